From an optimization exercise on the open Yosys and OpenROAD flow, aimed at a short achievable clock period and few clock cycles; shortcuts taken in it are not production practice. In this exercise RTL edits were held to simulation tests only and were not proved equivalent to the original. Order is by start time. A run may have started before the one above it ended, and the first run may already hold edits. Not every run is shown, and edits may drop behaviour that the tests do not exercise. The clock cells of runs 3 to 5 come from the design's own scripts or RTL, not from TritonCTS. The clock input has no modelled driver; a real chip could not lean on it and would need a root buffer or a full tree.

`config.mk`:
```
export PLATFORM = sky130hd
export DESIGN_NAME = cpu_sc_part
export DESIGN_NICKNAME = cpu_sc_part
export VERILOG_FILES = /design/flow/design.v
export SDC_FILE = /design/flow/constraint.sdc
export NUM_CORES = 8
export LEC_CHECK = 0
export CAP_MARGIN = 20
export CORE_MARGIN = 2
export CORE_UTILIZATION = 40
export SETUP_SLACK_MARGIN = 0.2
export SLEW_MARGIN = 20
```
`constraint.sdc`:
```
create_clock -name core_clock -period 9.0 [get_ports {clk}]
set_input_delay 1.8000 -clock core_clock [delete_from_list [all_inputs] [get_ports {clk}]]
set_output_delay 1.8000 -clock core_clock [all_outputs]
set_load 0.01 [all_outputs]
```
`design.v`:
```
`timescale 1ns/1ps
module reg32 (
    input clk,
    input reset,
    input we,
    input [31:0] d,
    output [31:0] q
);
    reg [31:0] data;
    always @(posedge clk) begin
        if (reset)
            data <= 32'b0;
        else if (we)
            data <= d;
    end
    assign q = data;
endmodule
`timescale 1ns/1ps
module decoder5to32 (
    input [4:0] rd,
    input reg_write_en,
    output [31:0] dec_out
);
    assign dec_out = (reg_write_en) ? (32'b1 << rd) : 32'b0;
endmodule
`timescale 1ns/1ps
module reg_file (
    input clk,
    input reset,
    input reg_write_en,
    input [4:0] rs1,
    input [4:0] rs2,
    input [4:0] rd,
    input [31:0] wd,
    output [31:0] rdata1,
    output [31:0] rdata2
);
    wire [31:0] reg_outputs [0:31];
    wire [31:0] dec_out;
    decoder5to32 decoder_inst (
        .rd(rd),
        .reg_write_en(reg_write_en),
        .dec_out(dec_out)
    );
    genvar i;
    generate
        for (i = 0; i < 32; i = i + 1) begin : reg_gen
            if (i == 0) begin
                assign reg_outputs[0] = 32'b0;
            end else begin
                reg32 reg_inst (
                    .clk(clk),
                    .reset(reset),
                    .we(dec_out[i]),
                    .d(wd),
                    .q(reg_outputs[i])
                );
            end
        end
    endgenerate
    assign rdata1 = reg_outputs[rs1];
    assign rdata2 = reg_outputs[rs2];
endmodule
`timescale 1ns/1ps
module aluaddsub (
  input  signed [31:0] A,
  input  signed [31:0] B,
  input  [0:0]         ctrl,       
  output signed [31:0] Y,
  output               pos_overflow,
  output               neg_overflow
);
  wire signed [31:0] B_inverted;
  wire signed [31:0] adder_input_B;
  wire signed [31:0] result;
  assign B_inverted = ~B;
  assign adder_input_B = ctrl ? B : (B_inverted);
  assign result = A + adder_input_B + (ctrl ? 32'b0 : 32'b1);
  assign Y = result;
  wire pos_ovf_add = ~A[31] & ~B[31] & result[31];
  wire neg_ovf_add = A[31] & B[31] & ~result[31];
  wire pos_ovf_sub = ~A[31] & B[31] & result[31];
  wire neg_ovf_sub = A[31] & ~B[31] & ~result[31];
  assign pos_overflow = ctrl ? pos_ovf_add : pos_ovf_sub;
  assign neg_overflow = ctrl ? neg_ovf_add : neg_ovf_sub;
endmodule
`timescale 1ns/1ps
module alulogic (
  input  [31:0] A,
  input  [31:0] B,
  input  [0:0]  ctrl,  
  output [31:0] Y
);
  assign Y = (ctrl ? (A | B) : (A & B));
endmodule
`timescale 1ns/1ps
module alushift (
  input  [31:0] A,
  input  [31:0] B,
  input  ctrl,  
  output [31:0] Y
);
  wire [4:0] shamt = B[4:0];
  assign Y = ctrl ? ($unsigned(A) >> shamt) : (A << shamt);
endmodule
`timescale 1ns/1ps
module alucomp (
  input  signed [31:0] A,
  input  signed [31:0] B,
  output [31:0] Y
);
  wire signed [31:0] sub;
  wire pos_ovf, neg_ovf;
  aluaddsub u_addsub (
    .A(A),
    .B(B),
    .ctrl(1'b0),
    .Y(sub),
    .pos_overflow(pos_ovf),
    .neg_overflow(neg_ovf)
  );
  wire overflow = pos_ovf | neg_ovf;
  assign Y = (sub[31] ^ overflow) ? 32'b1 : 32'b0;
endmodule
`timescale 1ns/1ps
module rv32ialu (
  input  signed [31:0] A,
  input  signed [31:0] B,
  input  [2:0]         alu_ctrl,
  output signed [31:0] Y,
  output               zero
);
  wire signed [31:0] add_sub_result;
  wire               add_sub_zero;
  wire signed [31:0] logic_result;
  wire signed [31:0] shift_result;
  wire signed [31:0] comp_result;
  aluaddsub adder_inst (
    .A(A),
    .B(B),
    .ctrl(alu_ctrl[0]),   
    .Y(add_sub_result),
    .pos_overflow(),
    .neg_overflow()
  );
  alulogic logic_inst (
    .A(A),
    .B(B),
    .ctrl(alu_ctrl[0]),   
    .Y(logic_result)
  );
  alushift shift_inst (
    .A(A),
    .B(B),
    .ctrl(alu_ctrl[0]),   
    .Y(shift_result)
  );
  alucomp comp_inst (
    .A(A),
    .B(B),
    .Y(comp_result)
  );
  wire signed [31:0] result;
  assign result = (alu_ctrl == 3'b001) ? add_sub_result :   
                  (alu_ctrl == 3'b000) ? add_sub_result :   
                  (alu_ctrl == 3'b010) ? logic_result :     
                  (alu_ctrl == 3'b011) ? logic_result :     
                  (alu_ctrl == 3'b100) ? shift_result :     
                  (alu_ctrl == 3'b101) ? shift_result :     
                  (alu_ctrl == 3'b110) ? comp_result :      
                  32'b0;                                     
  assign Y = result;
  assign zero = (result == 32'b0);
endmodule
`timescale 1ns/1ps
module immGen (
    input  [1:0]  immSel,
    input  [31:0] instruction,
    output [31:0] immOut
);
    wire signed [31:0] imm_I = {{20{instruction[31]}}, instruction[31:20]};
    wire signed [31:0] imm_S = {{20{instruction[31]}}, instruction[31:25], instruction[11:7]};
    wire signed [31:0] imm_B = {{19{instruction[31]}}, instruction[31], instruction[7], instruction[30:25], instruction[11:8], 1'b0};
    assign immOut = (immSel == 2'b00) ? imm_I :
                    (immSel == 2'b01) ? imm_S :
                    (immSel == 2'b10) ? imm_B :
                    32'b0;
endmodule
`timescale 1ns/1ps
module PCInc (
    input  clk,
    input  [31:0] oldPC,
    output [31:0] newPC
);
    aluaddsub adder_inst (
        .A(oldPC),
        .B(32'd4),
        .ctrl(1'b1),               
        .Y(newPC),
        .pos_overflow(),
        .neg_overflow()
    );
endmodule
`timescale 1ns/1ps
module ControlUnit (
    input  [31:0] instruction,
    output        RegWrite,
    output        ALUSrc,
    output        MemWrite,
    output        MemRead,
    output [2:0]  ALUOp,
    output [1:0]  ImmSel
);
    wire [6:0] opcode = instruction[6:0];
    wire [2:0] funct3 = instruction[14:12];
    wire [6:0] funct7 = instruction[31:25];
    localparam OP_R_TYPE    = 7'b0110011;   
    localparam OP_I_TYPE    = 7'b0010011;   
    localparam OP_LW        = 7'b0000011;   
    localparam OP_SW        = 7'b0100011;   
    assign RegWrite = (opcode == OP_R_TYPE) ? 1'b1 :
                      (opcode == OP_I_TYPE) ? 1'b1 :
                      (opcode == OP_LW)    ? 1'b1 :
                      1'b0;
    assign ALUSrc = (opcode == OP_I_TYPE) ? 1'b1 :
                    (opcode == OP_LW)    ? 1'b1 :
                    (opcode == OP_SW)    ? 1'b1 :
                    1'b0;
    assign MemWrite = (opcode == OP_SW) ? 1'b1 : 1'b0;
    assign MemRead = (opcode == OP_LW) ? 1'b1 : 1'b0;
    assign ALUOp = (opcode == OP_R_TYPE) ?
                   (funct7[5] == 1'b0 ?
                       (funct3 == 3'b000 ? 3'b001 :   
                        funct3 == 3'b111 ? 3'b010 :   
                        funct3 == 3'b110 ? 3'b011 :   
                        3'b001) :                      
                       (funct3 == 3'b000 ? 3'b000 :   
                        3'b001)) :                     
                   (opcode == OP_I_TYPE) ?
                       (funct3 == 3'b000 ? 3'b001 :   
                        funct3 == 3'b111 ? 3'b010 :   
                        3'b001) :                      
                   3'b001;                            
    assign ImmSel = (opcode == OP_SW)  ? 2'b01 :   
                    (opcode == OP_LW)  ? 2'b00 :   
                    (opcode == OP_I_TYPE) ? 2'b00 :   
                    2'b00;   
endmodule
`timescale 1ns/1ps
module cpu_sc_part (
    input         clk,
    input         reset,
    output [9:0]  imem_addr,
    input  [31:0] imem_rdata,
    output [9:0]  dmem_addr,
    output [31:0] dmem_wdata,
    output        dmem_we,
    input  [31:0] dmem_rdata
);
    wire [31:0] pc;
    wire [31:0] pc_plus4;
    wire [31:0] instruction;
    wire RegWrite;
    wire ALUSrc;
    wire MemWrite;
    wire MemRead;
    wire [2:0] ALUOp;
    wire [1:0] ImmSel;
    wire [31:0] rdata1;
    wire [31:0] rdata2;
    wire [31:0] immOut;
    wire [31:0] alu_b;
    wire [31:0] alu_result;
    wire alu_zero;
    wire [31:0] mem_read_data;
    wire [31:0] wb_data;
    reg32 PC_reg (
        .clk(clk),
        .reset(reset),
        .we(1'b1),
        .d(pc_plus4),
        .q(pc)
    );
    PCInc pcinc_inst (
        .clk(clk),
        .oldPC(pc),
        .newPC(pc_plus4)
    );
    assign imem_addr   = pc[11:2];
    assign instruction = imem_rdata;
    ControlUnit CU (
        .instruction(instruction),
        .RegWrite(RegWrite),
        .ALUSrc(ALUSrc),
        .MemWrite(MemWrite),
        .MemRead(MemRead),
        .ALUOp(ALUOp),
        .ImmSel(ImmSel)
    );
    immGen IMM (
        .immSel(ImmSel),
        .instruction(instruction),
        .immOut(immOut)
    );
    reg_file RF (
        .clk(clk),
        .reset(reset),
        .reg_write_en(RegWrite),
        .rs1(instruction[19:15]),
        .rs2(instruction[24:20]),
        .rd(instruction[11:7]),
        .wd(wb_data),
        .rdata1(rdata1),
        .rdata2(rdata2)
    );
    assign alu_b = ALUSrc ? immOut : rdata2;
    rv32ialu ALU (
        .A(rdata1),
        .B(alu_b),
        .alu_ctrl(ALUOp),
        .Y(alu_result),
        .zero(alu_zero)
    );
    assign dmem_addr     = alu_result[11:2];
    assign dmem_wdata    = rdata2;
    assign dmem_we       = MemWrite;
    assign mem_read_data = dmem_rdata;
    assign wb_data = MemRead ? mem_read_data : alu_result;
endmodule
```
`run.sh`:
```
#!/bin/bash
# synth_recipe.tcl (not shown) runs the flow's synth.tcl, then flattens the netlist and writes it again
# the make line also repeats each setting of config.mk as NAME=value (left out here)
make -C /OpenROAD-flow-scripts/flow DESIGN_CONFIG=/design/flow/config.mk WORK_HOME=/design/flow/orfs CLKGATE_MAP_FILE= SYNTH_SCRIPT=/design/flow/synth_recipe.tcl finish
```
==> results of run 1 <==
## layer usage
| layer | vias to the layer above | global-route usage [%] | part of all wire (%) |
|---|---|---|---|
| li1 | 23900 | - | - |
| met1 | 28100 | 61.1 | 35 |
| met2 | 5687 | 71.2 | 39 |
| met3 | 2032 | 21.5 | 15 |
| met4 | 24 | 44.1 | 11 |
| met5 | - | 1.74 | 0.12 |
## cells in the final DEF, fill, tap and decap left out, drive strengths merged, types with 16 or more instances in the layout
cell type	netlist	routed
o41ai	94	94
nand4	108	108
and3	117	117
or4	28	28
o21ai	306	306
a222oi	39	39
a22o	53	53
nand3	451	451
a221oi	41	41
and2	44	44
inv	16	20
clkbuf	385	150
nor3	84	84
o21a	48	48
xnor2	41	41
clkinv	0	23
a21oi	518	518
nor4	20	20
a21o	30	30
diode	0	29
o31ai	38	38
buf	289	495
clkdlybuf4s50	0	111
nor2	448	448
nand2	893	893
maj3	19	19
a31oi	49	49
ha	31	31
a211oi	195	195
mux2i	18	18
a22oi	707	707
or3	16	16
dfxtp	1002	1002
a2111oi	35	35
nand3b	21	21
## repair_timing
| action | CTS | global route |
|---|---|---|
| hold endpoints to repair | 0 | 0 |
| endpoints found under the setup margin | 5 | 5 |
| resized for setup | 21 | 29 |
| pin swaps | 1 | 3 |
## tightest hold or removal path: cells and delay by family, from the launching register on
kind	cells	cell delay, ps
compound gates	1	50
flops	1	320
simple gates	1	50
## metrics by stage
| stage | cells | hold slack, ps |
|---|---|---|
| 2_1_floorplan | 6369 | 440 |
| 3_3_place_gp | 7963 | 445 |
| 6_report | 8191 | 471 |
| 3_5_place_dp | 7965 | 461 |
| 5_1_grt | 8164 | 490 |
| 4_1_cts | 8160 | 469 |
## registers in the layout, summed over array words and instances (netlist names)
name and cells:
PC_reg.data 10, RF.reg_gen.genblk1.reg_inst.data 992
## area by class of cell
type                            instances  area [um^2]  share of cell area [%]
Multi-Input combinational cell       4675        28800                    47.8
Sequential cell                      1002        20100                    33.2
Timing Repair Buffer                  612         5350                    8.86
Clock buffer                          147         3120                    5.17
Tap cell                             1662         2080                    3.44
Clock inverter                         48          772                    1.28
Antenna cell                           29         72.6                   0.120
Inverter                               16         67.6                   0.112
## worst min path at each step
stage	end	slack, ps	cells after the start
floorplan	RF.reg_gen[14].genblk1.reg_inst.data[26]	440	2
global placement	PC_reg.data[2]	440	1
detailed placement	RF.reg_gen[20].genblk1.reg_inst.data[13]	460	2
CTS	RF.reg_gen[20].genblk1.reg_inst.data[13]	470	2
global route	RF.reg_gen[12].genblk1.reg_inst.data[20]	490	2
finish	RF.reg_gen[7].genblk1.reg_inst.data[1]	470	2
## cells by family after synthesis
family / Yosys count
fa+ha+maj: 51
buf+inv: 692
flops: 1002
xor+xnor: 53
simple gates: 2315
compound gates: 2227
mux: 29
==> summary.txt, run 1 <==
Global routing
  – First-pass GRT wire length: 466000 um
  – GRT Util Overall: 51.5%
  – Antenna violations before repair: 34
  – Pin count of the biggest net entering global routing: 189
  – Vias in the first global route: 54300
  – Gr ovfl total: 0

Die
  – Die H: roughly 360 um
  – Row cnt: 131
  – Die area: about 130000 um^2
  – Core area: around 130000 um^2
  – Io pins: between 100 and 150
  – Initial Util: between 40% and 50%
  – Chip Width: 361 um

Worst setup path
  – WS Path Type: primary input to primary output
  – Reg2Reg Capture Point: RF.reg_gen[24].genblk1.reg_inst.data[24]
  – Startpoint types: primary input
  – Reg2Reg Depth: 20
  – Crit path top cell by count: buf_4
  – Worst path arrival time: between 6000 and 7000 ps
  – Critical-path cell list: clkdlybuf4s50_1, buf_4, nand2_1, buf_12, nor2_4, buf_4, a22oi_1, nand2_1, nor4_1, and2_1, inv_1, ha_1, and2_1, a221o_1, buf_4, nor2b_1, xnor2_1, mux2i_1, dlygate4sd2_1
  – End of the critical path: dmem_addr[7]
  – Worst stage delay on the critical path: about 900 ps
  – CP max-delay cell: nor2_4
  – CP delay by family, top: buffers and inverters
  – Crit path required time: 7200 ps
  – Worst Setup End Kind: primary output
  – CP Max Fanout: 12
  – R2R setup slack: ~3000 ps
  – Critical path startpoint: imem_rdata[19]
  – Worst path buffer plus inverter count: 7
  – Critical path depth: 19
  – Reg-to-Reg Start: RF.reg_gen[25].genblk1.reg_inst.data[13]

Drt
  – Post-route ant nets: 0
  – Initial DRC count: 12100
  – DRT Pass-1 Iters: 8
  – Drt total wl: 348000 um
  – DRC: 0
  – Post-DR wirelength/cell: between 40 and 50 um
  – Vias: 59800
  – Via density: approximately 7.3

Synthesis
  – EDFF count, synth: 0
  – Synth Area in Compound Gates: between 30% and 40%
  – Synth warn: 2
  – Post-Synth XOR/XNOR Area: 0.909%
  – Syn avg cell area: 8.01 um^2
  – Async set-reset flop share out of synthesis: 0%
  – Cell area after synthesis: 51000 um^2
  – Post-synthesis sequential area ratio: between 30% and 40%
  – Top cells by area, synth: dfxtp_1 (39%), a22oi_1 (10%), nand2_1 (6.4%), a21oi_1 (4.9%), nand3_1 (4.4%)
  – Post-synth top area share: 39.3%
  – Cells after Synth: 6369
  – Largest family of logic cells by synthesized area: compound AO/OA/AOI/OAI gates
  – Area leader, netlist: dfxtp_1
  – Mux contribution to synthesized area: 0.672%
  – Most frequent cell after synthesis: dfxtp_1
  – Post-synthesis adder-cell area fraction: 1.18%
  – Commonest cells in the synthesized netlist: dfxtp_1 (1002), nand2_1 (873), a22oi_1 (707)
  – Post-Syn Nets: 6467
  – Register bit count reported by yosys: about 1000
  – Synth Flop Type: dfxtp_1
  – Post-Synth Simple-Gate Area: 21.4%
  – Synth unique cells: 112

CTS
  – Total CTS buffers: 109
  – Clock transition at path regs: 60 ps
  – CTS Hold Buffers Added: 0
  – H-tree lvl count: 3
  – CTS tree: built
  – Clock sink total: 1002
  – Latest clock arrival within the worst-skew pair: 840 ps
  – Clock Tree Buf Depth: 3
  – Setup repair bufs after CTS: 0
  – CTS Root Cell: clkbuf_16

Final layout
  – Post-layout util: 47.5%
  – Fin area: 60400 um^2
  – Layout overhead on the synthesized area: 18.3%
  – Share of cells above drive strength 1: 15.2%
  – Final net count: roughly 6500
  – Fillers: 12300

STA
  – Slew at the pin closest to its max-slew limit: about 1200 ps
  – Setup-failing EPs final: 0
  – Fin worst setup slack: ~230 ps
  – Slew headroom: 17.7%
  – Fmax achieved: 114 MHz
  – Final cycle utilization of the critical path: between 90% and 100%
  – RSZ-0062 raised after global routing: false
  – Sum Neg Setup Slack: 0 ps
  – Slew Limit Fails: 0
  – Max Clock Skew: 76.3 ps
  – Fin. Hold Viols: 0
  – Tmin final: roughly 8800 ps

Place
  – Area of placed instances: 56200 um^2
  – Dpl ws: -207 ps
  – Final HPWL DP: approximately 230000 um
  – Placer's final routability congestion estimate: roughly 1.1
  – Number of port buffers: 118

Min path
  – Hold path startpoint: RF.reg_gen[7].genblk1.reg_inst.data[1]
  – Min-delay worst type: flop to flop

Run
  – Max-cap violation count: 0

Run status
  – Status: no timing/DRC/antenna violations
Testbench counts, summed over its fixed seeds: cycles 30,849.
Power of run 1 is not shown: the default activity estimate is doubtful for this run.
==> inputs of run 2 (changes only) <==
--- a/design.v
+++ b/design.v
@@ -259,71 +259,123 @@
 );
-    wire [31:0] pc;
-    wire [31:0] pc_plus4;
-    wire [31:0] instruction;
-    wire RegWrite;
-    wire ALUSrc;
-    wire MemWrite;
-    wire MemRead;
-    wire [2:0] ALUOp;
-    wire [1:0] ImmSel;
-    wire [31:0] rdata1;
-    wire [31:0] rdata2;
-    wire [31:0] immOut;
-    wire [31:0] alu_b;
-    wire [31:0] alu_result;
-    wire alu_zero;
-    wire [31:0] mem_read_data;
-    wire [31:0] wb_data;
-    reg32 PC_reg (
-        .clk(clk),
-        .reset(reset),
-        .we(1'b1),
-        .d(pc_plus4),
-        .q(pc)
-    );
-    PCInc pcinc_inst (
-        .clk(clk),
-        .oldPC(pc),
-        .newPC(pc_plus4)
-    );
-    assign imem_addr   = pc[11:2];
-    assign instruction = imem_rdata;
-    ControlUnit CU (
-        .instruction(instruction),
-        .RegWrite(RegWrite),
-        .ALUSrc(ALUSrc),
-        .MemWrite(MemWrite),
-        .MemRead(MemRead),
-        .ALUOp(ALUOp),
-        .ImmSel(ImmSel)
-    );
-    immGen IMM (
-        .immSel(ImmSel),
-        .instruction(instruction),
-        .immOut(immOut)
-    );
-    reg_file RF (
-        .clk(clk),
-        .reset(reset),
-        .reg_write_en(RegWrite),
-        .rs1(instruction[19:15]),
-        .rs2(instruction[24:20]),
-        .rd(instruction[11:7]),
-        .wd(wb_data),
-        .rdata1(rdata1),
-        .rdata2(rdata2)
-    );
-    assign alu_b = ALUSrc ? immOut : rdata2;
-    rv32ialu ALU (
-        .A(rdata1),
-        .B(alu_b),
-        .alu_ctrl(ALUOp),
-        .Y(alu_result),
-        .zero(alu_zero)
-    );
-    assign dmem_addr     = alu_result[11:2];
-    assign dmem_wdata    = rdata2;
-    assign dmem_we       = MemWrite;
-    assign mem_read_data = dmem_rdata;
-    assign wb_data = MemRead ? mem_read_data : alu_result;
+    reg  [9:0]  pc;
+    reg  [31:0] ir;
+    reg         e_wr;        
+    reg  [4:0]  e_rd;
+    reg         e_ld;
+    reg         e_st;
+    reg         e_and;
+    reg         e_or;
+    reg         e_sub;
+    reg         e_fa;        
+    reg         e_fb;        
+    reg  [31:0] e_a;
+    reg  [31:0] e_b;
+    reg  [9:0]  e_addr;
+    reg         w_wr;
+    reg  [4:0]  w_rd;
+    reg  [31:0] w_res;
+    reg  [9:0]  p_addr;
+    reg         p_we;
+    reg  [31:0] p_wdata;
+    reg         b_v;
+    reg  [9:0]  b_addr;
+    reg  [31:0] b_data;
+    reg  [31:0] rf [1:31];
+    wire [6:0] d_op  = ir[6:0];
+    wire [4:0] d_rd  = ir[11:7];
+    wire [2:0] d_f3  = ir[14:12];
+    wire [4:0] d_rs1 = ir[19:15];
+    wire [4:0] d_rs2 = ir[24:20];
+    wire d_isr = (d_op == 7'b0110011);
+    wire d_isi = (d_op == 7'b0010011);
+    wire d_isl = (d_op == 7'b0000011);
+    wire d_iss = (d_op == 7'b0100011);
+    wire d_wr  = (d_isr | d_isi | d_isl) & (d_rd != 5'd0);
+    wire d_and = (d_isr & ~ir[30] & (d_f3 == 3'b111)) | (d_isi & (d_f3 == 3'b111));
+    wire d_or  =  d_isr & ~ir[30] & (d_f3 == 3'b110);
+    wire d_sub =  d_isr &  ir[30] & (d_f3 == 3'b000);
+    wire [31:0] d_immi = {{20{ir[31]}}, ir[31:20]};
+    wire [11:0] d_imma = d_iss ? {ir[31:25], ir[11:7]} : ir[31:20];
+    wire [31:0] rf1 = (d_rs1 == 5'd0) ? 32'd0 : rf[d_rs1];
+    wire [31:0] rf2 = (d_rs2 == 5'd0) ? 32'd0 : rf[d_rs2];
+    wire [31:0] d_v1 = (w_wr && w_rd == d_rs1) ? w_res : rf1;
+    wire [31:0] d_v2 = (w_wr && w_rd == d_rs2) ? w_res : rf2;
+    wire [11:0] d_asum = d_v1[11:0] + d_imma;
+    wire stall = (d_isl | d_iss) & e_wr & (e_rd == d_rs1);
+    wire d_go  = ~stall;    
+    wire [31:0] x_a = e_fa ? w_res : e_a;
+    wire [31:0] x_b = e_fb ? w_res : e_b;
+    wire [31:0] x_alu = e_and ? (x_a & x_b) :
+                        e_or  ? (x_a | x_b) :
+                        e_sub ? (x_a - x_b) :
+                                (x_a + x_b);
+    wire        x_hit = b_v & (b_addr == p_addr);
+    wire [31:0] x_ld  = x_hit ? b_data : dmem_rdata;
+    wire [31:0] x_res = e_ld ? x_ld : x_alu;
+    wire        pend_v    = b_v | e_st;
+    wire [9:0]  pend_addr = b_v ? b_addr : e_addr;
+    wire [31:0] pend_data = b_v ? b_data : x_b;
+    wire        next_ld   = d_isl & d_go;
+    always @(posedge clk) begin
+        if (reset) begin
+            pc    <= 10'd0;
+            ir    <= 32'd0;
+            e_wr  <= 1'b0;
+            e_ld  <= 1'b0;
+            e_st  <= 1'b0;
+            w_wr  <= 1'b0;
+            p_we  <= 1'b0;
+            b_v   <= 1'b0;
+        end else begin
+            if (d_go) begin
+                pc <= pc + 10'd1;
+                ir <= imem_rdata;
+            end
+            e_wr <= d_go & d_wr;
+            e_ld <= d_go & d_isl;
+            e_st <= d_go & d_iss;
+            w_wr <= e_wr;
+            if (next_ld) begin
+                p_we <= 1'b0;
+                b_v  <= pend_v;
+            end else begin
+                p_we <= pend_v;
+                b_v  <= 1'b0;
+            end
+        end
+    end
+    always @(posedge clk) begin
+        e_rd   <= d_rd;
+        e_and  <= d_and;
+        e_or   <= d_or;
+        e_sub  <= d_sub;
+        e_fa   <= e_wr & (e_rd == d_rs1);
+        e_fb   <= ~d_isi & e_wr & (e_rd == d_rs2);
+        e_a    <= d_v1;
+        e_b    <= d_isi ? d_immi : d_v2;
+        e_addr <= d_asum[11:2];
+        w_rd   <= e_rd;
+        w_res  <= x_res;
+        if (next_ld) begin
+            p_addr <= d_asum[11:2];
+            b_addr <= pend_addr;
+            b_data <= pend_data;
+        end else begin
+            p_addr  <= pend_addr;
+            p_wdata <= pend_data;
+        end
+    end
+    integer i;
+    always @(posedge clk) begin
+        for (i = 1; i < 32; i = i + 1) begin
+            if (reset)
+                rf[i] <= 32'd0;
+            else if (w_wr && w_rd == i)
+                rf[i] <= w_res;
+        end
+    end
+    assign imem_addr  = pc;
+    assign dmem_addr  = p_addr;
+    assign dmem_wdata = p_wdata;
+    assign dmem_we    = p_we;
 endmodule
==> summary.txt, run 2 <==
Global routing
  – First-pass GRT wire length: 470000 um (+0.86%)
  – Gr ovfl total: 0 (unchanged)
  – Vias in the first global route: 59200 (+9.0%)
  – Antenna violations before repair: 26 (-24%)
  – Pin count of the biggest net entering global routing: 217 (+15%)
  – GRT Util Overall: 44.0% (-7.5 points)

STA
  – Setup-failing EPs final: 0 (unchanged)
  – Final cycle utilization of the critical path: 64.7% (-33 points)
  – Max Clock Skew: 41.1 ps (-35.2 ps)
  – Slew at the pin closest to its max-slew limit: 1330 ps (+91.1 ps)
  – RSZ-0062 raised after global routing: false
  – Slew Limit Fails: 0 (unchanged)
  – Fin worst setup slack: 3180 ps (+2950 ps)
  – Fin. Hold Viols: 0 (unchanged)
  – Slew headroom: 11.6% (-6.1 points)
  – Fmax achieved: 172 MHz (+51%)
  – Sum Neg Setup Slack: 0 ps (unchanged)
  – Tmin final: 5820 ps (-2950 ps)

Worst setup path
  – WS Path Type: flop to flop
  – Startpoint types: flop
  – Worst Setup End Kind: flop
  – Critical-path cell list: buf_4, nand2b_1, nor2_4, buf_4, a22oi_1, nand2_1, nor3_1, a211oi_1, a21o_1, ha_1, and3_1, a211o_1, o31a_1, xor2_1, mux2_2
  – CP max-delay cell: nor2_4
  – Worst stage delay on the critical path: 930 ps (+30 ps)
  – Crit path required time: 9670 ps (+2470 ps)
  – Worst path arrival time: 6490 ps (-480 ps)
  – CP Max Fanout: 21 (+9)
  – Crit path top cell by count: buf_4

CTS
  – Clock sink total: 1245 (+24%)
  – CTS tree: built
  – Latest clock arrival within the worst-skew pair: 820 ps (-20 ps)
  – Clock transition at path regs: 60 ps (about the same)
  – CTS Hold Buffers Added: 0 (unchanged)
  – H-tree lvl count: 4 (+1)
  – Clock Tree Buf Depth: 3 (unchanged)
  – Setup repair bufs after CTS: 0 (unchanged)
  – Resized cells post-CTS: 0 (-100%)
  – Total CTS buffers: 139 (+28%)
  – CTS Root Cell: clkbuf_16

Synthesis
  – Cell area after synthesis: 58900 um^2 (+15%)
  – Top cells by area, synth: dfxtp_1 (40%), nand2_1 (15%), a21oi_1 (9.8%), a22oi_1 (5.1%), clkbuf_1 (4.4%)
  – Async set-reset flop share out of synthesis: 0% (unchanged)
  – Area leader, netlist: dfxtp_1
  – Post-Syn Nets: 7689 (+19%)
  – Syn avg cell area: 7.77 um^2 (-3.0%)
  – Synth warn: 34 (+32)
  – Register bit count reported by yosys: 1245 (+24%)
  – Post-synth top area share: 39.8% (+0.50 points)
  – Synth unique cells: 80 (-29%)
  – Most frequent cell after synthesis: nand2_1
  – Commonest cells in the synthesized netlist: nand2_1 (2320), dfxtp_1 (1171), a21oi_1 (1150)
  – Cells after Synth: 7577 (+19%)
  – Synth Flop Type: dfxtp_1
  – EDFF count, synth: 74 (+74)
  – Post-synthesis sequential area ratio: 43.6% (+4.3 points)

Min path
  – Min-delay worst type: flop to flop

Die
  – Die H: 388 um (+7.3%)
  – Die area: 150000 um^2 (+15%)
  – Initial Util: 40.4% (+0.19 points)
  – Io pins: 119 (unchanged)
  – Chip Width: 388 um (+7.3%)
  – Core area: 146000 um^2 (+15%)
  – Row cnt: 140 (+6.9%)

Drt
  – Vias: 66300 (+11%)
  – DRT Pass-1 Iters: 12 (+4)
  – DRC: 0 (unchanged)
  – Post-DR wirelength/cell: 37.2 um (-12%)
  – Post-route ant nets: 0 (unchanged)
  – Drt total wl: 347000 um (-0.32%)
  – Via density: 7.11 (-2.5%)
  – Initial DRC count: 16400 (+36%)

Final layout
  – Commonest non-fill, non-tap cell in the layout: nand2_1
  – Layout overhead on the synthesized area: 13.3%
  – Commonest non-fill, non-tap cells in the layout: nand2_1 (2287), dfxtp_1 (1155), a21oi_1 (1150), a22oi_1 (403), a221oi_1 (228)
  – Biggest register: rf
  – Share of cells above drive strength 1: 8.22% (-6.9 points)
  – Final net count: 7385 (+13%)
  – Fillers: 14200 (+15%)
  – Multi-input combinational cell area: 31100 um^2 (+7.6%)
  – Number of flip-flops in the largest register: 992 (unchanged)
  – Register area: 25700 um^2 (+28%)

Place
  – Dpl ws: 3510 ps (+3720 ps)
  – Final HPWL DP: 188000 um (-18%)
  – Placer's final routability congestion estimate: 1.01 (-6.2%)
  – Number of port buffers: 118 (unchanged)

Run
  – Max-cap violation count: 0 (unchanged)

Run status
  – Status: no timing/DRC/antenna violations
[run 2: kinds of logic (layout without fill, tap and decap cells)]
kind of cell               count (synthesis)  count (layout)  synth area share (%)
muxes                                    164             164                  2.88
other                                      0              28                     0
AOI/OAI and AO/OA                       2324            2324                  25.7
DFF                                     1245            1245                  43.6
and+or+nand+nor                         2883            2883                  20.0
buffers and inverters                    812             619                  5.33
xor gates and xnor gates                 103             103                  1.53
adders and majority gates                 46              46                 0.990
[run 2: critical path, delay by kind of cell, from the launching register on]
family                   cells  cell delay (ps)
adder cells (fa/ha/maj)      1              290
multiplexers                 1              270
AO/OA/AOI/OAI                5             1850
XOR/XNOR                     1              170
AND/OR/NAND/NOR              5             1900
flip-flops                   1              310
buffers and inverters        2              840
[run 2: worst paths after layout]
path,start,end,slack (ps),cells past startpoint
hold reg to reg,ir[10],e_rd[3],390,0
setup / recovery,ir[15],p_addr[9],3180,15
hold / removal,ir[10],e_rd[3],390,0
setup reg to reg,ir[15],p_addr[9],3180,15
[run 2: layout make-up]
class                           count  area share (%)
Multi-Input combinational cell   5520            46.5
Sequential cell                  1245            38.5
Clock buffer                      207            6.18
Timing Repair Buffer              287            3.83
Tap cell                         1917            3.59
Clock inverter                     45           0.814
Inverter                           80           0.450
Antenna cell                       28           0.105
[run 2: metrics by stage]
step	hold slack [ps]	utilization, %	cells	instance area [um^2]
2_1_floorplan	356	-	7577	58900
6_report	385	45.7	9329	66700
4_1_cts	391	45.6	9299	66600
3_3_place_gp	378	42.4	9047	61900
3_5_place_dp	383	42.4	9047	61900
5_1_grt	396	45.7	9305	66700
[run 2: routing by layer]
metal / global-route usage (%) / part of all wire [%]
met5: 1.72 / 0.13
met4: 32.4 / 9.6
met3: 21.4 / 17
met2: 59.6 / 38
met1: 53.3 / 35
Testbench counts for the RTL of run 2, summed over its fixed seeds: cycles 31,934.
Power of run 2 is not shown: the default activity estimate is doubtful for this run.
==> inputs of run 3 (changes only) <==
--- a/design.v
+++ b/design.v
@@ -259,16 +259,64 @@
 );
+    function [11:0] add12;
+        input [11:0] a;
+        input [11:0] b;
+        reg   [11:0] g, p, gn, pn;
+        integer l, n;
+        begin
+            g = a & b;
+            p = a ^ b;
+            for (l = 1; l < 12; l = l * 2) begin
+                gn = g;
+                pn = p;
+                for (n = l; n < 12; n = n + 1) begin
+                    gn[n] = g[n] | (p[n] & g[n-l]);
+                    pn[n] = p[n] & p[n-l];
+                end
+                g = gn;
+                p = pn;
+            end
+            add12 = (a ^ b) ^ {g[10:0], 1'b0};
+        end
+    endfunction
     reg  [9:0]  pc;
-    reg  [31:0] ir;
-    reg         e_wr;        
+    reg         r_wr;        
+    reg  [4:0]  r_rd;
+    reg         r_isl;       
+    reg         r_iss;       
+    reg         r_add;       
+    reg         r_lg;        
+    reg         r_and;
+    reg         r_sub;
+    reg  [31:0] r_immi;
+    reg  [11:0] r_imma;      
+    reg  [31:1] r_s1;        
+    reg  [31:1] r_s2;
+    reg         r_b1, r_b2;  
+    reg         r_1s, r_1l, r_1m, r_1w, r_1r;
+    reg         r_2s, r_2l, r_2m, r_2w, r_2r, r_2i;    
+    reg         r_3s, r_3l, r_3m, r_3w, r_3r;          
+    reg         d_wr;
+    reg  [4:0]  d_rd;
+    reg         d_isl;
+    reg         d_iss;
+    reg         d_add;
+    reg         d_lg;
+    reg         d_and;
+    reg         d_sub;
+    reg  [31:0] d_immi;
+    reg  [11:0] d_imma;
+    reg  [31:0] d_r1;        
+    reg  [31:0] d_r2;
+    reg         d_1s, d_1l, d_1m, d_1w, d_1r;
+    reg         d_2s, d_2l, d_2m, d_2w, d_2r, d_2i;
+    reg         d_3s, d_3l, d_3m, d_3w, d_3r;
+    reg         e_wr;
     reg  [4:0]  e_rd;
     reg         e_ld;
-    reg         e_st;
+    reg         e_add;
+    reg         e_lg;
     reg         e_and;
-    reg         e_or;
-    reg         e_sub;
-    reg         e_fa;        
-    reg         e_fb;        
-    reg  [31:0] e_a;
-    reg  [31:0] e_b;
-    reg  [9:0]  e_addr;
+    reg  [31:0] e_p;         
+    reg  [31:0] e_g;         
+    reg         e_cin;       
     reg         w_wr;
@@ -279,41 +327,76 @@
     reg  [31:0] p_wdata;
-    reg         b_v;
-    reg  [9:0]  b_addr;
-    reg  [31:0] b_data;
     reg  [31:0] rf [1:31];
-    wire [6:0] d_op  = ir[6:0];
-    wire [4:0] d_rd  = ir[11:7];
-    wire [2:0] d_f3  = ir[14:12];
-    wire [4:0] d_rs1 = ir[19:15];
-    wire [4:0] d_rs2 = ir[24:20];
-    wire d_isr = (d_op == 7'b0110011);
-    wire d_isi = (d_op == 7'b0010011);
-    wire d_isl = (d_op == 7'b0000011);
-    wire d_iss = (d_op == 7'b0100011);
-    wire d_wr  = (d_isr | d_isi | d_isl) & (d_rd != 5'd0);
-    wire d_and = (d_isr & ~ir[30] & (d_f3 == 3'b111)) | (d_isi & (d_f3 == 3'b111));
-    wire d_or  =  d_isr & ~ir[30] & (d_f3 == 3'b110);
-    wire d_sub =  d_isr &  ir[30] & (d_f3 == 3'b000);
-    wire [31:0] d_immi = {{20{ir[31]}}, ir[31:20]};
-    wire [11:0] d_imma = d_iss ? {ir[31:25], ir[11:7]} : ir[31:20];
-    wire [31:0] rf1 = (d_rs1 == 5'd0) ? 32'd0 : rf[d_rs1];
-    wire [31:0] rf2 = (d_rs2 == 5'd0) ? 32'd0 : rf[d_rs2];
-    wire [31:0] d_v1 = (w_wr && w_rd == d_rs1) ? w_res : rf1;
-    wire [31:0] d_v2 = (w_wr && w_rd == d_rs2) ? w_res : rf2;
-    wire [11:0] d_asum = d_v1[11:0] + d_imma;
-    wire stall = (d_isl | d_iss) & e_wr & (e_rd == d_rs1);
-    wire d_go  = ~stall;    
-    wire [31:0] x_a = e_fa ? w_res : e_a;
-    wire [31:0] x_b = e_fb ? w_res : e_b;
-    wire [31:0] x_alu = e_and ? (x_a & x_b) :
-                        e_or  ? (x_a | x_b) :
-                        e_sub ? (x_a - x_b) :
-                                (x_a + x_b);
-    wire        x_hit = b_v & (b_addr == p_addr);
-    wire [31:0] x_ld  = x_hit ? b_data : dmem_rdata;
-    wire [31:0] x_res = e_ld ? x_ld : x_alu;
-    wire        pend_v    = b_v | e_st;
-    wire [9:0]  pend_addr = b_v ? b_addr : e_addr;
-    wire [31:0] pend_data = b_v ? b_data : x_b;
-    wire        next_ld   = d_isl & d_go;
+    wire [31:0] f_ins = imem_rdata;
+    wire [6:0]  f_op  = f_ins[6:0];
+    wire [4:0]  f_rd  = f_ins[11:7];
+    wire [2:0]  f_f3  = f_ins[14:12];
+    wire [4:0]  f_rs1 = f_ins[19:15];
+    wire [4:0]  f_rs2 = f_ins[24:20];
+    wire f_isr = (f_op == 7'b0110011);
+    wire f_isi = (f_op == 7'b0010011);
+    wire f_isl = (f_op == 7'b0000011);
+    wire f_iss = (f_op == 7'b0100011);
+    wire f_and = (f_isr & ~f_ins[30] & (f_f3 == 3'b111)) | (f_isi & (f_f3 == 3'b111));
+    wire f_or  =  f_isr & ~f_ins[30] & (f_f3 == 3'b110);
+    wire f_r1 = r_wr & (r_rd == f_rs1);
+    wire f_d1 = d_wr & (d_rd == f_rs1);
+    wire f_e1 = e_wr & (e_rd == f_rs1);
+    wire f_r2 = r_wr & (r_rd == f_rs2);
+    wire f_d2 = d_wr & (d_rd == f_rs2);
+    wire f_e2 = e_wr & (e_rd == f_rs2);
+    wire f_stall = (f_isl | f_iss) & f_r1 & r_isl;
+    wire [31:0] k_g [0:5];
+    wire [31:0] k_p [0:5];
+    assign k_g[0] = e_g;
+    assign k_p[0] = e_p;
+    genvar gi, gl;
+    generate
+        for (gl = 0; gl < 5; gl = gl + 1) begin : ks_lvl
+            for (gi = 0; gi < 32; gi = gi + 1) begin : ks_bit
+                if (gi >= (1 << gl)) begin : ks_op
+                    assign k_g[gl+1][gi] = k_g[gl][gi] | (k_p[gl][gi] & k_g[gl][gi-(1<<gl)]);
+                    assign k_p[gl+1][gi] = k_p[gl][gi] & k_p[gl][gi-(1<<gl)];
+                end else begin : ks_pass
+                    assign k_g[gl+1][gi] = k_g[gl][gi];
+                    assign k_p[gl+1][gi] = k_p[gl][gi];
+                end
+            end
+        end
+    endgenerate
+    wire [31:0] x_c   = k_g[5] | (k_p[5] & {32{e_cin}});
+    wire [31:0] x_sum = e_p ^ {x_c[30:0], e_cin};
+    wire [31:0] x_lg  = e_and ? e_g : (e_p | e_g);
+    wire [31:0] x_ld  = dmem_rdata;
+    wire [31:0] x_res = ({32{e_add}} & x_sum) |
+                        ({32{e_lg}}  & x_lg)  |
+                        ({32{e_ld}}  & x_ld);
+    reg  [31:0] r_rf1, r_rf2;
+    integer j;
+    always @(*) begin
+        r_rf1 = 32'd0;
+        r_rf2 = 32'd0;
+        for (j = 1; j < 32; j = j + 1) begin
+            r_rf1 = r_rf1 | ({32{r_s1[j]}} & rf[j]);
+            r_rf2 = r_rf2 | ({32{r_s2[j]}} & rf[j]);
+        end
+    end
+    wire [31:0] d_e1 = ({32{d_1l}} & x_lg) | ({32{d_1m}} & x_ld) |
+                       ({32{d_1w}} & w_res) | ({32{d_1r}} & d_r1);
+    wire [31:0] d_v1 = d_1s ? x_sum : d_e1;
+    wire [31:0] d_e2 = ({32{d_2l}} & x_lg) | ({32{d_2m}} & x_ld) |
+                       ({32{d_2w}} & w_res) | ({32{d_2r}} & d_r2) | ({32{d_2i}} & d_immi);
+    wire [31:0] d_bx = d_2s ? (x_sum ^ {32{d_sub}}) : (d_e2 ^ {32{d_sub}});
+    wire [31:0] d_v3 = ({32{d_3s}} & x_sum) | ({32{d_3l}} & x_lg) | ({32{d_3m}} & x_ld) |
+                       ({32{d_3w}} & w_res) | ({32{d_3r}} & d_r2);
+    wire [11:0] a_rf = add12(d_r1[11:0], d_imma);
+    wire [11:0] a_w  = add12(w_res[11:0], d_imma);
+    wire [11:0] a_lg = add12(x_lg[11:0], d_imma);
+    wire [11:0] s_cs = e_p[11:0] ^ {e_g[10:0], e_cin} ^ d_imma;
+    wire [11:0] c_cs = (e_p[11:0] & {e_g[10:0], e_cin}) |
+                       (e_p[11:0] & d_imma) |
+                       ({e_g[10:0], e_cin} & d_imma);
+    wire [11:0] a_ad = add12(s_cs, {c_cs[10:0], 1'b0});
+    wire [9:0]  d_addr = ({10{d_1s}} & a_ad[11:2]) | ({10{d_1l}} & a_lg[11:2]) |
+                         ({10{d_1w}} & a_w[11:2])  |
+                         ({10{d_1r}} & a_rf[11:2]);
     always @(posedge clk) begin
@@ -321,47 +404,78 @@
             pc    <= 10'd0;
-            ir    <= 32'd0;
+            r_wr  <= 1'b0;
+            r_iss <= 1'b0;
+            d_wr  <= 1'b0;
+            d_iss <= 1'b0;
             e_wr  <= 1'b0;
-            e_ld  <= 1'b0;
-            e_st  <= 1'b0;
             w_wr  <= 1'b0;
             p_we  <= 1'b0;
-            b_v   <= 1'b0;
         end else begin
-            if (d_go) begin
+            if (!f_stall)
                 pc <= pc + 10'd1;
-                ir <= imem_rdata;
-            end
-            e_wr <= d_go & d_wr;
-            e_ld <= d_go & d_isl;
-            e_st <= d_go & d_iss;
-            w_wr <= e_wr;
-            if (next_ld) begin
-                p_we <= 1'b0;
-                b_v  <= pend_v;
-            end else begin
-                p_we <= pend_v;
-                b_v  <= 1'b0;
-            end
+            r_wr  <= (f_isr | f_isi | f_isl) & (f_rd != 5'd0) & ~f_stall;
+            r_iss <= f_iss & ~f_stall;
+            d_wr  <= r_wr;
+            d_iss <= r_iss;
+            e_wr  <= d_wr;
+            w_wr  <= e_wr;
+            p_we  <= d_iss;
         end
     end
+    integer k;
     always @(posedge clk) begin
+        r_rd   <= f_rd;
+        r_isl  <= f_isl;
+        r_add  <= ~f_isl & ~f_and & ~f_or;
+        r_lg   <= f_and | f_or;
+        r_and  <= f_and;
+        r_sub  <= f_isr & f_ins[30] & (f_f3 == 3'b000);
+        r_immi <= {{20{f_ins[31]}}, f_ins[31:20]};
+        r_imma <= f_iss ? {f_ins[31:25], f_ins[11:7]} : f_ins[31:20];
+        for (k = 1; k < 32; k = k + 1) begin
+            r_s1[k] <= (f_rs1 == k);
+            r_s2[k] <= (f_rs2 == k);
+        end
+        r_b1   <= f_e1;
+        r_b2   <= f_e2;
+        r_1s   <= f_r1 & r_add;
+        r_1l   <= f_r1 & r_lg;
+        r_1m   <= f_r1 & r_isl;
+        r_1w   <= ~f_r1 & f_d1;
+        r_1r   <= ~f_r1 & ~f_d1;
+        r_2s   <= ~f_isi & f_r2 & r_add;
+        r_2l   <= ~f_isi & f_r2 & r_lg;
+        r_2m   <= ~f_isi & f_r2 & r_isl;
+        r_2w   <= ~f_isi & ~f_r2 & f_d2;
+        r_2r   <= ~f_isi & ~f_r2 & ~f_d2;
+        r_2i   <= f_isi;
+        r_3s   <= f_r2 & r_add;
+        r_3l   <= f_r2 & r_lg;
+        r_3m   <= f_r2 & r_isl;
+        r_3w   <= ~f_r2 & f_d2;
+        r_3r   <= ~f_r2 & ~f_d2;
+        d_rd   <= r_rd;
+        d_isl  <= r_isl;
+        d_add  <= r_add;
+        d_lg   <= r_lg;
+        d_and  <= r_and;
+        d_sub  <= r_sub;
+        d_immi <= r_immi;
+        d_imma <= r_imma;
+        d_r1   <= r_b1 ? w_res : r_rf1;
+        d_r2   <= r_b2 ? w_res : r_rf2;
+        {d_1s, d_1l, d_1m, d_1w, d_1r} <= {r_1s, r_1l, r_1m, r_1w, r_1r};
+        {d_2s, d_2l, d_2m, d_2w, d_2r, d_2i} <= {r_2s, r_2l, r_2m, r_2w, r_2r, r_2i};
+        {d_3s, d_3l, d_3m, d_3w, d_3r} <= {r_3s, r_3l, r_3m, r_3w, r_3r};
         e_rd   <= d_rd;
+        e_ld   <= d_isl;
+        e_add  <= d_add;
+        e_lg   <= d_lg;
         e_and  <= d_and;
-        e_or   <= d_or;
-        e_sub  <= d_sub;
-        e_fa   <= e_wr & (e_rd == d_rs1);
-        e_fb   <= ~d_isi & e_wr & (e_rd == d_rs2);
-        e_a    <= d_v1;
-        e_b    <= d_isi ? d_immi : d_v2;
-        e_addr <= d_asum[11:2];
+        e_p    <= d_v1 ^ d_bx;
+        e_g    <= d_v1 & d_bx;
+        e_cin  <= d_sub;
+        p_addr  <= d_addr;
+        p_wdata <= d_v3;
         w_rd   <= e_rd;
         w_res  <= x_res;
-        if (next_ld) begin
-            p_addr <= d_asum[11:2];
-            b_addr <= pend_addr;
-            b_data <= pend_data;
-        end else begin
-            p_addr  <= pend_addr;
-            p_wdata <= pend_data;
-        end
     end
==> flow/run.sh (new file) <==
#!/bin/bash
# The standard layout with two changes:
#  - the clock tree is built by flow/mycts.tcl (clock port -> 4 buffers ->
#    leaf buffers -> flip-flops) instead of TritonCTS, through ORFS's
#    PRE_CTS_TCL hook (flow/cts_hook.tcl);
#  - timing repair aims at a setup slack of SETUP_MARGIN ns at the design's
#    clock period.
# ORFS writes each step's log under orfs/logs/; the make output goes to
# standard_flow.log.
set -euo pipefail
here=$(pwd)
export MYCTS_LEAF=22 MYCTS_MID=4 MYCTS_ROOT=0
SETUP_MARGIN=6.3
bash standard.sh SETUP_SLACK_MARGIN=$SETUP_MARGIN PRE_CTS_TCL=$here/flow/cts_hook.tcl finish > standard_flow.log 2>&1
==> flow/cts_hook.tcl (new file) <==
# Sourced by ORFS's cts.tcl before clock tree synthesis (PRE_CTS_TCL): builds
# the clock tree with mycts.tcl and turns the clock_tree_synthesis call that
# follows into a no-op.  The rest of cts.tcl (legalisation, timing repair)
# runs as usual.
source [file join [file dirname [info script]] mycts.tcl]
mycts_build
global_connect
set_propagated_clock [all_clocks]
rename clock_tree_synthesis {}
proc clock_tree_synthesis { args } {
  puts "clock tree built by mycts.tcl; clock_tree_synthesis $args skipped"
}
==> flow/mycts.tcl (new file) <==
# Clock tree built by hand: clock port -> (optional root buffer) -> mid buffers
# -> leaf buffers -> flip-flops.  Sinks are split into leaf clusters by
# recursive bisection along the longer side; leaf buffers are grouped the same
# way under the mid buffers.  Buffers sit at the centroid of what they drive
# and are legalised by the detailed placement that follows.
#
# Settings (environment): MYCTS_LEAF  most sinks per leaf buffer
#                         MYCTS_MID   number of mid buffers
#                         MYCTS_ROOT  1: one root buffer drives the mid buffers
#                         MYCTS_BUF   buffer cell

proc mycts_env { name default } {
  if { [info exists ::env($name)] && $::env($name) != "" } { return $::env($name) }
  return $default
}

# items: list of {x y payload}; split into groups of at most max items
proc mycts_bisect { items max } {
  if { [llength $items] <= $max } { return [list $items] }
  set xs [lmap it $items { lindex $it 0 }]
  set ys [lmap it $items { lindex $it 1 }]
  set dx [expr { [tcl::mathfunc::max {*}$xs] - [tcl::mathfunc::min {*}$xs] }]
  set dy [expr { [tcl::mathfunc::max {*}$ys] - [tcl::mathfunc::min {*}$ys] }]
  set k [expr { $dx >= $dy ? 0 : 1 }]
  set sorted [lsort -integer -index $k $items]
  # split so that both halves are a whole number of groups as far as possible
  set n [llength $sorted]
  set groups [expr { ($n + $max - 1) / $max }]
  set left [expr { $groups / 2 }]
  set cut [expr { int(round(double($n) * $left / $groups)) }]
  return [concat [mycts_bisect [lrange $sorted 0 [expr { $cut - 1 }]] $max] \
            [mycts_bisect [lrange $sorted $cut end] $max]]
}

# split items into exactly n groups of nearly equal size
proc mycts_split { items n } {
  if { $n <= 1 } { return [list $items] }
  set xs [lmap it $items { lindex $it 0 }]
  set ys [lmap it $items { lindex $it 1 }]
  set dx [expr { [tcl::mathfunc::max {*}$xs] - [tcl::mathfunc::min {*}$xs] }]
  set dy [expr { [tcl::mathfunc::max {*}$ys] - [tcl::mathfunc::min {*}$ys] }]
  set k [expr { $dx >= $dy ? 0 : 1 }]
  set sorted [lsort -integer -index $k $items]
  set nl [expr { $n / 2 }]
  set cut [expr { int(round(double([llength $sorted]) * $nl / $n)) }]
  return [concat [mycts_split [lrange $sorted 0 [expr { $cut - 1 }]] $nl] \
            [mycts_split [lrange $sorted $cut end] [expr { $n - $nl }]]]
}

proc mycts_centroid { items } {
  set sx 0.0
  set sy 0.0
  foreach it $items {
    set sx [expr { $sx + [lindex $it 0] }]
    set sy [expr { $sy + [lindex $it 1] }]
  }
  set n [llength $items]
  return [list [expr { int($sx / $n) }] [expr { int($sy / $n) }]]
}

proc mycts_build { } {
  set leafmax [mycts_env MYCTS_LEAF 20]
  set nmid [mycts_env MYCTS_MID 4]
  set useroot [mycts_env MYCTS_ROOT 1]
  set bufname [mycts_env MYCTS_BUF sky130_fd_sc_hd__clkbuf_16]

  set db [ord::get_db]
  set block [ord::get_db_block]
  set master [$db findMaster $bufname]
  set clknet [$block findNet clk]
  $clknet setSigType CLOCK

  set sinks {}
  foreach it [$clknet getITerms] {
    set xy [$it getAvgXY]
    lappend sinks [list [lindex $xy 1] [lindex $xy 2] $it]
  }
  puts "mycts: [llength $sinks] sinks"

  set leaves [mycts_bisect $sinks $leafmax]
  set leafbufs {}
  set i 0
  foreach grp $leaves {
    set c [mycts_centroid $grp]
    set inst [odb::dbInst_create $block $master "mycts_leaf_$i"]
    set net [odb::dbNet_create $block "mycts_leafnet_$i"]
    $net setSigType CLOCK
    foreach it $grp {
      set iterm [lindex $it 2]
      $iterm disconnect
      $iterm connect $net
    }
    [$inst findITerm X] connect $net
    $inst setLocation [lindex $c 0] [lindex $c 1]
    $inst setPlacementStatus PLACED
    lappend leafbufs [list [lindex $c 0] [lindex $c 1] $inst]
    incr i
  }
  puts "mycts: [llength $leafbufs] leaf buffers"

  set mids [mycts_split $leafbufs $nmid]
  set midbufs {}
  set j 0
  foreach grp $mids {
    set c [mycts_centroid $grp]
    set inst [odb::dbInst_create $block $master "mycts_mid_$j"]
    set net [odb::dbNet_create $block "mycts_midnet_$j"]
    $net setSigType CLOCK
    foreach it $grp {
      [[lindex $it 2] findITerm A] connect $net
    }
    [$inst findITerm X] connect $net
    $inst setLocation [lindex $c 0] [lindex $c 1]
    $inst setPlacementStatus PLACED
    lappend midbufs [list [lindex $c 0] [lindex $c 1] $inst]
    incr j
  }
  puts "mycts: [llength $midbufs] mid buffers"

  if { $useroot } {
    set c [mycts_centroid $midbufs]
    set inst [odb::dbInst_create $block $master "mycts_root"]
    set net [odb::dbNet_create $block "mycts_rootnet"]
    $net setSigType CLOCK
    foreach it $midbufs {
      [[lindex $it 2] findITerm A] connect $net
    }
    [$inst findITerm X] connect $net
    [$inst findITerm A] connect $clknet
    $inst setLocation [lindex $c 0] [lindex $c 1]
    $inst setPlacementStatus PLACED
  } else {
    foreach it $midbufs {
      [[lindex $it 2] findITerm A] connect $clknet
    }
  }
}
==> standard.sh (new file) <==
#!/bin/bash
# synth_recipe.tcl (not shown) runs the flow's synth.tcl, then flattens the netlist and writes it again
# the make line also repeats each setting of config.mk as NAME=value (left out here)
make -C /OpenROAD-flow-scripts/flow DESIGN_CONFIG=/design/flow/config.mk WORK_HOME=/design/flow/orfs CLKGATE_MAP_FILE= SYNTH_SCRIPT=/design/flow/synth_recipe.tcl "${@:-finish}"
--- a/config.mk
+++ b/config.mk
@@ -8,5 +8,6 @@
 export CAP_MARGIN = 20
+export CELL_PAD_IN_SITES_DETAIL_PLACEMENT = 1
+export CELL_PAD_IN_SITES_GLOBAL_PLACEMENT = 1
 export CORE_MARGIN = 2
 export CORE_UTILIZATION = 40
-export SETUP_SLACK_MARGIN = 0.2
 export SLEW_MARGIN = 20
removed: run.sh
==> summary.txt, run 3 <==
Run status
  – Status: no timing/DRC/antenna violations

Worst setup path
  – Reg-to-Reg Start: e_p[3]
  – CP max-delay cell: dfxtp_4
  – Reg2Reg Capture Point: e_p[18]
  – Worst path buffer plus inverter count: 3 (+1)
  – Crit path required time: 9440 ps (-230 ps)
  – Worst Setup End Kind: flop
  – R2R setup slack: 6040 ps (+2860 ps)
  – Critical-path cell list: ha_4, nor4_4, a221oi_4, a21oi_4, o22ai_4, buf_12, buf_8, a41oi_4, buf_6, xnor2_4, o21a_1, xor2_1, ha_2
  – Worst path arrival time: 3390 ps (-3100 ps)
  – CP delay by family, top: compound AO/OA/AOI/OAI gates
  – CP Max Fanout: 4 (-81%)
  – Startpoint types: flop
  – Reg2Reg Depth: 13 (-2)
  – WS Path Type: flop to flop
  – Worst stage delay on the critical path: 370 ps (-560 ps)

Place
  – Placer's final routability congestion estimate: 0.938 (-7.3%)
  – Final HPWL DP: 236000 um (+26%)
  – Area of placed instances: 64900 um^2 (+4.8%)
  – Number of port buffers: 118 (unchanged)

Drt
  – Vias: 70400 (+6.1%)
  – Post-DR wirelength/cell: 43.0 um (+16%)
  – Post-route ant nets: 0 (unchanged)
  – DRC: 0 (unchanged)
  – Via density: 7.32 (+3.0%)
  – Initial DRC count: 12600 (-23%)
  – DRT Pass-1 Iters: 9 (-3)
  – Drt total wl: 414000 um (+19%)

Synthesis
  – Commonest cells in the synthesized netlist: nand2_1 (2195), dfxtp_1 (1376), a21oi_1 (1168)
  – EDFF count, synth: 0 (-100%)
  – Synth Flop Type: dfxtp_1
  – Post-synth top area share: 44.6% (+4.8 points)
  – Synth warn: 2 (-94%)
  – Async set-reset flop share out of synthesis: 0% (unchanged)
  – Post-Syn Nets: 7921 (+3.0%)
  – Register bit count reported by yosys: 1376 (+11%)
  – Most frequent cell after synthesis: nand2_1
  – Synth unique cells: 75 (-6.3%)
  – Post-synthesis sequential area ratio: 44.6% (+1.0 points)
  – Area leader, netlist: dfxtp_1
  – Cells after Synth: 7760 (+2.4%)
  – Cell area after synthesis: 61700 um^2 (+4.8%)
  – Syn avg cell area: 7.96 um^2 (+2.4%)
  – Top cells by area, synth: dfxtp_1 (45%), nand2_1 (13%), a21oi_1 (9.5%), a221oi_1 (4.6%), a22o_1 (4.6%)

STA
  – Slew Limit Fails: 0 (unchanged)
  – Hold_ws: 321 ps (-63.9 ps)
  – Max Clock Skew: 48.4 ps (+7.25 ps)
  – RSZ-0062 raised after global routing: true
  – Sum Neg Setup Slack: 0 ps (unchanged)
  – Setup-failing EPs final: 0 (unchanged)
  – Slew at the pin closest to its max-slew limit: 1180 ps (-147 ps)
  – Final cycle utilization of the critical path: 32.9% (-32 points)
  – Fin. Hold Viols: 0 (unchanged)
  – Slew headroom: 21.4% (+9.8 points)
  – Tmin final: 2960 ps (-2860 ps)
  – Fmax achieved: 338 MHz (+97%)

Min path
  – Hold path startpoint: r_3s
  – Hold Crit Depth: 0 (unchanged)
  – Hold endpoint: d_3s
  – Min-delay worst type: flop to flop

Final layout
  – Number of flip-flops in the largest register: 992 (unchanged)
  – Final net count: 7703 (+4.3%)
  – Commonest non-fill, non-tap cell in the layout: nand2_1
  – Biggest register: rf
  – Fin area: 69300 um^2 (+3.8%)
  – Register area: 27800 um^2 (+8.4%)
  – Share of cells above drive strength 1: 12.1% (+3.9 points)
  – Commonest non-fill, non-tap cells in the layout: nand2_1 (2147), dfxtp_1 (1224), a21oi_1 (1148), a22oi_1 (342), a22o_1 (324)
  – Fillers: 18100 (+28%)
  – Multi-input combinational cell area: 32700 um^2 (+5.3%)
  – Layout overhead on the synthesized area: 12.2%

Global routing
  – GRT Util Overall: 50.2% (+6.1 points)
  – Vias in the first global route: 65400 (+11%)
  – Pin count of the biggest net entering global routing: 118 (-46%)
  – Gr ovfl total: 0 (unchanged)
  – First-pass GRT wire length: 554000 um (+18%)
  – Antenna violations before repair: 40 (+54%)

Die
  – Core area: 154000 um^2 (+5.3%)
  – Chip Width: 397 um (+2.4%)
  – Initial Util: 40.2% (-0.19 points)
  – Io pins: 119 (unchanged)
  – Die H: 397 um (+2.4%)
  – Row cnt: 144 (+2.9%)
  – Die area: 158000 um^2 (+4.8%)

CTS
  – Clock transition at path regs: 100 ps (+40 ps)
  – CTS Hold Buffers Added: 0 (unchanged)
  – Latest clock arrival within the worst-skew pair: 570 ps (-250 ps)

Run
  – Max-cap violation count: 0 (unchanged)
[run 3: changes by cell type in the layout (fill, tap and decap cells not counted), sizes merged, moves of 39 or more]
| cell | change |
|---|---|
| nand3 | +68 |
| nand2 | -126 |
| dfxtp | +205 |
| a22oi | -57 |
| a221oi | +98 |
| mux2i | -121 |
| edfxtp | -74 |
| ha | +39 |
| nor3 | +45 |
| clkbuf | -134 |
| clkdlybuf4s50 | -102 |
| a222oi | +56 |
| a22o | +132 |
| buf | +227 |
[run 3: how the worst max path moves through the flow]
stage                         startpoint  endpoint  slack, ps  cells past startpoint
after floorplan           imem_rdata[18]     pc[7]       5670                     10
after global placement    imem_rdata[19]     pc[4]       4470                     10
after detailed placement  imem_rdata[19]     pc[8]       4520                     10
after CTS                 dmem_rdata[28]   e_p[28]       6100                      6
after global routing              e_p[3]   e_p[28]       5960                     11
final                             e_p[3]   e_p[18]       6040                     13
[run 3: kinds of logic after synthesis]
logic type / count (synthesis) / synth area share [%]
compound gates: 2469 / 27.1
fa+ha+maj: 95 / 2.06
mux: 10 / 0.176
xor+xnor: 147 / 2.09
simple gates: 2839 / 18.8
flops: 1376 / 44.6
buf+inv: 824 / 5.17
[run 3: timing repair]
item / 4_1_cts / 5_1_grt
buffers inserted: 68 / 31
setup endpoints to repair: 1200 / 505
pin swaps: 119 / 83
gates resized for setup: 652 / 173
cloned: 7 / 0
[run 3: worst reg2reg max path: stages, from the launching register on]
cell and delay, ps:
dfxtp_4 370, ha_4 170, nor4_4 320, a221oi_4 140, a21oi_4 270, o22ai_4 150, buf_12 160, buf_8 120
a41oi_4 270, buf_6 160, xnor2_4 130, o21a_1 150, xor2_1 150, ha_2 290
[run 3: through the flow]
step	worst slack (ps)	std cells	util [%]
2_1_floorplan	5670	7760	-
3_3_place_gp	4470	9411	42.2
3_5_place_dp	4520	9411	42.2
4_1_cts	6100	9553	44.4
5_1_grt	5960	9585	45.0
6_report	6040	9615	45.1
[run 3: cell type report]
type / instances / area share [%]
Antenna cell: 31 / 0.112
Buffer: 67 / 2.42
Inverter: 84 / 0.463
Multi-Input combinational cell: 5561 / 47.2
Sequential cell: 1376 / 40.2
Tap cell: 2044 / 3.69
Timing Repair Buffer: 452 / 5.90
[run 3: layer usage]
layer  global-route usage (%)  vias to the layer above  part of all wire [%]
met5                        0                        -                 0.077
met3                     17.9                     1988                    14
met2                     68.9                     6493                    39
met4                     37.7                       36                   9.4
li1                         -                    27100                     -
met1                     63.8                    34700                    37
Testbench counts for the RTL of run 3, summed over its fixed seeds: cycles 31,255.
Power of run 3 is not shown: the default activity estimate is doubtful for this run.
==> inputs of run 4 (changes only) <==
--- a/design.v
+++ b/design.v
@@ -312,2 +312,5 @@
     reg         d_3s, d_3l, d_3m, d_3w, d_3r;
+    reg         d_l1s, d_l1e, d_l2s, d_l2e;
+    reg         d_qn, d_qa, d_qb, d_qc;
+    reg         d_qs;
     reg         e_wr;
@@ -318,5 +321,5 @@
     reg         e_and;
-    reg  [31:0] e_p;         
-    reg  [31:0] e_g;         
-    reg         e_cin;       
+    reg  [31:0] e_p;
+    reg  [31:0] e_g;
+    reg         e_cin;
     reg         w_wr;
@@ -340,2 +343,3 @@
     wire f_or  =  f_isr & ~f_ins[30] & (f_f3 == 3'b110);
+    wire f_lg  =  f_and | f_or;
     wire f_r1 = r_wr & (r_rd == f_rs1);
@@ -367,3 +371,3 @@
     wire [31:0] x_sum = e_p ^ {x_c[30:0], e_cin};
-    wire [31:0] x_lg  = e_and ? e_g : (e_p | e_g);
+    wire [31:0] x_lg  = e_and ? (e_p & e_g) : (e_p | e_g);
     wire [31:0] x_ld  = dmem_rdata;
@@ -382,8 +386,28 @@
     end
-    wire [31:0] d_e1 = ({32{d_1l}} & x_lg) | ({32{d_1m}} & x_ld) |
+    wire [31:0] d_ea = ({32{d_1l}} & x_lg) | ({32{d_1m}} & x_ld) |
                        ({32{d_1w}} & w_res) | ({32{d_1r}} & d_r1);
-    wire [31:0] d_v1 = d_1s ? x_sum : d_e1;
-    wire [31:0] d_e2 = ({32{d_2l}} & x_lg) | ({32{d_2m}} & x_ld) |
+    wire [31:0] d_eb = ({32{d_2l}} & x_lg) | ({32{d_2m}} & x_ld) |
                        ({32{d_2w}} & w_res) | ({32{d_2r}} & d_r2) | ({32{d_2i}} & d_immi);
-    wire [31:0] d_bx = d_2s ? (x_sum ^ {32{d_sub}}) : (d_e2 ^ {32{d_sub}});
+    wire [31:0] d_sb = {32{d_sub}};
+    wire [31:0] d_bx = d_eb ^ d_sb;              
+    wire [31:0] d_aw = ({32{d_1w}} & w_res) | ({32{d_1r}} & d_r1);
+    wire [31:0] d_bw = (({32{d_2w}} & w_res) | ({32{d_2r}} & d_r2) |
+                        ({32{d_2i}} & d_immi)) ^ d_sb;
+    wire [31:0] e_gc = {e_g[30:0], e_cin};
+    wire [31:0] q_as = e_p ^ e_gc ^ d_bw;
+    wire [31:0] q_ac = (e_p & e_gc) | (e_p & d_bw) | (e_gc & d_bw);
+    wire [31:0] q_bp = e_p ^ d_sb;
+    wire [31:0] q_bg = e_gc ^ d_sb;
+    wire [31:0] q_bs = d_aw ^ q_bp ^ q_bg;
+    wire [31:0] q_bc = (d_aw & q_bp) | (d_aw & q_bg) | (q_bp & q_bg);
+    wire [31:0] d_x  = ({32{d_qa}} & q_as) | ({32{d_qb}} & q_bs) |
+                       ({32{d_qc & ~d_sub}} & {e_p[30:0], 1'b0});
+    wire [31:0] d_y  = ({32{d_qa}} & {q_ac[30:0], 1'b0}) |
+                       ({32{d_qb}} & {q_bc[30:0], d_sub}) |
+                       ({32{d_qc & ~d_sub}} & {e_gc[30:0], 1'b0});
+    wire        d_ci = d_sub & ~d_qc;
+    wire [31:0] n_p  = ({32{d_l1s}} & x_sum) | ({32{d_l1e}} & d_ea) |
+                       ({32{d_qn}} & (d_ea ^ d_bx)) | ({32{d_qs}} & (d_x ^ d_y));
+    wire [31:0] n_g  = ({32{d_l2s}} & x_sum) | ({32{d_l2e}} & d_eb) |
+                       ({32{d_qn}} & (d_ea & d_bx)) | ({32{d_qs}} & (d_x & d_y));
     wire [31:0] d_v3 = ({32{d_3s}} & x_sum) | ({32{d_3l}} & x_lg) | ({32{d_3m}} & x_ld) |
@@ -468,2 +492,11 @@
         {d_3s, d_3l, d_3m, d_3w, d_3r} <= {r_3s, r_3l, r_3m, r_3w, r_3r};
+        d_l1s  <=  r_lg &  r_1s;
+        d_l1e  <=  r_lg & ~r_1s;
+        d_l2s  <=  r_lg &  r_2s;
+        d_l2e  <=  r_lg & ~r_2s;
+        d_qn   <= ~r_lg & ~r_1s & ~r_2s;
+        d_qs   <= ~r_lg & (r_1s | r_2s);
+        d_qa   <= ~r_lg &  r_1s & ~r_2s;
+        d_qb   <= ~r_lg & ~r_1s &  r_2s;
+        d_qc   <= ~r_lg &  r_1s &  r_2s;
         e_rd   <= d_rd;
@@ -473,5 +506,5 @@
         e_and  <= d_and;
-        e_p    <= d_v1 ^ d_bx;
-        e_g    <= d_v1 & d_bx;
-        e_cin  <= d_sub;
+        e_p    <= n_p;
+        e_g    <= n_g;
+        e_cin  <= d_ci;
         p_addr  <= d_addr;
--- a/flow/run.sh
+++ b/flow/run.sh
@@ -12,3 +12,3 @@
 export MYCTS_LEAF=22 MYCTS_MID=4 MYCTS_ROOT=0
-SETUP_MARGIN=6.3
+SETUP_MARGIN=6.4
 bash standard.sh SETUP_SLACK_MARGIN=$SETUP_MARGIN PRE_CTS_TCL=$here/flow/cts_hook.tcl finish > standard_flow.log 2>&1
==> summary.txt, run 4 <==
Synthesis
  – Area leader, netlist: dfxtp_1
  – Cells after Synth: 8286 (+6.8%)
  – Top cells by area, synth: dfxtp_1 (42%), nand2_1 (13%), a21oi_1 (8.6%), a22o_1 (4.6%), a221oi_1 (4.4%)
  – Synth warn: 2 (unchanged)
  – EDFF count, synth: 0 (unchanged)
  – Cell area after synthesis: 66500 um^2 (+7.7%)
  – Synth Flop Type: dfxtp_1
  – Commonest cells in the synthesized netlist: nand2_1 (2303), dfxtp_1 (1384), a21oi_1 (1145)
  – Post-Syn Nets: 8560 (+8.1%)
  – Async set-reset flop share out of synthesis: 0% (unchanged)
  – Synth unique cells: 72 (-4.0%)
  – Post-synthesis sequential area ratio: 41.7% (-2.9 points)
  – Register bit count reported by yosys: 1384 (+0.58%)
  – Post-synth top area share: 41.7% (-2.9 points)
  – Post-Synth XOR/XNOR Area: 3.10% (+1.0 points)
  – Mux contribution to synthesized area: 0.130% (-0.046 points)
  – Synth Area in Compound Gates: 26.8% (-0.32 points)
  – Post-Synth Simple-Gate Area: 17.8% (-0.98 points)
  – Largest family of logic cells by synthesized area: compound AO/OA/AOI/OAI gates
  – Most frequent cell after synthesis: nand2_1
  – Syn avg cell area: 8.02 um^2 (+0.84%)
  – Post-synthesis adder-cell area fraction: 5.19% (+3.1 points)

CTS
  – Clock transition at path regs: 100 ps (about the same)
  – Latest clock arrival within the worst-skew pair: 580 ps (about the same)
  – CTS Hold Buffers Added: 0 (unchanged)

STA
  – Fmax achieved: 338 MHz (about the same)
  – Slew headroom: 18.6% (-2.9 points)
  – Sum Neg Setup Slack: 0 ps (unchanged)
  – Setup-failing EPs final: 0 (unchanged)
  – Slew Limit Fails: 0 (unchanged)
  – Final cycle utilization of the critical path: 32.9% (about the same)
  – RSZ-0062 raised after global routing: true
  – Hold_ws: 324 ps (+3.01 ps)
  – Fin worst setup slack: 6040 ps (-1.50 ps)
  – Slew at the pin closest to its max-slew limit: 1220 ps (+41.1 ps)
  – Fin. Hold Viols: 0 (unchanged)
  – Tmin final: 2960 ps (+1.50 ps)
  – Max Clock Skew: 49.9 ps (+1.55 ps)

Final layout
  – Final net count: 8421 (+9.3%)
  – Layout overhead on the synthesized area: 15.1%
  – Share of cells above drive strength 1: 14.5% (+2.4 points)
  – Number of flip-flops in the largest register: 992 (unchanged)
  – Commonest non-fill, non-tap cells in the layout: nand2_1 (2254), dfxtp_1 (1227), a21oi_1 (1120), a22oi_1 (378), a22o_1 (352)
  – Biggest register: rf
  – Post-layout util: 46.4% (+1.3 points)
  – Commonest non-fill, non-tap cell in the layout: nand2_1

Die
  – Die H: 412 um (+3.7%)
  – Initial Util: 40.3% (+0.12 points)
  – Io pins: 119 (unchanged)
  – Row cnt: 149 (+3.5%)
  – Chip Width: 412 um (+3.7%)
  – Core area: 165000 um^2 (+7.4%)
  – Die area: 170000 um^2 (+7.6%)

Worst setup path
  – CP max-delay cell: or4_4
  – Startpoint types: primary input
  – Worst Setup End Kind: flop
  – Crit path required time: 9410 ps (-30 ps)
  – Worst path arrival time: 3370 ps (-20 ps)
  – CP delay by family, top: simple AND/OR/NAND/NOR gates
  – CP Max Fanout: 4 (unchanged)
  – Worst path buffer plus inverter count: 1 (-2)
  – Worst stage delay on the critical path: 590 ps (+220 ps)
  – Critical-path cell list: buf_6, or4_4, nor2_4, nand3_4, and4_4, nand3_2, xor2_1, nor2_1
  – WS Path Type: primary input to flop

Global routing
  – Busiest grt layer: met2
  – Pin count of the biggest net entering global routing: 207 (+75%)
  – Met2 usage: 70.6% (+1.8 points)
  – Met3 usage: 17.4% (-0.55 points)
  – Gr ovfl total: 0 (unchanged)
  – Vias in the first global route: 70500 (+7.7%)
  – Antenna violations before repair: 39 (-2.5%)
  – GRT Util Overall: 49.1% (-1.0 points)
  – First-pass GRT wire length: 585000 um (+5.7%)
  – GR Layer Usage met1: 61.4% (-2.4 points)

Place
  – Placer's final routability congestion estimate: 0.949 (+1.2%)
  – Number of port buffers: 118 (unchanged)
  – Final HPWL DP: 246000 um (+4.0%)
  – Dpl ws: 4340 ps (-189 ps)

Run
  – Max-cap violation count: 0 (unchanged)

Run status
  – Status: no timing/DRC/antenna violations

Drt
  – Post-route ant nets: 0 (unchanged)
  – Vias: 75400 (+7.1%)
  – Post-DR wirelength/cell: 42.3 um (-1.7%)
  – Drt total wl: 439000 um (+6.0%)
  – Initial DRC count: 13000 (+2.7%)
  – DRT Pass-1 Iters: 12 (+3)
  – DRC: 0 (unchanged)
  – Via density: 7.28 (-0.59%)

Min path
  – Min-delay worst type: flop to flop
-- run 4: cell count changes in the layout (fill, tap and decap cells not counted), moves of 30 or more --
cell / before / now
a22oi_1: 342 / 378
buf_6: 82 / 131
o221ai_1: 0 / 43
nand2_1: 2147 / 2254
fa_1: 10 / 70
inv_1: 79 / 139
buf_4: 281 / 332
a221o_1: 3 / 75
xnor2_1: 52 / 129
a222oi_1: 117 / 87
nor2_1: 133 / 102
-- run 4: path summary, 6_finish.rpt --
| check | from | depth (start not counted) | slack, ps | end |
|---|---|---|---|---|
| min | r_2r | 0 | 320 | d_2r |
| max reg2reg | e_p[2] | 10 | 6070 | p_addr[8] |
| min reg2reg | r_2r | 0 | 320 | d_2r |
| max | imem_rdata[6] | 8 | 6040 | pc[7] |
-- run 4: kinds of logic after synthesis --
logic type | after synthesis
muxes | 8
DFF | 1384
AOI/OAI and AO/OA | 2573
xor gates and xnor gates | 235
buffers and inverters | 936
and+or+nand+nor | 2912
adders and majority gates | 238
-- run 4: per-layer routing --
layer | up-vias | part of all wire (%) | wire length [um]
met4 | 20 | 8.7 | 38100
met1 | 37300 | 36 | 160000
li1 | 29200 | - | -
met5 | - | 0.079 | 347
met3 | 2083 | 14 | 63200
met2 | 6887 | 40 | 177000
-- run 4: final cells by class --
class / instances / area, um^2
repair inverters: 1 / 8.76
well taps: 2189 / 2740
plain buffers: 67 / 1680
repair buffers: 579 / 5630
inverters: 146 / 577
fillers: 19300 / 88500
flip-flops and latches: 1384 / 28000
diodes: 29 / 72.6
multi-input cells: 5968 / 37800
-- run 4: what timing repair did --
action / in CTS / in global routing
cloned: 6 / 7
buffers inserted: 137 / 61
endpoints found under the setup margin: 1282 / 1053
resized for setup: 887 / 281
pin swaps: 214 / 182
-- run 4: per-stage QoR --
step / instance area (um^2) / cells
after floorplan: 67100 / 8286
after global placement: 70200 / 10100
after detailed placement: 70200 / 10100
after CTS: 74600 / 10300
after global routing: 76500 / 10300
final: 76500 / 10400
Testbench counts for the RTL of run 4, summed over its fixed seeds: cycles 31,255.
Power of run 4 is not shown: the default activity estimate is doubtful for this run.
==> inputs of run 5 (changes only) <==
--- a/design.v
+++ b/design.v
@@ -281,2 +281,3 @@
     reg  [9:0]  pc;
+    reg  [31:0] ib;          
     reg         r_wr;        
@@ -331,22 +332,22 @@
     reg  [31:0] rf [1:31];
-    wire [31:0] f_ins = imem_rdata;
-    wire [6:0]  f_op  = f_ins[6:0];
-    wire [4:0]  f_rd  = f_ins[11:7];
-    wire [2:0]  f_f3  = f_ins[14:12];
-    wire [4:0]  f_rs1 = f_ins[19:15];
-    wire [4:0]  f_rs2 = f_ins[24:20];
-    wire f_isr = (f_op == 7'b0110011);
-    wire f_isi = (f_op == 7'b0010011);
-    wire f_isl = (f_op == 7'b0000011);
-    wire f_iss = (f_op == 7'b0100011);
-    wire f_and = (f_isr & ~f_ins[30] & (f_f3 == 3'b111)) | (f_isi & (f_f3 == 3'b111));
-    wire f_or  =  f_isr & ~f_ins[30] & (f_f3 == 3'b110);
-    wire f_lg  =  f_and | f_or;
-    wire f_r1 = r_wr & (r_rd == f_rs1);
-    wire f_d1 = d_wr & (d_rd == f_rs1);
-    wire f_e1 = e_wr & (e_rd == f_rs1);
-    wire f_r2 = r_wr & (r_rd == f_rs2);
-    wire f_d2 = d_wr & (d_rd == f_rs2);
-    wire f_e2 = e_wr & (e_rd == f_rs2);
-    wire f_stall = (f_isl | f_iss) & f_r1 & r_isl;
+    wire [31:0] c_ins = ib;
+    wire [6:0]  c_op  = c_ins[6:0];
+    wire [4:0]  c_rd  = c_ins[11:7];
+    wire [2:0]  c_f3  = c_ins[14:12];
+    wire [4:0]  c_rs1 = c_ins[19:15];
+    wire [4:0]  c_rs2 = c_ins[24:20];
+    wire c_isr = (c_op == 7'b0110011);
+    wire c_isi = (c_op == 7'b0010011);
+    wire c_isl = (c_op == 7'b0000011);
+    wire c_iss = (c_op == 7'b0100011);
+    wire c_and = (c_isr & ~c_ins[30] & (c_f3 == 3'b111)) | (c_isi & (c_f3 == 3'b111));
+    wire c_or  =  c_isr & ~c_ins[30] & (c_f3 == 3'b110);
+    wire c_lg  =  c_and | c_or;
+    wire c_r1 = r_wr & (r_rd == c_rs1);
+    wire c_d1 = d_wr & (d_rd == c_rs1);
+    wire c_e1 = e_wr & (e_rd == c_rs1);
+    wire c_r2 = r_wr & (r_rd == c_rs2);
+    wire c_d2 = d_wr & (d_rd == c_rs2);
+    wire c_e2 = e_wr & (e_rd == c_rs2);
+    wire c_stall = (c_isl | c_iss) & c_r1 & r_isl;
     wire [31:0] k_g [0:5];
@@ -428,2 +429,3 @@
             pc    <= 10'd0;
+            ib    <= 32'd0;
             r_wr  <= 1'b0;
@@ -436,6 +438,8 @@
         end else begin
-            if (!f_stall)
+            if (!c_stall) begin
                 pc <= pc + 10'd1;
-            r_wr  <= (f_isr | f_isi | f_isl) & (f_rd != 5'd0) & ~f_stall;
-            r_iss <= f_iss & ~f_stall;
+                ib <= imem_rdata;
+            end
+            r_wr  <= (c_isr | c_isi | c_isl) & (c_rd != 5'd0) & ~c_stall;
+            r_iss <= c_iss & ~c_stall;
             d_wr  <= r_wr;
@@ -449,32 +453,32 @@
     always @(posedge clk) begin
-        r_rd   <= f_rd;
-        r_isl  <= f_isl;
-        r_add  <= ~f_isl & ~f_and & ~f_or;
-        r_lg   <= f_and | f_or;
-        r_and  <= f_and;
-        r_sub  <= f_isr & f_ins[30] & (f_f3 == 3'b000);
-        r_immi <= {{20{f_ins[31]}}, f_ins[31:20]};
-        r_imma <= f_iss ? {f_ins[31:25], f_ins[11:7]} : f_ins[31:20];
+        r_rd   <= c_rd;
+        r_isl  <= c_isl;
+        r_add  <= ~c_isl & ~c_and & ~c_or;
+        r_lg   <= c_and | c_or;
+        r_and  <= c_and;
+        r_sub  <= c_isr & c_ins[30] & (c_f3 == 3'b000);
+        r_immi <= {{20{c_ins[31]}}, c_ins[31:20]};
+        r_imma <= c_iss ? {c_ins[31:25], c_ins[11:7]} : c_ins[31:20];
         for (k = 1; k < 32; k = k + 1) begin
-            r_s1[k] <= (f_rs1 == k);
-            r_s2[k] <= (f_rs2 == k);
+            r_s1[k] <= (c_rs1 == k);
+            r_s2[k] <= (c_rs2 == k);
         end
-        r_b1   <= f_e1;
-        r_b2   <= f_e2;
-        r_1s   <= f_r1 & r_add;
-        r_1l   <= f_r1 & r_lg;
-        r_1m   <= f_r1 & r_isl;
-        r_1w   <= ~f_r1 & f_d1;
-        r_1r   <= ~f_r1 & ~f_d1;
-        r_2s   <= ~f_isi & f_r2 & r_add;
-        r_2l   <= ~f_isi & f_r2 & r_lg;
-        r_2m   <= ~f_isi & f_r2 & r_isl;
-        r_2w   <= ~f_isi & ~f_r2 & f_d2;
-        r_2r   <= ~f_isi & ~f_r2 & ~f_d2;
-        r_2i   <= f_isi;
-        r_3s   <= f_r2 & r_add;
-        r_3l   <= f_r2 & r_lg;
-        r_3m   <= f_r2 & r_isl;
-        r_3w   <= ~f_r2 & f_d2;
-        r_3r   <= ~f_r2 & ~f_d2;
+        r_b1   <= c_e1;
+        r_b2   <= c_e2;
+        r_1s   <= c_r1 & r_add;
+        r_1l   <= c_r1 & r_lg;
+        r_1m   <= c_r1 & r_isl;
+        r_1w   <= ~c_r1 & c_d1;
+        r_1r   <= ~c_r1 & ~c_d1;
+        r_2s   <= ~c_isi & c_r2 & r_add;
+        r_2l   <= ~c_isi & c_r2 & r_lg;
+        r_2m   <= ~c_isi & c_r2 & r_isl;
+        r_2w   <= ~c_isi & ~c_r2 & c_d2;
+        r_2r   <= ~c_isi & ~c_r2 & ~c_d2;
+        r_2i   <= c_isi;
+        r_3s   <= c_r2 & r_add;
+        r_3l   <= c_r2 & r_lg;
+        r_3m   <= c_r2 & r_isl;
+        r_3w   <= ~c_r2 & c_d2;
+        r_3r   <= ~c_r2 & ~c_d2;
         d_rd   <= r_rd;
--- a/flow/run.sh
+++ b/flow/run.sh
@@ -12,3 +12,3 @@
 export MYCTS_LEAF=22 MYCTS_MID=4 MYCTS_ROOT=0
-SETUP_MARGIN=6.4
+SETUP_MARGIN=6.5
 bash standard.sh SETUP_SLACK_MARGIN=$SETUP_MARGIN PRE_CTS_TCL=$here/flow/cts_hook.tcl finish > standard_flow.log 2>&1
==> summary.txt, run 5 <==
Run
  – Max-cap violation count: 0 (unchanged)

Die
  – Row cnt: 150 (+0.67%)
  – Core area: 168000 um^2 (+1.6%)
  – Die area: 173000 um^2 (+1.8%)
  – Chip Width: 415 um (+0.90%)
  – Io pins: 119 (unchanged)
  – Die H: 415 um (+0.90%)
  – Initial Util: 40.4% (+0.098 points)

Synthesis
  – Post-synthesis sequential area ratio: 41.9% (+0.20 points)
  – Post-synth top area share: 41.9% (+0.20 points)
  – Area leader, netlist: dfxtp_1
  – Async set-reset flop share out of synthesis: 0% (unchanged)
  – Cell area after synthesis: 67700 um^2 (+1.8%)
  – Cells after Synth: 8476 (+2.3%)
  – Synth Flop Type: dfxtp_1
  – Register bit count reported by yosys: 1416 (+2.3%)
  – EDFF count, synth: 0 (unchanged)
  – Syn avg cell area: 7.99 um^2 (-0.46%)
  – Top cells by area, synth: dfxtp_1 (42%), nand2_1 (13%), a21oi_1 (8.6%), a22o_1 (4.4%), a221oi_1 (4.3%)
  – Commonest cells in the synthesized netlist: nand2_1 (2398), dfxtp_1 (1416), a21oi_1 (1168)
  – Post-Syn Nets: 8750 (+2.2%)
  – Most frequent cell after synthesis: nand2_1
  – Synth unique cells: 69 (-4.2%)
  – Synth warn: 2 (unchanged)

Global routing
  – Pin count of the biggest net entering global routing: 115 (-44%)
  – Vias in the first global route: 73000 (+3.6%)
  – GRT Util Overall: 48.8% (-0.32 points)
  – Gr ovfl total: 0 (unchanged)
  – Antenna violations before repair: 44 (+13%)
  – First-pass GRT wire length: 597000 um (+1.9%)

Drt
  – DRC: 0 (unchanged)
  – Vias: 77400 (+2.7%)
  – DRT Pass-1 Iters: 10 (-2)
  – Via density: 7.33 (+0.72%)
  – Post-DR wirelength/cell: 41.9 um (-0.89%)
  – Post-route ant nets: 0 (unchanged)
  – Drt total wl: 443000 um (+1.0%)
  – Initial DRC count: 13900 (+7.3%)

Worst setup path
  – Worst path arrival time: 3380 ps (about the same)
  – Worst Setup End Kind: flop
  – Startpoint types: flop
  – Crit path required time: 9450 ps (+40 ps)
  – CP Max Fanout: 4 (unchanged)
  – WS Path Type: flop to flop

Place
  – Final HPWL DP: 244000 um (-0.90%)
  – Dpl ws: 4780 ps (+443 ps)
  – Number of port buffers: 118 (unchanged)
  – Placer's final routability congestion estimate: 0.946 (-0.37%)

Final layout
  – Fillers: 19300 (+0.26%)
  – Layout overhead on the synthesized area: 18.0%
  – Commonest non-fill, non-tap cells in the layout: nand2_1 (2341), dfxtp_1 (1262), a21oi_1 (650), a21oi_2 (514), a22oi_1 (363)
  – Multi-input combinational cell area: 40300 um^2 (+6.7%)
  – Biggest register: rf
  – Register area: 28700 um^2 (+2.4%)
  – Share of cells above drive strength 1: 20.2% (+5.6 points)
  – Number of flip-flops in the largest register: 992 (unchanged)
  – Commonest non-fill, non-tap cell in the layout: nand2_1
  – Final net count: 8583 (+1.9%)

STA
  – Max Clock Skew: 85.3 ps (+35.4 ps)
  – Hold_ws: 305 ps (-19.8 ps)
  – Fin. Hold Viols: 0 (unchanged)
  – Slew at the pin closest to its max-slew limit: 1270 ps (+45.8 ps)
  – Fmax achieved: 342 MHz (+1.1%)
  – Slew headroom: 15.6% (-2.9 points)
  – Fin worst setup slack: 6070 ps (+32.9 ps)
  – Sum Neg Setup Slack: 0 ps (unchanged)
  – Final cycle utilization of the critical path: 32.5% (-0.37 points)
  – Slew Limit Fails: 0 (unchanged)
  – Setup-failing EPs final: 0 (unchanged)
  – RSZ-0062 raised after global routing: true
  – Tmin final: 2930 ps (-32.9 ps)

CTS
  – Latest clock arrival within the worst-skew pair: 600 ps (+20 ps)
  – CTS Hold Buffers Added: 0 (unchanged)
  – Clock transition at path regs: 110 ps (about the same)

Min path
  – Min-delay worst type: flop to flop

Run status
  – Status: no timing/DRC/antenna violations
run 5: layout make-up:
class                           instances  area share, %
Antenna cell                           54          0.169
Sequential cell                      1416           35.9
Multi-Input combinational cell       6107           50.5
Tap cell                             2204           3.45
Buffer                                 69           2.16
Inverter                              144          0.692
Timing Repair Buffer                  571           7.11
run 5: what timing repair did:
item / in CTS / in global routing
pin swaps: 225 / 111
setup buffers: 170 / 50
endpoints found under the setup margin: 1221 / 642
gates resized for setup: 906 / 216
cloned: 11 / 1
run 5: worst max-delay path, cell delays in order (launching register included):
cell       delay, ps
dfxtp_4          380
buf_6            140
a311oi_4         420
o31ai_4          100
buf_6            140
a2111oi_4        270
buf_4            190
o31a_4           180
buf_12           110
o31ai_4           60
a311oi_2         360
xnor2_2          150
a221o_1          330
run 5: worst paths after layout:
path / from / to / slack, ps / depth (start not counted)
worst max-delay path: e_p[1] / p_wdata[24] / 6070 / 12
worst max register to register: e_p[1] / p_wdata[24] / 6070 / 12
worst min register to register: r_2l / d_2l / 300 / 0
worst min-delay path: r_2l / d_2l / 300 / 0
run 5: stage by stage:
stage / area [um^2] / cells / utilization, %
global placement: 72900 / 10200 / 43.5
global route: 79800 / 10500 / 47.6
floorplan: 71200 / 8476 / -
finish: 79900 / 10600 / 47.7
detailed placement: 73000 / 10200 / 43.6
CTS: 78300 / 10500 / 46.7
run 5: cell families (layout without fill, tap and decap cells):
kind of cell	after synthesis	count (layout)	share of synthesized area, %
DFF	1416	1416	41.9
and+or+nand+nor	3050	3051	18.3
muxes	7	7	0.115
adders and majority gates	238	238	5.10
other	0	54	0
AOI/OAI and AO/OA	2579	2579	26.3
xor gates and xnor gates	232	232	3.00
buffers and inverters	954	784	5.31
run 5: layer usage:
metal,routed length [um],up-vias,global-route usage (%)
li1,-,29700,-
met1,166000,38500,63.3
met2,172000,7134,66.6
met3,66400,2115,18.8
met4,37900,26,32.4
met5,439,-,0.611
Testbench counts for the RTL of run 5, summed over its fixed seeds: cycles 31,319.
Power of run 5 is not shown: the default activity estimate is doubtful for this run.

-- what the ideal ports hide --
In the flow no input, the clock included, has a driving cell. The finished layouts below were timed again as built, in two steps. Step 1: set_driving_cell puts a clkbuf_16 on clk and a buf_2 on each other input, an assumption about the parent block. Step 2, shift: input delay + t, output delay - t, t = (earliest + latest rising clock arrival at the registers) / 2. This alone moves slack from input paths to output paths. Three values: no drivers, after step 1, after step 2; two values: the first two.
run	t (ns)	setup WS [ns]	pins driven straight from the clock port
run 1	0.885	0.226 / 0.201 / -0.001	1
run 2	0.891	3.181 / 3.181 / 3.181	1
run 3	0.769	6.041 / 5.909 / 5.456	4
run 4	0.764	6.040 / 5.939 / 5.423	4
run 5	0.766	6.073 / 5.949 / 5.485	4
Met with ideal ports but missed after step 2: setup timing in run 1. For run 4, which loses most, drivers alone change the setup slack by -0.101 ns; drivers and shift together by -0.617 ns.
